This design comes from an exercise in tuning for a short achievable clock period and few clock cycles on the open sky130 flow, not from production work.
RTL that was checked went through simulation tests only; none was proved equivalent to the original.
Order is by start time. A run may have started before the one above it ended, and the first run may already hold edits.
Some runs may be left out. An edit can pass the tests and still lose a function that they never use.
Only the layout flow was run in run 2; the RTL was not checked for function there.

==> constraint.sdc <==
create_clock -name core_clock -period 75.0 [get_ports {clk}]
set_input_delay 15.0000 -clock core_clock [delete_from_list [all_inputs] [get_ports {clk}]]
set_output_delay 15.0000 -clock core_clock [all_outputs]
set_load 0.01 [all_outputs]
==> config.mk <==
export PLATFORM = sky130hd
export DESIGN_NAME = Riscv
export DESIGN_NICKNAME = Riscv
export VERILOG_FILES = /design/flow/design.v
export SDC_FILE = /design/flow/constraint.sdc
export NUM_CORES = 4
export LEC_CHECK = 0
export CAP_MARGIN = 20
export CORE_MARGIN = 2
export CORE_UTILIZATION = 40
export PLACE_DENSITY = 0.6
export SLEW_MARGIN = 20
==> design.v <==
module Regfile(
    input clk,
    input reg_write,
    input [4:0] write_reg_addr,
    input [31:0] write_reg_data,
    input [4:0] read_reg0_addr,
    input [4:0] read_reg1_addr,
    output [31:0] read_reg0_data,
    output [31:0] read_reg1_data
);
reg [31:0] reg_mem [1:31];
always @(posedge clk) begin
    if (reg_write && write_reg_addr != 5'd0)
        reg_mem[write_reg_addr] <= write_reg_data;
end
assign read_reg0_data = (read_reg0_addr == 5'd0) ? 32'd0 :
                        (reg_write && write_reg_addr == read_reg0_addr) ? write_reg_data :
                        reg_mem[read_reg0_addr];
assign read_reg1_data = (read_reg1_addr == 5'd0) ? 32'd0 :
                        (reg_write && write_reg_addr == read_reg1_addr) ? write_reg_data :
                        reg_mem[read_reg1_addr];
endmodule
module ID(
    input [31:0] instruction,
    output reg [3:0] alu_op,
    output reg use_imm,
    output reg reg_write,
    output reg mem_read,
    output reg mem_write,
    output reg branch,
    output reg use_rs1,
    output reg use_rs2,
    output [2:0] funct3,
    output [4:0] rs1,
    output [4:0] rs2,
    output [4:0] rd,
    output reg [31:0] imm
);
wire [6:0] opcode = instruction[6:0];
wire [6:0] funct7 = instruction[31:25];
assign funct3 = instruction[14:12];
assign rs1 = instruction[19:15];
assign rs2 = instruction[24:20];
assign rd  = instruction[11:7];
always @(*) begin
    alu_op = 4'd0;
    use_imm = 1'b0;
    reg_write = 1'b0;
    mem_read = 1'b0;
    mem_write = 1'b0;
    branch = 1'b0;
    use_rs1 = 1'b0;
    use_rs2 = 1'b0;
    imm = 32'd0;
    case (opcode)
        7'b0110011: begin  
            use_rs1 = 1'b1;
            use_rs2 = 1'b1;
            if (funct7 == 7'b0000000) begin
                reg_write = 1'b1;
                case (funct3)
                    3'b000: alu_op = 4'd0;
                    3'b001: alu_op = 4'd2;
                    3'b100: alu_op = 4'd5;
                    3'b101: alu_op = 4'd3;
                    3'b110: alu_op = 4'd6;
                    3'b111: alu_op = 4'd7;
                    default: reg_write = 1'b0;
                endcase
            end else if (funct7 == 7'b0100000) begin
                reg_write = 1'b1;
                case (funct3)
                    3'b000: alu_op = 4'd1;
                    3'b101: alu_op = 4'd4;
                    default: reg_write = 1'b0;
                endcase
            end else if (funct7 == 7'b0000001) begin
                reg_write = 1'b1;
                case (funct3)
                    3'b000: alu_op = 4'd8;
                    3'b101: alu_op = 4'd9;
                    default: reg_write = 1'b0;
                endcase
            end
        end
        7'b0010011: begin  
            if (funct3 == 3'b000) begin
                use_rs1 = 1'b1;
                use_imm = 1'b1;
                reg_write = 1'b1;
                imm = {{20{instruction[31]}}, instruction[31:20]};
            end
        end
        7'b0000011: begin  
            if (funct3 == 3'b010) begin
                use_rs1 = 1'b1;
                use_imm = 1'b1;
                reg_write = 1'b1;
                mem_read = 1'b1;
                imm = {{20{instruction[31]}}, instruction[31:20]};
            end
        end
        7'b0100011: begin  
            if (funct3 == 3'b010) begin
                use_rs1 = 1'b1;
                use_rs2 = 1'b1;
                use_imm = 1'b1;
                mem_write = 1'b1;
                imm = {{20{instruction[31]}}, instruction[31:25], instruction[11:7]};
            end
        end
        7'b1100011: begin  
            if (funct3 == 3'b000 || funct3 == 3'b001 || funct3 == 3'b100 || funct3 == 3'b101) begin
                use_rs1 = 1'b1;
                use_rs2 = 1'b1;
                alu_op = 4'd1;
                branch = 1'b1;
                imm = {{20{instruction[31]}}, instruction[7], instruction[30:25], instruction[11:8], 1'b0};
            end
        end
        default: ;
    endcase
end
endmodule
module EX(
    input [3:0] alu_op,
    input [31:0] a,
    input [31:0] b,
    input [2:0] funct3,
    output reg [31:0] result,
    output reg taken
);
always @(*) begin
    case (alu_op)
        4'd0: result = a + b;
        4'd1: result = a - b;
        4'd2: result = a << b[4:0];
        4'd3: result = a >> b[4:0];
        4'd4: result = $signed(a) >>> b[4:0];
        4'd5: result = a ^ b;
        4'd6: result = a | b;
        4'd7: result = a & b;
        4'd8: result = a * b;
        4'd9: result = (b == 32'd0) ? 32'hffffffff : a / b;
        default: result = 32'd0;
    endcase
end
always @(*) begin
    case (funct3)
        3'b000: taken = (a == b);
        3'b001: taken = (a != b);
        3'b100: taken = ($signed(a) < $signed(b));
        3'b101: taken = ($signed(a) >= $signed(b));
        default: taken = 1'b0;
    endcase
end
endmodule
module Riscv(
    input clk,
    input rst_n,
    output [31:0] i_addr,
    input [31:0] i_data,
    output [31:0] d_addr,
    output [31:0] d_wdata,
    output d_we,
    input [31:0] d_rdata
);
reg [31:0] pc;
wire stall;
wire flush;
wire [31:0] branch_target;
assign i_addr = pc;
always @(posedge clk or negedge rst_n) begin
    if (~rst_n)
        pc <= 32'd0;
    else if (flush)
        pc <= branch_target;
    else if (~stall)
        pc <= pc + 32'd4;
end
reg ifid_valid;
reg [31:0] ifid_pc;
reg [31:0] ifid_ins;
always @(posedge clk or negedge rst_n) begin
    if (~rst_n) begin
        ifid_valid <= 1'b0;
        ifid_pc <= 32'd0;
        ifid_ins <= 32'd0;
    end else if (flush) begin
        ifid_valid <= 1'b0;
    end else if (~stall) begin
        ifid_valid <= 1'b1;
        ifid_pc <= pc;
        ifid_ins <= i_data;
    end
end
wire [3:0] d_alu_op;
wire d_use_imm, d_reg_write, d_mem_read, d_mem_write, d_branch, d_use_rs1, d_use_rs2;
wire [2:0] d_funct3;
wire [4:0] d_rs1, d_rs2, d_rd;
wire [31:0] d_imm;
ID ID0(
    .instruction(ifid_ins),
    .alu_op(d_alu_op),
    .use_imm(d_use_imm),
    .reg_write(d_reg_write),
    .mem_read(d_mem_read),
    .mem_write(d_mem_write),
    .branch(d_branch),
    .use_rs1(d_use_rs1),
    .use_rs2(d_use_rs2),
    .funct3(d_funct3),
    .rs1(d_rs1),
    .rs2(d_rs2),
    .rd(d_rd),
    .imm(d_imm)
);
wire wb_write;
wire [4:0] wb_rd;
wire [31:0] wb_data;
wire [31:0] d_rs1_val, d_rs2_val;
Regfile Regfile0(
    .clk(clk),
    .reg_write(wb_write),
    .write_reg_addr(wb_rd),
    .write_reg_data(wb_data),
    .read_reg0_addr(d_rs1),
    .read_reg1_addr(d_rs2),
    .read_reg0_data(d_rs1_val),
    .read_reg1_data(d_rs2_val)
);
reg idex_valid;
reg [31:0] idex_pc;
reg [3:0] idex_alu_op;
reg idex_use_imm, idex_reg_write, idex_mem_read, idex_mem_write, idex_branch;
reg [2:0] idex_funct3;
reg [4:0] idex_rs1, idex_rs2, idex_rd;
reg [31:0] idex_imm, idex_rs1_val, idex_rs2_val;
assign stall = ifid_valid && idex_valid && idex_mem_read && idex_rd != 5'd0 &&
               ((d_use_rs1 && d_rs1 == idex_rd) || (d_use_rs2 && d_rs2 == idex_rd));
always @(posedge clk or negedge rst_n) begin
    if (~rst_n) begin
        idex_valid <= 1'b0;
        idex_pc <= 32'd0;
        idex_alu_op <= 4'd0;
        idex_use_imm <= 1'b0;
        idex_reg_write <= 1'b0;
        idex_mem_read <= 1'b0;
        idex_mem_write <= 1'b0;
        idex_branch <= 1'b0;
        idex_funct3 <= 3'd0;
        idex_rs1 <= 5'd0;
        idex_rs2 <= 5'd0;
        idex_rd <= 5'd0;
        idex_imm <= 32'd0;
        idex_rs1_val <= 32'd0;
        idex_rs2_val <= 32'd0;
    end else begin
        idex_valid <= ifid_valid && ~flush && ~stall;
        idex_pc <= ifid_pc;
        idex_alu_op <= d_alu_op;
        idex_use_imm <= d_use_imm;
        idex_reg_write <= d_reg_write;
        idex_mem_read <= d_mem_read;
        idex_mem_write <= d_mem_write;
        idex_branch <= d_branch;
        idex_funct3 <= d_funct3;
        idex_rs1 <= d_rs1;
        idex_rs2 <= d_rs2;
        idex_rd <= d_rd;
        idex_imm <= d_imm;
        idex_rs1_val <= d_rs1_val;
        idex_rs2_val <= d_rs2_val;
    end
end
reg exmem_valid;
reg exmem_reg_write, exmem_mem_read, exmem_mem_write;
reg [4:0] exmem_rd;
reg [31:0] exmem_alu, exmem_store;
reg memwb_valid;
reg memwb_reg_write;
reg [4:0] memwb_rd;
reg [31:0] memwb_data;
wire fwd_ex_ok = exmem_valid && exmem_reg_write && ~exmem_mem_read && exmem_rd != 5'd0;
wire fwd_wb_ok = memwb_valid && memwb_reg_write && memwb_rd != 5'd0;
wire [31:0] ex_a = (fwd_ex_ok && exmem_rd == idex_rs1) ? exmem_alu :
                   (fwd_wb_ok && memwb_rd == idex_rs1) ? memwb_data : idex_rs1_val;
wire [31:0] ex_rs2 = (fwd_ex_ok && exmem_rd == idex_rs2) ? exmem_alu :
                     (fwd_wb_ok && memwb_rd == idex_rs2) ? memwb_data : idex_rs2_val;
wire [31:0] ex_b = (idex_use_imm) ? idex_imm : ex_rs2;
wire [31:0] ex_result;
wire ex_cond;
EX EX0(
    .alu_op(idex_alu_op),
    .a(ex_a),
    .b(ex_b),
    .funct3(idex_funct3),
    .result(ex_result),
    .taken(ex_cond)
);
assign flush = idex_valid && idex_branch && ex_cond;
assign branch_target = idex_pc + idex_imm;
always @(posedge clk or negedge rst_n) begin
    if (~rst_n) begin
        exmem_valid <= 1'b0;
        exmem_reg_write <= 1'b0;
        exmem_mem_read <= 1'b0;
        exmem_mem_write <= 1'b0;
        exmem_rd <= 5'd0;
        exmem_alu <= 32'd0;
        exmem_store <= 32'd0;
    end else begin
        exmem_valid <= idex_valid;
        exmem_reg_write <= idex_reg_write;
        exmem_mem_read <= idex_mem_read;
        exmem_mem_write <= idex_mem_write;
        exmem_rd <= idex_rd;
        exmem_alu <= ex_result;
        exmem_store <= ex_rs2;
    end
end
assign d_addr = exmem_alu;
assign d_wdata = exmem_store;
assign d_we = exmem_valid && exmem_mem_write;
always @(posedge clk or negedge rst_n) begin
    if (~rst_n) begin
        memwb_valid <= 1'b0;
        memwb_reg_write <= 1'b0;
        memwb_rd <= 5'd0;
        memwb_data <= 32'd0;
    end else begin
        memwb_valid <= exmem_valid;
        memwb_reg_write <= exmem_reg_write;
        memwb_rd <= exmem_rd;
        memwb_data <= exmem_mem_read ? d_rdata : exmem_alu;
    end
end
assign wb_write = memwb_valid && memwb_reg_write;
assign wb_rd = memwb_rd;
assign wb_data = memwb_data;
endmodule
==> run.sh <==
#!/bin/bash
# synth_recipe.tcl (not shown) runs the flow's synth.tcl, then flattens the netlist and writes it again
# the make line also repeats each setting of config.mk as NAME=value (left out here)
make -C /OpenROAD-flow-scripts/flow DESIGN_CONFIG=/design/flow/config.mk WORK_HOME=/design/flow/orfs CLKGATE_MAP_FILE= SYNTH_SCRIPT=/design/flow/synth_recipe.tcl finish
==> results of run 1 <==
-- placed cells by master, fill, tap and decap left out, types with 161 or more instances in the layout --
master / synthesis / layout
mux2i_1: 438 / 428
mux4_2: 372 / 372
nor3_1: 266 / 244
fa_1: 411 / 411
mux2_2: 183 / 176
edfxtp_1: 992 / 992
nand2_1: 1036 / 1024
a21o_1: 162 / 161
buf_4: 4 / 2172
a21oi_1: 708 / 632
o21ai_0: 568 / 501
nand3_1: 186 / 180
clkdlybuf4s50_1: 0 / 161
o21a_1: 180 / 178
xnor2_1: 331 / 324
inv_1: 692 / 688
ha_1: 783 / 755
nor2_1: 1095 / 1038
dfrtp_1: 346 / 333
-- critical path, delay by kind of cell, from the launching register on --
family | cells | cell delay, ns
simple gates | 86 | 15.37
compound gates | 214 | 39.43
buf+inv | 36 | 5.50
flops | 1 | 0.40
mux | 8 | 2.38
xor+xnor | 2 | 0.28
fa+ha+maj | 31 | 8.53
-- state kept, by name, indices dropped and copies added (netlist names), 13 cells and up --
name	flops
idex_imm	13
exmem_store	32
idex_pc	32
idex_rs2_val	32
Regfile0.reg_mem	992
ifid_ins	32
pc	32
exmem_alu	32
ifid_pc	32
idex_rs1_val	32
memwb_data	32
-- worst max path at each step --
stage                              to  slack [ns]  depth (start not counted)
3_5_place_dp   exmem_alu[0]$_DFF_PN0_       -1.66                        356
5_1_grt        exmem_alu[0]$_DFF_PN0_       -0.69                        385
3_3_place_gp   exmem_alu[0]$_DFF_PN0_        0.15                        371
2_1_floorplan  exmem_alu[0]$_DFF_PN0_       0.001                        386
4_1_cts        exmem_alu[0]$_DFF_PN0_       0.009                        371
6_report       exmem_alu[0]$_DFF_PN0_        2.77                        377
-- cell type report --
cell class              instances  area share, %
repair buffers               2384          13.28
well taps                    3724          3.320
clock buffers                 176          2.643
multi-input cells            8541          50.99
inverters                     717          1.919
flip-flops and latches       1338          27.42
clock inverters                50         0.3405
diodes                         49        0.08736
-- layer usage --
metal  track usage, %  vias to the layer above  wire [µm]
met3            6.033                     1424      41840
met1            43.61                    51596     195800
met5                0                        -        144
met4            24.12                       24      42270
met2            56.12                     5180     234900
li1                 -                    44950          -
-- metrics by stage --
stage | instances | TNS, ns | worst slack (ns) | util [%] | hold slack (ns)
after floorplan | 11197 | 0 | 0.001165 | - | 0.3312
after global placement | 16591 | 0 | 0.1464 | 47.66 | 0.3336
after detailed placement | 16594 | -1.662 | -1.662 | 47.67 | 0.3362
after CTS | 16826 | 0 | 0.008882 | 49.25 | 0.3492
after global routing | 16952 | -0.6915 | -0.6915 | 50.22 | 0.3589
final | 16979 | 0 | 2.770 | 50.24 | 0.3471
-- cells by family after synthesis --
| group | count (synthesis) |
|---|---|
| AO/OA/AOI/OAI | 2645 |
| flip-flops | 1338 |
| adder cells (fa/ha/maj) | 1195 |
| multiplexers | 995 |
| XOR/XNOR | 480 |
| buffers and inverters | 1319 |
| AND/OR/NAND/NOR | 3225 |
-- repair_timing --
item,CTS,global route
setup buffers,6,102
endpoints found under the setup margin,1,3
gates cloned,0,2
pin swaps,10,224
gates resized for setup,47,388
==> flow_summary.json, run 1 <==
{
  "drive_gt1_share_pct": 26.95,
  "period_minus_slack_ns": 72.23,
  "cpMostUsedCell": "o21a_1",
  "cts_buffer_depth": 4,
  "startpoint_type": "flip-flop",
  "ys_warn_count": 4,
  "cp.arrival_ns": 72.85,
  "synthAdderAreaFrac_pct": 16.06,
  "seq_area_frac_synth_pct": 34.24,
  "cap_viol_max_count": 0,
  "muxShareOfSynthArea_pct": 13.23,
  "die_h_um": 533.8,
  "drc": 0,
  "status": "complete, no violations",
  "grt_pass1_vias": 102706,
  "yosysTopAreaCellShare_pct": 26.53,
  "synth_edf_count": 992,
  "tightest_slew_ns": 1.345,
  "grt_usage_pct": 35.17,
  "avgSynthCellArea_um2": 10.03,
  "port_buffers": 162,
  "period_share_pct": 96.31,
  "placed_cell_area_mm2": 0.1332,
  "synthArstFlopShare_pct": 25.86,
  "r2r_cells": 377,
  "io_pins": 163,
  "synth_fp_nets": 12457,
  "critPathMaxStageDelay_ns": 0.60,
  "detail_route.iter0.violations": 10636,
  "crit_slowest_cell": "or4_1",
  "synth_top_cells_by_count": "nor2_1 (1095), nand2_1 (1036), edfxtp_1 (992)",
  "min_from": "idex_mem_write$_DFF_PN0_",
  "seqCellArea_mm2": 0.03848,
  "critPathMaxFanout": 12,
  "wl_per_cell_um": 30.33,
  "synth-simple-area-share_pct": 12.92,
  "crit_start": "memwb_rd[2]$_DFF_PN0_",
  "drt_wl_total_um": 515000,
  "hpwl_um": 378900,
  "viasPerCell": 6.077,
  "finish.instance_area_mm2": 0.1404,
  "multiInputGateArea_mm2": 0.07157,
  "ys_ff_latch": 1338,
  "synthCells": 11197,
  "hold_viol": 0,
  "yosysMostFrequentCell": "nor2_1",
  "ys.flop_type": "edfxtp_1",
  "hold_path_depth": 0,
  "antenna_found_initial": 44,
  "yosysUniqueCellTypes": 122,
  "cts_buffers": 138,
  "clkLatencyLatePin_ns": 0.80,
  "cts_root_buffer": "clkbuf_16",
  "vias": 103174,
  "r2r-start": "memwb_rd[2]$_DFF_PN0_",
  "netlist_area_mm2": 0.1123,
  "fin_skew_ns": 0.06694,
  "cts_tree": "built",
  "fill_cells": 25426,
  "critPathKind": "flip-flop to flip-flop",
  "htreeDepth": 4,
  "firstDrtPassIters": 6,
  "timing.rr.end": "exmem_alu[0]$_DFF_PN0_",
  "dieArea_mm2": 0.2849,
  "max_freq_ghz": 0.01384,
  "cp_data_required_time_ns": 75.62,
  "grt-ovfl-total": 0,
  "synthXorXnorAreaFrac_pct": 3.745,
  "synth_top_family_by_area": "adder cells",
  "setup_violations": 0,
  "core_area_mm2": 0.2794,
  "relSlewSlack_pct": 10.36,
  "holdBufCountCts": 0,
  "ant_nets": 0,
  "grt_pass1_wl_um": 728800,
  "synth_top_cell_by_area": "edfxtp_1",
  "gp_congestion": 1.035,
  "grt_max_degree": 137,
  "slew_viol_final": 0,
  "area_delta_synth_final_pct": 25.02,
  "synth_compound_area_share_pct": 15.31,
  "rows": 194,
  "endpoint_kind": "flip-flop",
  "path_clk_slew_ns": 0.06,
  "holdCritPathClass": "flip-flop to flip-flop",
  "start_util_pct": 40.19,
  "yosys-top-cells-area": "edfxtp_1 (27%), ha_1 (8.7%), dfrtp_1 (7.7%)",
  "cts.sinks": 1338,
  "fp.dieW_um": 533.8,
  "rrSetupSlack_ns": 2.77,
  "whs_endpoint": "exmem_mem_write$_DFF_PN0_",
  "final_nets": 14380
}
Testbench counts, summed over its fixed seeds: cycles 29,252.
Power of run 1 is not shown: the default activity estimate is doubtful for this run.
==> run 2, diff against run 1 <==
==> design.v (replaced) <==
module Regfile(
    input clk,
    input reg_write,
    input [4:0] write_reg_addr,
    input [31:0] write_reg_data,
    input [4:0] read_reg0_addr,
    input [4:0] read_reg1_addr,
    output [31:0] read_reg0_data,
    output [31:0] read_reg1_data
);
reg [31:0] reg_mem [1:31];
always @(posedge clk) begin
    if (reg_write && write_reg_addr != 5'd0)
        reg_mem[write_reg_addr] <= write_reg_data;
end
assign read_reg0_data = (read_reg0_addr == 5'd0) ? 32'd0 : reg_mem[read_reg0_addr];
assign read_reg1_data = (read_reg1_addr == 5'd0) ? 32'd0 : reg_mem[read_reg1_addr];
endmodule
module ID(
    input [31:0] instruction,
    output reg [3:0] alu_op,
    output reg use_imm,
    output reg reg_write,
    output reg mem_read,
    output reg mem_write,
    output reg branch,
    output reg use_rs1,
    output reg use_rs2,
    output [2:0] funct3,
    output [4:0] rs1,
    output [4:0] rs2,
    output [4:0] rd,
    output reg [31:0] imm
);
wire [6:0] opcode = instruction[6:0];
wire [6:0] funct7 = instruction[31:25];
assign funct3 = instruction[14:12];
assign rs1 = instruction[19:15];
assign rs2 = instruction[24:20];
assign rd  = instruction[11:7];
always @(*) begin
    alu_op = 4'd0;
    use_imm = 1'b0;
    reg_write = 1'b0;
    mem_read = 1'b0;
    mem_write = 1'b0;
    branch = 1'b0;
    use_rs1 = 1'b0;
    use_rs2 = 1'b0;
    imm = 32'd0;
    case (opcode)
        7'b0110011: begin  
            use_rs1 = 1'b1;
            use_rs2 = 1'b1;
            if (funct7 == 7'b0000000) begin
                reg_write = 1'b1;
                case (funct3)
                    3'b000: alu_op = 4'd0;
                    3'b001: alu_op = 4'd2;
                    3'b100: alu_op = 4'd5;
                    3'b101: alu_op = 4'd3;
                    3'b110: alu_op = 4'd6;
                    3'b111: alu_op = 4'd7;
                    default: reg_write = 1'b0;
                endcase
            end else if (funct7 == 7'b0100000) begin
                reg_write = 1'b1;
                case (funct3)
                    3'b000: alu_op = 4'd1;
                    3'b101: alu_op = 4'd4;
                    default: reg_write = 1'b0;
                endcase
            end else if (funct7 == 7'b0000001) begin
                reg_write = 1'b1;
                case (funct3)
                    3'b000: alu_op = 4'd8;
                    3'b101: alu_op = 4'd9;
                    default: reg_write = 1'b0;
                endcase
            end
        end
        7'b0010011: begin  
            if (funct3 == 3'b000) begin
                use_rs1 = 1'b1;
                use_imm = 1'b1;
                reg_write = 1'b1;
                imm = {{20{instruction[31]}}, instruction[31:20]};
            end
        end
        7'b0000011: begin  
            if (funct3 == 3'b010) begin
                use_rs1 = 1'b1;
                use_imm = 1'b1;
                reg_write = 1'b1;
                mem_read = 1'b1;
                imm = {{20{instruction[31]}}, instruction[31:20]};
            end
        end
        7'b0100011: begin  
            if (funct3 == 3'b010) begin
                use_rs1 = 1'b1;
                use_rs2 = 1'b1;
                use_imm = 1'b1;
                mem_write = 1'b1;
                imm = {{20{instruction[31]}}, instruction[31:25], instruction[11:7]};
            end
        end
        7'b1100011: begin  
            if (funct3 == 3'b000 || funct3 == 3'b001 || funct3 == 3'b100 || funct3 == 3'b101) begin
                use_rs1 = 1'b1;
                use_rs2 = 1'b1;
                alu_op = 4'd1;
                branch = 1'b1;
                imm = {{20{instruction[31]}}, instruction[7], instruction[30:25], instruction[11:8], 1'b0};
            end
        end
        default: ;
    endcase
end
endmodule
module PCSEL(
    input [31:0] ins,
    input [31:0] pc,
    input [24:0] pc_hi_m1,
    input en,
    input [31:0] other,
    output pred,
    output [31:0] pc_next
);
wire [12:0] off = {ins[31], ins[7], ins[30:25], ins[11:8], 1'b0};
assign pred = (ins[6:0] == 7'b1100011) && ~ins[13] && (&off[12:7]);
wire [7:0] lo = {1'b0, pc[6:0]} + {1'b0, off[6:0]};
wire sel = pred && en;
assign pc_next[6:0] = sel ? lo[6:0] : other[6:0];
assign pc_next[31:7] = sel ? (lo[7] ? pc[31:7] : pc_hi_m1) : other[31:7];
endmodule
module EX(
    input [3:0] alu_op,
    input [31:0] a,
    input [31:0] b,
    input [2:0] funct3,
    output reg [31:0] result,
    output reg taken
);
always @(*) begin
    case (alu_op)
        4'd0: result = a + b;
        4'd1: result = a - b;
        4'd2: result = a << b[4:0];
        4'd3: result = a >> b[4:0];
        4'd4: result = $signed(a) >>> b[4:0];
        4'd5: result = a ^ b;
        4'd6: result = a | b;
        4'd7: result = a & b;
        4'd8: result = a * b;
        default: result = 32'd0;
    endcase
end
always @(*) begin
    case (funct3)
        3'b000: taken = (a == b);
        3'b001: taken = (a != b);
        3'b100: taken = ($signed(a) < $signed(b));
        3'b101: taken = ($signed(a) >= $signed(b));
        default: taken = 1'b0;
    endcase
end
endmodule
module DIV(
    input clk,
    input rst_n,
    input req,
    input [31:0] a,
    input [31:0] b,
    output done,
    output [31:0] q
);
function [4:0] clz32;
    input [31:0] v;
    integer i;
    begin
        clz32 = 5'd31;
        for (i = 0; i < 32; i = i + 1)
            if (v[i]) clz32 = 5'd31 - i[4:0];
    end
endfunction
reg busy;
reg [4:0] cnt;
reg [31:0] rem_r, quo_r, div_r;
wire dz = (b == 32'd0);
wire lt = (a < b);
wire [4:0] d = clz32(b) - clz32(a);      
wire [4:0] pairs = {1'b0, d[4:1]} + 5'd1;  
wire [5:0] nbits = {pairs, 1'b0};
wire [31:0] rem0 = (nbits == 6'd32) ? 32'd0 : (a >> nbits);
wire [31:0] quo0 = a << (6'd32 - nbits);
reg [31:0] rem_s, quo_s;
reg [32:0] diff;
integer k;
always @(*) begin
    rem_s = rem_r;
    quo_s = quo_r;
    for (k = 0; k < 2; k = k + 1) begin
        diff = {rem_s, quo_s[31]} - {1'b0, div_r};
        if (!diff[32]) begin
            rem_s = diff[31:0];
            quo_s = {quo_s[30:0], 1'b1};
        end else begin
            rem_s = {rem_s[30:0], quo_s[31]};
            quo_s = {quo_s[30:0], 1'b0};
        end
    end
end
wire first_done = dz || lt;
assign done = req && (busy ? (cnt == 5'd1) : first_done);
assign q = busy ? quo_s : (dz ? 32'hffffffff : 32'd0);
always @(posedge clk or negedge rst_n) begin
    if (~rst_n) begin
        busy <= 1'b0;
        cnt <= 5'd0;
    end else if (req) begin
        if (busy) begin
            cnt <= cnt - 5'd1;
            if (cnt == 5'd1) busy <= 1'b0;
        end else if (!first_done) begin
            busy <= 1'b1;
            cnt <= pairs;
        end
    end
end
always @(posedge clk) begin
    if (req) begin
        if (busy) begin
            rem_r <= rem_s;
            quo_r <= quo_s;
        end else begin
            rem_r <= rem0;
            quo_r <= quo0;
            div_r <= b;
        end
    end
end
endmodule
module Riscv(
    input clk,
    input rst_n,
    output [31:0] i_addr,
    input [31:0] i_data,
    output [31:0] d_addr,
    output [31:0] d_wdata,
    output d_we,
    input [31:0] d_rdata
);
wire x_hold;
wire redirect;
wire [31:0] br_target;
reg [31:0] pc;
assign i_addr = pc;
wire f_pred;
wire [31:0] pc_next;
wire [31:0] pc_other = redirect ? br_target : x_hold ? pc : pc + 32'd4;
wire [24:0] pc_hi_m1 = pc[31:7] - 25'd1;
PCSEL PCSEL0(
    .ins(i_data),
    .pc(pc),
    .pc_hi_m1(pc_hi_m1),
    .en(~redirect && ~x_hold),
    .other(pc_other),
    .pred(f_pred),
    .pc_next(pc_next)
);
always @(posedge clk or negedge rst_n) begin
    if (~rst_n)
        pc <= 32'd0;
    else
        pc <= pc_next;
end
reg x_valid;
reg x_pred;
reg [31:0] x_ins;
reg [31:0] x_pc;
always @(posedge clk or negedge rst_n) begin
    if (~rst_n)
        x_valid <= 1'b0;
    else if (redirect)
        x_valid <= 1'b0;
    else if (~x_hold)
        x_valid <= 1'b1;
end
always @(posedge clk) begin
    if (~x_hold) begin
        x_ins <= i_data;
        x_pc <= pc;
        x_pred <= f_pred;
    end
end
wire [3:0] d_alu_op;
wire d_use_imm, d_reg_write, d_mem_read, d_mem_write, d_branch, d_use_rs1, d_use_rs2;
wire [2:0] d_funct3;
wire [4:0] d_rs1, d_rs2, d_rd;
wire [31:0] d_imm;
ID ID0(
    .instruction(x_ins),
    .alu_op(d_alu_op),
    .use_imm(d_use_imm),
    .reg_write(d_reg_write),
    .mem_read(d_mem_read),
    .mem_write(d_mem_write),
    .branch(d_branch),
    .use_rs1(d_use_rs1),
    .use_rs2(d_use_rs2),
    .funct3(d_funct3),
    .rs1(d_rs1),
    .rs2(d_rs2),
    .rd(d_rd),
    .imm(d_imm)
);
wire d_is_div = (d_alu_op == 4'd9);
reg m_ld, m_wen;
reg [4:0] m_rd;
reg [31:0] m_addr;
reg w_we;
reg [4:0] w_rd;
reg [31:0] w_data;
wire [31:0] rf_rs1, rf_rs2;
Regfile Regfile0(
    .clk(clk),
    .reg_write(w_we),
    .write_reg_addr(w_rd),
    .write_reg_data(w_data),
    .read_reg0_addr(d_rs1),
    .read_reg1_addr(d_rs2),
    .read_reg0_data(rf_rs1),
    .read_reg1_data(rf_rs2)
);
wire fwd_m1 = m_wen && ~m_ld && m_rd == d_rs1;
wire fwd_m2 = m_wen && ~m_ld && m_rd == d_rs2;
wire fwd_w1 = w_we && w_rd == d_rs1;
wire fwd_w2 = w_we && w_rd == d_rs2;
wire [31:0] rs1_val = fwd_m1 ? m_addr : fwd_w1 ? w_data : rf_rs1;
wire [31:0] rs2_val = fwd_m2 ? m_addr : fwd_w2 ? w_data : rf_rs2;
wire load_use = m_ld && ((d_use_rs1 && d_rs1 == m_rd) || (d_use_rs2 && d_rs2 == m_rd));
wire div_req = x_valid && d_is_div && ~load_use;
wire div_done;
wire [31:0] div_q;
assign x_hold = x_valid && (load_use || (d_is_div && ~div_done));
wire x_go = x_valid && ~x_hold;
wire [31:0] alu_b = d_use_imm ? d_imm : rs2_val;
wire [31:0] alu_res;
wire cond;
EX EX0(
    .alu_op(d_alu_op),
    .a(rs1_val),
    .b(alu_b),
    .funct3(d_funct3),
    .result(alu_res),
    .taken(cond)
);
DIV DIV0(
    .clk(clk),
    .rst_n(rst_n),
    .req(div_req),
    .a(rs1_val),
    .b(rs2_val),
    .done(div_done),
    .q(div_q)
);
wire taken = d_branch && cond;
assign redirect = x_go && (taken != x_pred);
assign br_target = x_pred ? x_pc + 32'd4 : x_pc + d_imm;
reg m_we;
reg [31:0] m_wdata;
assign d_addr = m_addr;
assign d_wdata = m_wdata;
assign d_we = m_we;
always @(posedge clk or negedge rst_n) begin
    if (~rst_n) begin
        m_we <= 1'b0;
        m_ld <= 1'b0;
        m_wen <= 1'b0;
    end else begin
        m_we <= x_go && d_mem_write;
        m_ld <= x_go && d_mem_read && d_rd != 5'd0;
        m_wen <= x_go && d_reg_write && d_rd != 5'd0;
    end
end
always @(posedge clk) begin
    m_rd <= d_rd;
    m_addr <= (d_mem_read || d_mem_write) ? rs1_val + d_imm :
              d_is_div ? div_q : alu_res;
    m_wdata <= rs2_val;
end
always @(posedge clk or negedge rst_n) begin
    if (~rst_n)
        w_we <= 1'b0;
    else
        w_we <= m_wen;
end
always @(posedge clk) begin
    w_rd <= m_rd;
    w_data <= m_ld ? d_rdata : m_addr;
end
endmodule
==> flow/run.sh (new file) <==
#!/bin/bash
# The standard layout, with two changes to how it is made (same clock
# period and constraints): the timing repair steps aim for a setup slack of
# MARGIN ns instead of 0, and the port buffers are a stronger buffer cell.
set -euo pipefail
MARGIN=$(cat flow/margin.txt)
bash standard.sh "SETUP_SLACK_MARGIN=$MARGIN" \
  "BUFFER_PORTS_ARGS=-buffer_cell sky130_fd_sc_hd__buf_4" finish > flow_standard.log 2>&1
==> flow/margin.txt (new file) <==
59
==> standard.sh (new file) <==
#!/bin/bash
# synth_recipe.tcl (not shown) runs the flow's synth.tcl, then flattens the netlist and writes it again
# the make line also repeats each setting of config.mk as NAME=value (left out here)
make -C /OpenROAD-flow-scripts/flow DESIGN_CONFIG=/design/flow/config.mk WORK_HOME=/design/flow/orfs CLKGATE_MAP_FILE= SYNTH_SCRIPT=/design/flow/synth_recipe.tcl "${@:-finish}"
--- a/config.mk
+++ b/config.mk
@@ -7,6 +7,8 @@
 export LEC_CHECK = 0
 export CAP_MARGIN = 20
 export CORE_MARGIN = 2
-export CORE_UTILIZATION = 40
-export PLACE_DENSITY = 0.6
+export CORE_UTILIZATION = 30
+export PLACE_DENSITY = 0.5
 export SLEW_MARGIN = 20
+export SYNTH_HIERARCHICAL = 1
+export SYNTH_MINIMUM_KEEP_SIZE = 0
removed: run.sh
==> flow_summary.json, run 2 <==
{
  "drive_gt1_share_pct": 17.82,
  "htreeDepth": 4,
  "wl_per_cell_um": 30.73,
  "cts.sinks": 1302,
  "critPathKind": "flip-flop to output port",
  "synth_top_cells_by_count": "edfxtp_1 (1153), nor2_1 (846), nand2_1 (713)",
  "slew_viol_final": 0,
  "gp_congestion": 0.9906,
  "fin_setup_tns_ns": 0,
  "r2r-start": "x_ins[16]$_DFFE_PN_",
  "cts_tree": "built",
  "ys.flop_type": "edfxtp_1",
  "cp_cell_sequence": "buf_6",
  "yosysTopAreaCellShare_pct": 35.90,
  "core_area_mm2": 0.3204,
  "cts_buffer_depth": 4,
  "cts_buffers": 156,
  "critPathMaxStageDelay_ns": 0.47,
  "setup_violations": 0,
  "synth-simple-area-share_pct": 10.84,
  "r2r_cells": 36,
  "fp.dieW_um": 571.0,
  "cp_data_required_time_ns": 60.00,
  "start_util_pct": 30.10,
  "startpoint_type": "flip-flop",
  "grt_max_degree": 99,
  "grt-ovfl-total": 0,
  "layout_commonest_cell": "edfxtp_1",
  "rsz0062_at_grt": "yes",
  "crit_buf_inv": 1,
  "detail_route.iter0.violations": 9578,
  "synth_top_family_by_area": "multiplexers",
  "synthCells": 8644,
  "min_from": "m_wen$_DFF_PN0_",
  "ys_ff_latch": 1302,
  "die_h_um": 571.0,
  "grt_usage_pct": 24.33,
  "drc": 0,
  "area_delta_synth_final_pct": 13.78,
  "synth_compound_area_share_pct": 11.66,
  "rrSetupSlack_ns": 61.10,
  "ys_warn_count": 11,
  "endpoint_kind": "output port",
  "io_pins": 163,
  "synthXorXnorAreaFrac_pct": 2.721,
  "synth_fp_nets": 9520,
  "status": "complete, no violations",
  "max_freq_ghz": 0.06090,
  "critPathMaxFanout": 1,
  "netlist_area_mm2": 0.09643,
  "seq_area_frac_synth_pct": 39.22,
  "hpwl_um": 276100,
  "rows": 208,
  "ant_nets": 0,
  "synthAdderAreaFrac_pct": 13.75,
  "cp.arrival_ns": 1.42,
  "vias": 75767,
  "yosysUniqueCellTypes": 124,
  "firstDrtPassIters": 8,
  "timing.rr.end": "m_addr[31]$_DFF_P_",
  "cts_root_buffer": "clkbuf_16",
  "yosys-top-cells-area": "edfxtp_1 (36%), mux4_2 (9.2%), fa_1 (8.6%)",
  "largest-register": "Regfile0.reg_mem",
  "grt_pass1_vias": 74798,
  "critPathTopFamily": "flip-flops",
  "grt_pass1_wl_um": 568900,
  "mostFrequentLayoutCells": "edfxtp_1 (1153), nor2_1 (809), nand2_1 (713), inv_1 (606), mux2i_1 (551)",
  "whs_endpoint": "w_we$_DFF_PN0_",
  "largest_register_ffs": 992,
  "relSlewSlack_pct": 15.74,
  "period_minus_slack_ns": 16.42,
  "dieArea_mm2": 0.3260,
  "drt_wl_total_um": 406400,
  "synthArstFlopShare_pct": 3.303,
  "fill_cells": 31848,
  "crit_slowest_cell": "dfrtp_2",
  "holdBufCountCts": 0,
  "hold_path_depth": 0,
  "seqCellArea_mm2": 0.03799,
  "clkLatencyLatePin_ns": 0.89,
  "hold_viol": 0,
  "path_clk_slew_ns": 0.06,
  "yosysMostFrequentCell": "edfxtp_1",
  "period_share_pct": 21.89,
  "cap_viol_max_count": 0,
  "avgSynthCellArea_um2": 11.16,
  "antenna_found_initial": 39,
  "viasPerCell": 5.730,
  "fin_skew_ns": 0.1204,
  "muxShareOfSynthArea_pct": 16.52,
  "tightest_slew_ns": 1.251,
  "holdCritPathClass": "flip-flop to flip-flop",
  "synth_top_cell_by_area": "edfxtp_1",
  "synth_edf_count": 1153,
  "multiInputGateArea_mm2": 0.05438,
  "final_nets": 9629,
  "port_buffers": 162
}
## run 2: changes by cell type after synthesis, moves of 151 or more
cell and change:
ha_1 -389, nand2_1 -323, dfrtp_1 -303, o21ai_0 -284
a21oi_1 -280, nor2_1 -249, nor3_1 -176, edfxtp_1 +161
xnor2_1 -160, o21a_1 -151
## run 2: worst reg2reg max path: cells and delay by family, from the launching register on
family	cells	cell delay, ns
AO/OA/AOI/OAI	11	3.37
adder cells (fa/ha/maj)	9	4.11
buffers and inverters	8	4.16
flip-flops	1	0.61
multiplexers	2	0.31
AND/OR/NAND/NOR	6	1.16
## run 2: cell families (layout without fill, tap and decap cells)
logic type | Yosys count | after routing
and+or+nand+nor | 2304 | 2304
other | 0 | 41
adders and majority gates | 810 | 810
xor gates and xnor gates | 298 | 298
DFF | 1302 | 1302
muxes | 1080 | 1080
buffers and inverters | 1193 | 1427
AOI/OAI and AO/OA | 1657 | 1657
## run 2: area by class of cell
type                    count  share of cell area, %
multi-input cells        6149                  49.56
flip-flops and latches   1302                  34.63
well taps                4305                  4.909
repair buffers            515                  4.042
clock buffers             204                  3.926
inverters                 629                  2.152
clock inverters            79                 0.6899
diodes                     41                0.09350
## run 2: Yosys stat by module, one instance, submodules excluded
module   times used  cells inside  flip-flops and latches  cell area [µm²]
EX                1          2994                       0            23510
DIV               1          1369                     102            11370
PCSEL             1           135                       0             1027
Riscv             1          1431                     208            13320
Regfile           1          2602                     992            46440
ID                1           113                       0            764.5
## run 2: routing by layer
metal	track usage, %	wire, µm	vias up
met5	0	44	-
met3	5.038	38150	730
met1	33.50	171000	39032
li1	-	-	32080
met2	36.72	177000	3917
met4	10.84	20170	8
## run 2: what timing repair did
item | in CTS | in global routing
hold endpoints to repair | 0 | 0
setup endpoints to repair | 122 | 122
setup buffers | 67 | 6
cloned | 2 | 0
gates resized for setup | 206 | 41
pin swaps | 4 | 1
## run 2: worst max path at each step
stage	start	end	depth (start not counted)
floorplan	i_data[8]	pc[27]$_DFF_PN0_	9
global placement	i_data[8]	pc[31]$_DFF_PN0_	9
detailed placement	i_data[8]	pc[13]$_DFF_PN0_	10
CTS	m_we$_DFF_PN0_	d_we	1
global route	m_we$_DFF_PN0_	d_we	1
finish	m_we$_DFF_PN0_	d_we	1
## run 2: through the flow
stage	cell area [µm²]	instances	setup slack, ns	utilization, %	hold slack [ns]
final	109700	13224	58.58	34.25	0.3209
after global routing	109700	13217	58.58	34.25	0.3560
after CTS	109400	13177	58.54	34.15	0.3159
after detailed placement	103200	12825	57.65	32.22	0.3616
after global placement	103200	12824	57.50	32.21	0.3765
after floorplan	96450	8644	58.27	-	0.3465
Power of run 2 is not shown: the default activity estimate is doubtful for this run.
==> run 3, diff against run 2 <==
--- a/design.v
+++ b/design.v
@@ -122,17 +122,22 @@
     input [31:0] ins,
     input [31:0] pc,
     input [24:0] pc_hi_m1,
+    input [24:0] pc_hi_p1,
+    input fwd_taken,
     input en,
     input [31:0] other,
     output pred,
     output [31:0] pc_next
 );
 wire [12:0] off = {ins[31], ins[7], ins[30:25], ins[11:8], 1'b0};
-assign pred = (ins[6:0] == 7'b1100011) && ~ins[13] && (&off[12:7]);
+wire s = off[12];
+wire near = s ? (&off[11:7]) : ~(|off[11:7]);
+assign pred = (ins[6:0] == 7'b1100011) && ~ins[13] && near && (s || fwd_taken);
 wire [7:0] lo = {1'b0, pc[6:0]} + {1'b0, off[6:0]};
 wire sel = pred && en;
+wire [24:0] hi = lo[7] ? (s ? pc[31:7] : pc_hi_p1) : (s ? pc_hi_m1 : pc[31:7]);
 assign pc_next[6:0] = sel ? lo[6:0] : other[6:0];
-assign pc_next[31:7] = sel ? (lo[7] ? pc[31:7] : pc_hi_m1) : other[31:7];
+assign pc_next[31:7] = sel ? hi : other[31:7];
 endmodule
 module EX(
     input [3:0] alu_op,
@@ -256,14 +261,19 @@
 wire [31:0] br_target;
 reg [31:0] pc;
 assign i_addr = pc;
+reg [1:0] bht [0:15];
 wire f_pred;
 wire [31:0] pc_next;
 wire [31:0] pc_other = redirect ? br_target : x_hold ? pc : pc + 32'd4;
 wire [24:0] pc_hi_m1 = pc[31:7] - 25'd1;
+wire [24:0] pc_hi_p1 = pc[31:7] + 25'd1;
+wire [1:0] f_ctr = bht[pc[5:2]];
 PCSEL PCSEL0(
     .ins(i_data),
     .pc(pc),
     .pc_hi_m1(pc_hi_m1),
+    .pc_hi_p1(pc_hi_p1),
+    .fwd_taken(f_ctr[1]),
     .en(~redirect && ~x_hold),
     .other(pc_other),
     .pred(f_pred),
@@ -368,6 +378,21 @@
 wire taken = d_branch && cond;
 assign redirect = x_go && (taken != x_pred);
 assign br_target = x_pred ? x_pc + 32'd4 : x_pc + d_imm;
+wire bht_upd = x_go && d_branch && ~d_imm[31];
+wire [1:0] bht_old = bht[x_pc[5:2]];
+wire [1:0] bht_new = taken ? ((bht_old == 2'd3) ? 2'd3 : bht_old + 2'd1)
+                           : ((bht_old == 2'd0) ? 2'd0 : bht_old - 2'd1);
+genvar gi;
+generate
+    for (gi = 0; gi < 16; gi = gi + 1) begin : g_bht
+        always @(posedge clk or negedge rst_n) begin
+            if (~rst_n)
+                bht[gi] <= 2'd1;
+            else if (bht_upd && x_pc[5:2] == gi)
+                bht[gi] <= bht_new;
+        end
+    end
+endgenerate
 reg m_we;
 reg [31:0] m_wdata;
 assign d_addr = m_addr;
==> flow_summary.json, run 3 <==
{
  "cts_tree": "built",
  "max_freq_ghz": 0.06080,
  "crit_slowest_cell": "dfrtp_2",
  "fin_ws_ns": 58.55,
  "area_delta_synth_final_pct": 13.44,
  "layout_commonest_cell": "edfxtp_1",
  "gp_congestion": 0.9525,
  "wl_per_cell_um": 31.01,
  "critPathTopFamily": "flip-flops",
  "vias": 78517,
  "critPathMaxStageDelay_ns": 0.47,
  "tightest_slew_ns": 1.263,
  "cts_buffers": 163,
  "cp_cell_sequence": "buf_6",
  "largest-register": "Regfile0.reg_mem",
  "htreeDepth": 4,
  "synthArstFlopShare_pct": 5.622,
  "cts_buffer_depth": 4,
  "cap_viol_max_count": 0,
  "drive_gt1_share_pct": 18.61,
  "largest_register_ffs": 992,
  "path_clk_slew_ns": 0.06,
  "dieArea_mm2": 0.3368,
  "setup_violations": 0,
  "grt_max_degree": 97,
  "holdBufCountCts": 0,
  "critPathKind": "flip-flop to output port",
  "cp_data_required_time_ns": 60.00,
  "fin_skew_ns": 0.1167,
  "multiInputGateArea_mm2": 0.05665,
  "firstDrtPassIters": 6,
  "cts.sinks": 1334,
  "yosys-top-cells-area": "edfxtp_1 (35%), mux4_2 (8.7%), fa_1 (8.4%)",
  "fp.dieW_um": 580.4,
  "grt_pass1_vias": 77608,
  "yosysMostFrequentCell": "edfxtp_1",
  "status": "complete, no violations",
  "crit_buf_inv": 1,
  "hpwl_um": 281900,
  "holdCritPathClass": "flip-flop to flip-flop",
  "slew_viol_final": 0,
  "detail_route.iter0.violations": 10346,
  "endpoint_kind": "output port",
  "period_minus_slack_ns": 16.45,
  "synth_fp_nets": 9801,
  "viasPerCell": 5.809,
  "final_nets": 9882,
  "clkLatencyLatePin_ns": 0.90,
  "die_h_um": 580.4,
  "antenna_found_initial": 36,
  "netlist_area_mm2": 0.09966,
  "port_buffers": 162,
  "yosysTopAreaCellShare_pct": 34.74,
  "startpoint_type": "flip-flop",
  "synth_top_cells_by_count": "edfxtp_1 (1153), nor2_1 (816), nand2_1 (751)",
  "period_share_pct": 21.93,
  "mostFrequentLayoutCells": "edfxtp_1 (1153), nor2_1 (780), nand2_1 (744), mux2i_1 (601), inv_1 (584)",
  "ys_warn_count": 12,
  "rsz0062_at_grt": "yes",
  "ys.flop_type": "edfxtp_1",
  "grt_pass1_wl_um": 587600,
  "grt-ovfl-total": 0,
  "seqCellArea_mm2": 0.03882,
  "critPathMaxFanout": 1,
  "avgSynthCellArea_um2": 11.17,
  "synth_top_cell_by_area": "edfxtp_1",
  "relSlewSlack_pct": 14.73,
  "dp_slack_ns": 57.54,
  "fin_setup_tns_ns": 0,
  "io_pins": 163,
  "synth_edf_count": 1153,
  "drt_wl_total_um": 419200,
  "ys_ff_latch": 1334,
  "seq_area_frac_synth_pct": 38.78,
  "cts_root_buffer": "clkbuf_16",
  "grt_usage_pct": 24.05,
  "rows": 211,
  "drc": 0,
  "hold_viol": 0,
  "synthCells": 8919,
  "yosysUniqueCellTypes": 142,
  "cp.arrival_ns": 1.45,
  "ant_nets": 0,
  "start_util_pct": 30.15,
  "core_area_mm2": 0.3305,
  "fill_cells": 32940
}
-- run 3: cell count changes after synthesis, sizes merged, moves of 16 or more --
cell | before | now
mux2 | 114 | 186
nand2 | 714 | 753
dfstp | 0 | 16
buf | 253 | 288
o21ai | 305 | 330
nor2 | 849 | 820
dfrtp | 43 | 59
a21oi | 454 | 432
inv | 617 | 594
mux2i | 570 | 603
a21o | 69 | 103
-- run 3: worst paths after layout --
| check | startpoint | endpoint | slack, ns | cells after the start |
|---|---|---|---|---|
| worst max-delay path | m_we$_DFF_PN0_ | d_we | 58.55 | 1 |
| worst min-delay path | m_wen$_DFF_PN0_ | w_we$_DFF_PN0_ | 0.39 | 0 |
| worst max register to register | x_ins[20]$_DFFE_PN_ | m_addr[23]$_DFF_P_ | 60.24 | 39 |
| worst min register to register | m_wen$_DFF_PN0_ | w_we$_DFF_PN0_ | 0.39 | 0 |
| max in group asynchronous | rst_n | pc[6]$_DFF_PN0_ | 59.66 | 2 |
| min in group asynchronous | rst_n | pc[20]$_DFF_PN0_ | 14.27 | 1 |
-- run 3: per-layer routing --
layer | global-route usage, % | vias up | wire (µm)
met4 | 10.79 | 12 | 20520
li1 | - | 33021 | -
met5 | 0 | - | 78
met2 | 35.74 | 4046 | 180300
met3 | 4.732 | 716 | 38390
met1 | 33.72 | 40722 | 179900
-- run 3: what timing repair did --
action | in CTS | in global routing
setup endpoints to repair | 129 | 124
pin swaps | 4 | 8
gates resized for setup | 217 | 15
gates cloned | 2 | 6
endpoints found under the hold margin | 0 | 0
buffers inserted | 64 | 10
-- run 3: per-module statistics from Yosys, one instance, submodules excluded --
module   area [µm²]  cells
EX            23650   2982
DIV           11370   1369
Regfile       46500   2601
Riscv         15710   1666
PCSEL          1653    188
ID            764.5    113
-- run 3: area by class of cell --
cell class                      instances  share of cell area (%)
Inverter                              609                   2.023
Antenna cell                           20                 0.04427
Clock buffer                          207                   3.854
Clock inverter                         88                  0.8323
Tap cell                             4366                   4.832
Sequential cell                      1334                   34.34
Timing Repair Buffer                  515                   3.964
Multi-Input combinational cell       6377                   50.11
-- run 3: cells by family after synthesis --
family	share of synthesized area, %
compound gates	11.76
xor+xnor	2.724
fa+ha+maj	13.41
buf+inv	5.303
flops	38.78
mux	17.17
simple gates	10.86
-- run 3: through the flow --
step | cell area, µm² | utilization (%) | std cells | hold WS, ns
after floorplan | 99800 | - | 8919 | 0.3465
after global placement | 106300 | 32.17 | 13118 | 0.3821
after detailed placement | 106400 | 32.18 | 13119 | 0.3815
after CTS | 112800 | 34.12 | 13480 | 0.3908
after global routing | 113000 | 34.20 | 13508 | 0.4077
final | 113100 | 34.20 | 13516 | 0.3913
Testbench counts for the RTL of run 3, summed over its fixed seeds: cycles 25,481.
Power of run 3 is not shown: the default activity estimate is doubtful for this run.
==> run 4, diff against run 3 <==
--- a/design.v
+++ b/design.v
@@ -124,6 +124,10 @@
     input [24:0] pc_hi_m1,
     input [24:0] pc_hi_p1,
     input fwd_taken,
+    input xr_ok,
+    input [4:0] xr_rd,
+    input xr_zero,
+    input xr_neg,
     input en,
     input [31:0] other,
     output pred,
@@ -132,7 +136,10 @@
 wire [12:0] off = {ins[31], ins[7], ins[30:25], ins[11:8], 1'b0};
 wire s = off[12];
 wire near = s ? (&off[11:7]) : ~(|off[11:7]);
-assign pred = (ins[6:0] == 7'b1100011) && ~ins[13] && near && (s || fwd_taken);
+wire known = xr_ok && ins[24:20] == 5'd0 && ins[19:15] == xr_rd;
+wire outcome = ins[14] ? (xr_neg ^ ins[12]) : (xr_zero ^ ins[12]);
+wire dir = known ? outcome : (s || fwd_taken);
+assign pred = (ins[6:0] == 7'b1100011) && ~ins[13] && near && dir;
 wire [7:0] lo = {1'b0, pc[6:0]} + {1'b0, off[6:0]};
 wire sel = pred && en;
 wire [24:0] hi = lo[7] ? (s ? pc[31:7] : pc_hi_p1) : (s ? pc_hi_m1 : pc[31:7]);
@@ -268,12 +275,18 @@
 wire [24:0] pc_hi_m1 = pc[31:7] - 25'd1;
 wire [24:0] pc_hi_p1 = pc[31:7] + 25'd1;
 wire [1:0] f_ctr = bht[pc[5:2]];
+wire xr_ok;
+wire xr_zero, xr_neg;
 PCSEL PCSEL0(
     .ins(i_data),
     .pc(pc),
     .pc_hi_m1(pc_hi_m1),
     .pc_hi_p1(pc_hi_p1),
     .fwd_taken(f_ctr[1]),
+    .xr_ok(xr_ok),
+    .xr_rd(d_rd),
+    .xr_zero(xr_zero),
+    .xr_neg(xr_neg),
     .en(~redirect && ~x_hold),
     .other(pc_other),
     .pred(f_pred),
@@ -375,6 +388,10 @@
     .done(div_done),
     .q(div_q)
 );
+wire [31:0] x_res = d_is_div ? div_q : alu_res;
+assign xr_ok = x_valid && d_reg_write && ~d_mem_read && d_rd != 5'd0;
+assign xr_zero = (x_res == 32'd0);
+assign xr_neg = x_res[31];
 wire taken = d_branch && cond;
 assign redirect = x_go && (taken != x_pred);
 assign br_target = x_pred ? x_pc + 32'd4 : x_pc + d_imm;
@@ -412,7 +429,7 @@
 always @(posedge clk) begin
     m_rd <= d_rd;
     m_addr <= (d_mem_read || d_mem_write) ? rs1_val + d_imm :
-              d_is_div ? div_q : alu_res;
+              x_res;
     m_wdata <= rs2_val;
 end
 always @(posedge clk or negedge rst_n) begin
==> flow_summary.json, run 4 <==
{
  "fin_skew_ns": 0.09059,
  "hpwl_um": 278400,
  "largest-register": "Regfile0.reg_mem",
  "layout_commonest_cell": "edfxtp_1",
  "rows": 211,
  "min_from": "m_wen$_DFF_PN0_",
  "mostFrequentLayoutCells": "edfxtp_1 (1153), nor2_1 (790), nand2_1 (749), inv_1 (602), mux2i_1 (567)",
  "period_share_pct": 22.07,
  "seq_area_frac_synth_pct": 38.67,
  "crit_buf_inv": 1,
  "yosys-top-cells-area": "edfxtp_1 (35%), mux4_2 (8.9%), fa_1 (8.3%)",
  "cp.arrival_ns": 1.55,
  "period_minus_slack_ns": 16.55,
  "core_area_mm2": 0.3311,
  "largest_register_ffs": 992,
  "cts_tree": "built",
  "antenna_found_initial": 37,
  "cts_root_buffer": "clkbuf_16",
  "firstDrtPassIters": 8,
  "max_freq_ghz": 0.06043,
  "setup_violations": 0,
  "path_clk_slew_ns": 0.06,
  "netlist_area_mm2": 0.09993,
  "slew_viol_final": 0,
  "cts_buffers": 164,
  "drive_gt1_share_pct": 18.43,
  "critPathMaxFanout": 1,
  "port_buffers": 162,
  "cap_viol_max_count": 0,
  "cts_buffer_depth": 4,
  "ant_nets": 0,
  "cts.sinks": 1334,
  "grt_pass1_vias": 78265,
  "relSlewSlack_pct": 19.75,
  "ys_ff_latch": 1334,
  "yosysTopAreaCellShare_pct": 34.65,
  "detail_route.iter0.violations": 10174,
  "drt_wl_total_um": 418300,
  "viasPerCell": 5.838,
  "critPathMaxStageDelay_ns": 0.52,
  "holdCritPathClass": "flip-flop to flip-flop",
  "die_h_um": 581.1,
  "fp.dieW_um": 581.1,
  "critPathKind": "flip-flop to output port",
  "final_nets": 9962,
  "synthArstFlopShare_pct": 5.622,
  "status": "complete, no violations",
  "grt_usage_pct": 23.96,
  "synth_top_cell_by_area": "edfxtp_1",
  "cp_data_required_time_ns": 60.00,
  "io_pins": 163,
  "fill_cells": 32805,
  "dieArea_mm2": 0.3377,
  "grt_max_degree": 107,
  "crit_slowest_cell": "dfrtp_2",
  "grt-ovfl-total": 0,
  "synth_fp_nets": 9895,
  "cp_cell_sequence": "buf_6",
  "startpoint_type": "flip-flop",
  "endpoint_kind": "output port",
  "vias": 79356,
  "htreeDepth": 4,
  "fin_setup_tns_ns": 0,
  "drc": 0,
  "gp_congestion": 0.9625,
  "yosysMostFrequentCell": "edfxtp_1",
  "ys_warn_count": 12,
  "critPathTopFamily": "flip-flops",
  "hold_viol": 0,
  "ys.flop_type": "edfxtp_1",
  "synth_top_cells_by_count": "edfxtp_1 (1153), nor2_1 (825), nand2_1 (751)",
  "yosysUniqueCellTypes": 132,
  "tightest_slew_ns": 1.191,
  "area_delta_synth_final_pct": 14.07,
  "synthCells": 9013,
  "grt_pass1_wl_um": 589300,
  "start_util_pct": 30.18,
  "crit_start": "m_we$_DFF_PN0_",
  "clkLatencyLatePin_ns": 0.90,
  "rsz0062_at_grt": "yes",
  "avgSynthCellArea_um2": 11.09,
  "synth_edf_count": 1153,
  "r2r-start": "x_ins[16]$_DFFE_PN_",
  "wl_per_cell_um": 30.78
}
-- run 4: cell types whose count changed in the layout (fill, tap and decap cells not counted), sizes merged, moves of 11 or more --
cell,before,now
nor2b,77,93
clkbuf,211,224
o221ai,36,23
mux2,186,169
mux2i,603,569
inv,607,624
a2111oi,11,28
a221oi,20,31
nor3,102,114
a21o,103,90
xor2,126,142
o21ai,330,345
o31ai,32,45
-- run 4: per-layer routing --
metal  share of wire (%)  vias up  track usage [%]
met5               0.024        -                0
met2                  43     4372            35.90
li1                    -    33403                -
met1                  42    40799            33.49
met3                 9.4      768            4.635
met4                 4.9       14            10.50
-- run 4: path summary, 6_finish.rpt --
check | end | slack [ns] | depth (start not counted)
setup reg to reg | pc[10]$_DFF_PN0_ | 59.56 | 46
min in group asynchronous | DIV0.cnt[4]$_DFFE_PN0P_ | 14.15 | 1
hold / removal | w_we$_DFF_PN0_ | 0.39 | 0
max in group asynchronous | pc[3]$_DFF_PN0_ | 59.70 | 2
setup / recovery | d_we | 58.45 | 1
hold reg to reg | w_we$_DFF_PN0_ | 0.39 | 0
-- run 4: repair_timing --
action                                  in CTS  in global routing
endpoints found under the setup margin     129                130
hold buffers                                 0                  0
pin swaps                                    7                 23
setup buffers                               65                  5
cloned                                       3                 11
gates resized for setup                    255                 37
-- run 4: layout make-up --
class	count	area (µm²)	area share [%]
Multi-Input combinational cell	6436	57170	50.15
Sequential cell	1334	38840	34.07
Tap cell	4366	5463	4.792
Timing Repair Buffer	520	4761	4.177
Clock buffer	216	4571	4.010
Inverter	624	2347	2.059
Clock inverter	82	802.0	0.7036
Antenna cell	15	37.54	0.03293
-- run 4: worst reg2reg max path, delay by kind of cell, from the launching register on --
| kind | cells | cell delay (ns) |
|---|---|---|
| simple gates | 9 | 2.13 |
| fa+ha+maj | 9 | 4.32 |
| flops | 1 | 0.34 |
| compound gates | 12 | 3.07 |
| xor+xnor | 2 | 0.43 |
| buf+inv | 11 | 3.57 |
| mux | 3 | 1.48 |
-- run 4: logic make-up (layout without fill, tap and decap cells) --
| logic type | count (synthesis) | in the layout | synth area share [%] |
|---|---|---|---|
| AO/OA/AOI/OAI | 1761 | 1761 | 12.07 |
| XOR/XNOR | 319 | 319 | 2.810 |
| adder cells (fa/ha/maj) | 818 | 818 | 13.36 |
| buffers and inverters | 1243 | 1442 | 5.336 |
| flip-flops | 1334 | 1334 | 38.67 |
| multiplexers | 1143 | 1143 | 16.78 |
| other | 0 | 15 | 0 |
| AND/OR/NAND/NOR | 2395 | 2395 | 10.97 |
-- run 4: modules after synthesis, one instance, submodules excluded --
| module | area, µm² | times used | flip-flops and latches | cells inside |
|---|---|---|---|---|
| PCSEL | 1754 | 1 | 0 | 230 |
| EX | 23760 | 1 | 0 | 3002 |
| DIV | 11370 | 1 | 102 | 1369 |
| Riscv | 15780 | 1 | 240 | 1698 |
| ID | 764.5 | 1 | 0 | 113 |
| Regfile | 46500 | 1 | 992 | 2601 |
-- run 4: per-stage QoR --
stage | std cells | cell area, µm² | utilization (%) | hold WS, ns | setup WS (ns)
6_report | 13593 | 114000 | 34.43 | 0.3858 | 58.45
4_1_cts | 13562 | 113500 | 34.29 | 0.3892 | 58.35
5_1_grt | 13584 | 114000 | 34.42 | 0.3958 | 58.39
3_5_place_dp | 13196 | 106800 | 32.27 | 0.3846 | 57.26
3_3_place_gp | 13195 | 106800 | 32.26 | 0.3837 | 57.27
2_1_floorplan | 9013 | 100200 | - | 0.3465 | 58.34
Testbench counts for the RTL of run 4, summed over its fixed seeds: cycles 25,024.
Power of run 4 is not shown: the default activity estimate is doubtful for this run.
==> run 5, diff against run 4 <==
==> flow/run.sh (replaced) <==
#!/bin/bash
# The standard layout, with three changes to how it is made (same clock
# period and constraints):
#  - the timing repair steps aim for a setup slack of MARGIN ns instead of 0;
#  - the port buffers are a stronger buffer cell;
#  - after placement, each flip-flop that drives an output port's buffer is
#    moved next to that buffer and the placement legalized again.
set -euo pipefail
MARGIN=$(cat flow/margin.txt)
KNOBS=("SETUP_SLACK_MARGIN=$MARGIN" "BUFFER_PORTS_ARGS=-buffer_cell sky130_fd_sc_hd__buf_4")
bash standard.sh "${KNOBS[@]}" place > flow_standard_place.log 2>&1
RES=orfs/results/$FLOW_PLATFORM/Riscv/base
cat > move_out_flops_run.tcl <<EOT
read_db $RES/3_place.odb
source flow/move_out_flops.tcl
detailed_placement
check_placement
write_db $RES/3_place.odb
EOT
openroad -no_init -exit move_out_flops_run.tcl > move_out_flops.log 2>&1
bash standard.sh "${KNOBS[@]}" finish > flow_standard.log 2>&1
==> flow/move_out_flops.tcl (new file) <==
# Moves each flip-flop that drives an output port's buffer next to that
# buffer, then legalizes the placement.
set block [ord::get_db_block]
set moved 0
foreach bt [$block getBTerms] {
  if {[$bt getIoType] != "OUTPUT"} { continue }
  set net [$bt getNet]
  foreach it [$net getITerms] {
    if {![$it isOutputSignal]} { continue }
    set buf [$it getInst]
    foreach bin [$buf getITerms] {
      if {![$bin isInputSignal]} { continue }
      set n2 [$bin getNet]
      if {$n2 == "NULL"} { continue }
      foreach it2 [$n2 getITerms] {
        if {![$it2 isOutputSignal]} { continue }
        set ff [$it2 getInst]
        if {![string match "*df*" [[$ff getMaster] getName]]} { continue }
        set loc [$buf getLocation]
        $ff setLocation [lindex $loc 0] [lindex $loc 1]
        $ff setPlacementStatus PLACED
        incr moved
      }
    }
  }
}
puts "moved $moved output flip-flops"
==> flow_summary.json, run 5 <==
{
  "fin_skew_ns": 0.1067,
  "gp_congestion": 0.9625,
  "max_freq_ghz": 0.06066,
  "ys_warn_count": 12,
  "endpoint_kind": "output port",
  "cp_cell_sequence": "buf_8, buf_6",
  "multiInputGateArea_mm2": 0.05743,
  "cap_viol_max_count": 0,
  "rows": 211,
  "die_h_um": 581.1,
  "critPathTopFamily": "flip-flops",
  "hold_path_depth": 0,
  "antenna_found_initial": 43,
  "synth_fp_nets": 9895,
  "cts_buffers": 161,
  "slew_viol_final": 0,
  "path_clk_slew_ns": 0.06,
  "fin_setup_tns_ns": 0,
  "whs_endpoint": "w_rd[0]$_DFF_P_",
  "start_util_pct": 30.18,
  "grt_usage_pct": 24.24,
  "htreeDepth": 4,
  "ant_nets": 0,
  "tightest_slew_ns": 1.390,
  "r2r_cells": 47,
  "cp.arrival_ns": 1.49,
  "core_area_mm2": 0.3311,
  "grt_pass1_wl_um": 594900,
  "grt-ovfl-total": 0,
  "yosys-top-cells-area": "edfxtp_1 (35%), mux4_2 (8.9%), fa_1 (8.3%)",
  "port_buffers": 162,
  "grt_max_degree": 107,
  "setup_violations": 0,
  "mostFrequentLayoutCells": "edfxtp_1 (1153), nor2_1 (790), nand2_1 (733), inv_1 (602), mux2i_1 (567)",
  "synth_top_cells_by_count": "edfxtp_1 (1153), nor2_1 (825), nand2_1 (751)",
  "layout_commonest_cell": "edfxtp_1",
  "rrSetupSlack_ns": 59.34,
  "holdBufCountCts": 0,
  "wl_per_cell_um": 30.99,
  "relSlewSlack_pct": 6.346,
  "r2r-start": "x_ins[16]$_DFFE_PN_",
  "yosysTopAreaCellShare_pct": 34.65,
  "io_pins": 163,
  "seqCellArea_mm2": 0.03883,
  "ys.flop_type": "edfxtp_1",
  "period_minus_slack_ns": 16.49,
  "critPathMaxFanout": 2,
  "grt_pass1_vias": 78556,
  "clkLatencyLatePin_ns": 0.89,
  "status": "complete, no violations",
  "timing.rr.end": "pc[22]$_DFF_PN0_",
  "rsz0062_at_grt": "yes",
  "cts_root_buffer": "clkbuf_16",
  "avgSynthCellArea_um2": 11.09,
  "synthCells": 9013,
  "synth_edf_count": 1153,
  "critPathKind": "flip-flop to output port",
  "yosysMostFrequentCell": "edfxtp_1",
  "cts_tree": "built",
  "critPathMaxStageDelay_ns": 0.33,
  "cp_data_required_time_ns": 60.00,
  "fp.dieW_um": 581.1,
  "holdCritPathClass": "flip-flop to flip-flop",
  "netlist_area_mm2": 0.09993,
  "synth_top_cell_by_area": "edfxtp_1",
  "area_delta_synth_final_pct": 14.67,
  "startpoint_type": "flip-flop",
  "drc": 0,
  "hpwl_um": 278400,
  "drive_gt1_share_pct": 19.00,
  "synthArstFlopShare_pct": 5.622,
  "largest_register_ffs": 992,
  "crit_slowest_cell": "dfxtp_2",
  "vias": 79472,
  "drt_wl_total_um": 422100,
  "viasPerCell": 5.835,
  "seq_area_frac_synth_pct": 38.67,
  "hold_viol": 0,
  "cts_buffer_depth": 4,
  "dieArea_mm2": 0.3377,
  "crit_buf_inv": 2,
  "fill_cells": 32700,
  "yosysUniqueCellTypes": 132,
  "largest-register": "Regfile0.reg_mem",
  "detail_route.iter0.violations": 9915,
  "final_nets": 9992,
  "period_share_pct": 21.98,
  "ys_ff_latch": 1334,
  "min_from": "m_rd[0]$_DFF_P_",
  "cts.sinks": 1334,
  "firstDrtPassIters": 6
}
run 5: final cells by class:
cell class	instances	area share (%)
clock inverters	87	0.7097
repair buffers	553	4.537
diodes	19	0.04149
inverters	624	2.048
flip-flops and latches	1334	33.89
multi-input cells	6436	50.12
well taps	4366	4.767
clock buffers	202	3.887
run 5: repair_timing:
action                                  4_1_cts  5_1_grt
pin swaps                                    28       26
gates resized for setup                     307       39
cloned                                       12        4
buffers inserted                             78       16
endpoints found under the setup margin      129      129
run 5: per-layer routing:
layer	vias to the layer above	wire [µm]	GRT usage, %
met5	-	75	0
met4	12	20200	10.72
met3	770	37290	4.096
met2	4325	183500	36.33
met1	40881	181000	34.23
li1	33484	-	-
run 5: Yosys stat by module, one instance, submodules excluded:
module | cells inside | times used
PCSEL | 230 | 1
EX | 3002 | 1
DIV | 1369 | 1
Riscv | 1698 | 1
Regfile | 2601 | 1
ID | 113 | 1
run 5: worst max-delay path by stage:
stage	startpoint	to	slack [ns]	depth (start not counted)
finish	m_addr[30]$_DFF_P_	d_addr[30]	58.51	2
global placement	i_data[31]	pc[29]$_DFF_PN0_	57.27	8
detailed placement	i_data[31]	pc[26]$_DFF_PN0_	57.26	8
floorplan	i_data[8]	pc[21]$_DFF_PN0_	58.34	10
CTS	m_addr[30]$_DFF_P_	d_addr[30]	58.47	2
global route	m_addr[30]$_DFF_P_	d_addr[30]	58.49	2
run 5: cells by family after synthesis:
logic type,after synthesis,synth area share (%)
adder cells (fa/ha/maj),818,13.36
AND/OR/NAND/NOR,2395,10.97
XOR/XNOR,319,2.810
AO/OA/AOI/OAI,1761,12.07
flip-flops,1334,38.67
buffers and inverters,1243,5.336
multiplexers,1143,16.78
run 5: metrics by stage:
step | util [%] | cell area (µm²) | worst slack, ns | std cells | hold WS, ns
after global routing | 34.61 | 114600 | 58.49 | 13616 | 0.3603
after global placement | 32.26 | 106800 | 57.27 | 13195 | 0.3837
final | 34.61 | 114600 | 58.51 | 13621 | 0.3415
after floorplan | - | 100200 | 58.34 | 9013 | 0.3465
after CTS | 34.46 | 114100 | 58.47 | 13575 | 0.3441
after detailed placement | 32.27 | 106800 | 57.26 | 13196 | 0.3846
Power of run 5 is not shown: the default activity estimate is doubtful for this run.
==> run 6, diff against run 5 <==
--- a/design.v
+++ b/design.v
@@ -341,7 +341,7 @@
 wire d_is_div = (d_alu_op == 4'd9);
 reg m_ld, m_wen;
 reg [4:0] m_rd;
-reg [31:0] m_addr;
+reg [31:0] m_addr, m_res;
 reg w_we;
 reg [4:0] w_rd;
 reg [31:0] w_data;
@@ -360,8 +360,8 @@
 wire fwd_m2 = m_wen && ~m_ld && m_rd == d_rs2;
 wire fwd_w1 = w_we && w_rd == d_rs1;
 wire fwd_w2 = w_we && w_rd == d_rs2;
-wire [31:0] rs1_val = fwd_m1 ? m_addr : fwd_w1 ? w_data : rf_rs1;
-wire [31:0] rs2_val = fwd_m2 ? m_addr : fwd_w2 ? w_data : rf_rs2;
+wire [31:0] rs1_val = fwd_m1 ? m_res : fwd_w1 ? w_data : rf_rs1;
+wire [31:0] rs2_val = fwd_m2 ? m_res : fwd_w2 ? w_data : rf_rs2;
 wire load_use = m_ld && ((d_use_rs1 && d_rs1 == m_rd) || (d_use_rs2 && d_rs2 == m_rd));
 wire div_req = x_valid && d_is_div && ~load_use;
 wire div_done;
@@ -428,8 +428,8 @@
 end
 always @(posedge clk) begin
     m_rd <= d_rd;
-    m_addr <= (d_mem_read || d_mem_write) ? rs1_val + d_imm :
-              x_res;
+    m_addr <= rs1_val + d_imm;
+    m_res <= x_res;
     m_wdata <= rs2_val;
 end
 always @(posedge clk or negedge rst_n) begin
@@ -440,6 +440,6 @@
 end
 always @(posedge clk) begin
     w_rd <= m_rd;
-    w_data <= m_ld ? d_rdata : m_addr;
+    w_data <= m_ld ? d_rdata : m_res;
 end
 endmodule
==> flow_summary.json, run 6 <==
{
  "status": "complete, no violations",
  "synthArstFlopShare_pct": 5.490,
  "largest_register_ffs": 992,
  "cp_data_required_time_ns": 60.00,
  "rsz0062_at_grt": "yes",
  "final_nets": 9893,
  "period_share_pct": 21.94,
  "drc": 0,
  "antenna_found_initial": 41,
  "max_freq_ghz": 0.06078,
  "use_met3_pct": 4.630,
  "slew_viol_final": 0,
  "gp_congestion": 0.9848,
  "start_util_pct": 30.09,
  "tightest_slew_ns": 1.358,
  "ant_nets": 0,
  "synthAdderAreaFrac_pct": 13.33,
  "core_area_mm2": 0.3329,
  "endpoint_kind": "output port",
  "muxShareOfSynthArea_pct": 16.85,
  "critPathKind": "flip-flop to output port",
  "dieArea_mm2": 0.3385,
  "yosysMostFrequentCell": "edfxtp_1",
  "top_usage_layer": "met2",
  "synth_top_family_by_area": "multiplexers",
  "crit_buf_inv": 1,
  "hold_ws_ns": 0.3757,
  "cap_viol_max_count": 0,
  "cts.sinks": 1366,
  "synthCells": 8963,
  "htreeDepth": 4,
  "synth-simple-area-share_pct": 10.88,
  "period_minus_slack_ns": 16.45,
  "globalRouteMet2Util_pct": 36.30,
  "die_h_um": 581.8,
  "holdCritPathClass": "flip-flop to flip-flop",
  "critPathMaxStageDelay_ns": 0.43,
  "synth_compound_area_share_pct": 11.61,
  "path_clk_slew_ns": 0.07,
  "critPathMaxFanout": 2,
  "multiInputGateArea_mm2": 0.05714,
  "fin_skew_ns": 0.07340,
  "relSlewSlack_pct": 9.454,
  "layout_commonest_cell": "edfxtp_1",
  "cp.arrival_ns": 1.45,
  "synth_top_cells_by_count": "edfxtp_1 (1153), nor2_1 (817), nand2_1 (739)",
  "startpoint_type": "flip-flop",
  "grt-ovfl-total": 0,
  "seq_area_frac_synth_pct": 39.22,
  "holdBufCountCts": 0,
  "hpwl_um": 279000,
  "crit_slowest_cell": "dfrtp_2",
  "io_pins": 163,
  "synth_fp_nets": 9845,
  "cts_tree": "built",
  "placed_cell_area_mm2": 0.1071,
  "firstDrtPassIters": 7,
  "detail_route.iter0.violations": 9749,
  "synth_edf_count": 1153,
  "hold_viol": 0,
  "synth_top_cell_by_area": "edfxtp_1",
  "ys_ff_latch": 1366,
  "finish.instance_area_mm2": 0.1143,
  "cts_buffers": 166,
  "clkLatencyLatePin_ns": 0.91,
  "met1_usage_pct": 32.59,
  "mostFrequentLayoutCells": "edfxtp_1 (1153), nor2_1 (781), nand2_1 (729), inv_1 (607), mux2i_1 (546)",
  "seqCellArea_mm2": 0.03941,
  "ys_warn_count": 12,
  "grt_pass1_vias": 77611,
  "viasPerCell": 5.770,
  "fin_setup_tns_ns": 0,
  "grt_pass1_wl_um": 585500,
  "cp_cell_sequence": "buf_6",
  "drive_gt1_share_pct": 18.83,
  "yosys-top-cells-area": "edfxtp_1 (35%), mux4_2 (8.9%), fa_1 (8.3%)",
  "ys.flop_type": "edfxtp_1",
  "grt_max_degree": 96,
  "fill_cells": 32804,
  "area_delta_synth_final_pct": 14.09,
  "cts_root_buffer": "clkbuf_16",
  "port_buffers": 162,
  "largest-register": "Regfile0.reg_mem",
  "synthXorXnorAreaFrac_pct": 2.847,
  "yosysTopAreaCellShare_pct": 34.56,
  "setup_violations": 0,
  "rows": 212,
  "drt_wl_total_um": 416000,
  "fp.dieW_um": 581.8,
  "grt_usage_pct": 23.89,
  "post-route-util_pct": 34.33,
  "netlist_area_mm2": 0.1002,
  "avgSynthCellArea_um2": 11.18,
  "wl_per_cell_um": 30.67,
  "yosysUniqueCellTypes": 134,
  "critPathTopFamily": "flip-flops",
  "cts_buffer_depth": 4,
  "vias": 78250
}
==> run 6: final cells by class <==
class / count / share of cell area [%]
multi-input combinational: 6358 / 50.00
sequential: 1366 / 34.48
tap: 4387 / 4.803
clock buffer: 212 / 3.951
timing repair buffer: 491 / 3.905
inverter: 628 / 2.066
clock inverter: 91 / 0.7324
antenna: 28 / 0.06131
==> run 6: modules after synthesis (local to each module, per instance) <==
module / cells / copies in the design
PCSEL: 230 / 1
Regfile: 2601 / 1
DIV: 1369 / 1
ID: 113 / 1
EX: 3002 / 1
Riscv: 1648 / 1
==> run 6: kinds of logic after synthesis <==
logic type,count (synthesis)
AOI/OAI and AO/OA,1695
xor gates and xnor gates,324
adders and majority gates,818
buffers and inverters,1240
DFF,1366
muxes,1151
and+or+nand+nor,2369
==> run 6: what timing repair did <==
item	CTS	global route
gates resized for setup	251	51
gates cloned	8	5
buffers inserted	45	8
pin swaps	15	29
endpoints found under the setup margin	129	130
==> run 6: worst paths after layout <==
path,start,to,slack [ns],cells after the start
worst max-delay path,pc[16]$_DFF_PN0_,i_addr[16],58.55,1
worst min-delay path,m_rd[3]$_DFF_P_,w_rd[3]$_DFF_P_,0.38,0
worst max register to register,x_ins[16]$_DFFE_PN_,pc[31]$_DFF_PN0_,59.55,42
worst min register to register,m_rd[3]$_DFF_P_,w_rd[3]$_DFF_P_,0.38,0
max in group asynchronous,rst_n,m_ld$_DFF_PN0_,59.54,2
min in group asynchronous,rst_n,pc[26]$_DFF_PN0_,14.17,1
==> run 6: metal layers <==
metal / routed length, µm / part of all wire, %
met5: 94 / 0.023
met4: 22350 / 5.4
met3: 38670 / 9.3
met2: 182000 / 44
met1: 172800 / 42
==> run 6: stage by stage <==
step                      setup WS [ns]  std cells
after CTS                         58.52      13520
after global placement            57.56      13164
after floorplan                   58.34       8963
final                             58.55      13561
after detailed placement          57.59      13164
after global routing              58.52      13538
Testbench counts for the RTL of run 6, summed over its fixed seeds: cycles 25,024.
Power of run 6 is not shown: the default activity estimate is doubtful for this run.

-- what the ideal ports hide --
Ports are ideal in the flow. The routed layouts listed here were re-timed in OpenROAD.
Step 1 sets driving cells, clkbuf_16 on the clock port and buf_2 on the other inputs (assumed; they add their load-dependent delay and slew).
Step 2 times the ports against the registers' clock, not the clock port: input delays grow and output delays shrink by t, the midpoint of the rising clock arrivals with the driver on.
Three values: no drivers, after step 1, after step 2; two values: the first two.
run | t (ns) | slack for setup (ns) | worst setup path at the end
run 1 | 0.848 | 2.770 / 2.770 / 2.770 | register to register
run 2 | 0.927 | 58.580 / 58.481 / 58.053 | input to register
run 3 | 0.930 | 58.553 / 58.459 / 58.065 | input to register
run 4 | 0.958 | 58.451 / 58.350 / 58.042 | input to register
run 5 | 0.940 | 58.513 / 58.415 / 57.909 | input to register
run 6 | 0.972 | 58.548 / 58.455 / 57.914 | input to register
After both steps setup and hold are still met in every run listed. For run 6, which loses most, drivers alone change the setup slack by -0.093 ns; drivers and shift together by -0.634 ns.
